From an optimization exercise on the open Yosys and OpenROAD flow, aimed at small area; shortcuts taken in it are not production practice. RTL that was checked went through simulation tests only; none was proved equivalent to the original. Runs are listed by start time; runs that overlapped did not see each other's results, and the first one shown may already differ from the original design. The series may have gaps, and a smaller design here may also do less where the tests do not look. Only the layout flow was run in run 4; the RTL was not checked for function there. Power is estimated from default activity; no workload was simulated.

--- design.v ---
`timescale 1ns / 1ps
module Debouncer(
    input  wire clk,
    input  wire rst,
    input  wire btn_in,
    output reg  btn_out
);
    reg sync_0, sync_1;
    parameter THRESH = 1000;
    reg [$clog2(THRESH+1)-1:0] count;
    reg stable_state;
    always @(posedge clk or posedge rst) begin
        if (rst) begin
            sync_0       <= 1'b0;
            sync_1       <= 1'b0;
            count        <= 0;
            stable_state <= 0;
            btn_out      <= 0;
        end else begin
            sync_0 <= btn_in;
            sync_1 <= sync_0;
            if (sync_1 != stable_state) begin
                if (count < THRESH)
                    count <= count + 1;
                else begin
                    stable_state <= sync_1;
                    count <= 0;
                    btn_out <= (sync_1 == 1'b1) ? 1'b1 : 1'b0;
                end
            end else begin
                count <= 0;
                btn_out <= 0;
            end
        end
    end
endmodule
`timescale 1ns / 1ps
module vending_fsm(
    input  wire        clk,
    input  wire        rst,
    input  wire [1:0]  sw_item,    
    input  wire        db_btnU,    
    input  wire        db_btnL,    
    input  wire        db_btnR,    
    input  wire        db_btnD,    
    input  wire        db_btnC,    
    output reg  [11:0] display_val,    
    output reg         led_purchase,
    output reg         led_insuff
);
    localparam [1:0] ST_SELECT = 2'b00,
                     ST_COIN   = 2'b01,
                     ST_VEND   = 2'b10;
    reg [1:0] state, nxt_state;
    reg [11:0] price;      
    reg [11:0] coin_sum;   
    reg [11:0] change;
    reg insufficient_flag;
    function [11:0] get_price(input [1:0] sel);
        case(sel)
            2'b00: get_price = 12'd50;    
            2'b01: get_price = 12'd75;    
            2'b10: get_price = 12'd100;   
            2'b11: get_price = 12'd135;   
        endcase
    endfunction
    always @(posedge clk or posedge rst) begin
        if (rst)
            state <= ST_SELECT;
        else
            state <= nxt_state;
    end
    always @(*) begin
        nxt_state = state;
        case(state)
            ST_SELECT: begin
                if (db_btnU)       nxt_state = ST_COIN;
                else if (db_btnL)  nxt_state = ST_COIN;
                else if (db_btnR)  nxt_state = ST_COIN;
                else if (db_btnC)  nxt_state = ST_COIN;
            end
            ST_COIN: begin
                if (db_btnD)
                    nxt_state = ST_SELECT;
                else if (db_btnC) begin
                    if (coin_sum >= price)
                        nxt_state = ST_VEND;
                    else
                        nxt_state = ST_COIN;
                end
            end
            ST_VEND: begin
                if (db_btnC || db_btnD)
                    nxt_state = ST_SELECT;
            end
            default: nxt_state = ST_SELECT;
        endcase
    end
    always @(posedge clk or posedge rst) begin
        if (rst) begin
            coin_sum          <= 12'd0;
            price             <= 12'd0;
            change            <= 12'd0;
            insufficient_flag <= 1'b0;
            led_purchase      <= 1'b0;
            led_insuff        <= 1'b0;
            display_val       <= 12'd0;
        end else begin
            case(state)
                ST_SELECT: begin
                    price <= get_price(sw_item);
                    coin_sum <= 0;
                    insufficient_flag <= 1'b0;
                    led_purchase <= 1'b0;
                    led_insuff   <= 1'b0;
                    if (db_btnU)                     
                        coin_sum <= 12'd50;
                    else if (db_btnL)                
                        coin_sum <= 12'd25;
                    else if (db_btnR)                
                        coin_sum <= 12'd10;
                    else if (db_btnC) begin          
                        if (coin_sum >= price)
                            change <= coin_sum - price;
                        else
                            insufficient_flag <= 1'b1;
                    end
                    display_val <= price;  
                end
                ST_COIN: begin
                    if (db_btnU)
                        coin_sum <= coin_sum + 12'd50;
                    else if (db_btnL)
                        coin_sum <= coin_sum + 12'd25;
                    else if (db_btnR)
                        coin_sum <= coin_sum + 12'd10;
                    if (coin_sum >= price)
                        insufficient_flag <= 1'b0;
                    if (db_btnC) begin
                        if (coin_sum >= price) begin
                            change       <= coin_sum - price;
                            led_purchase <= 1'b1;  
                        end else begin
                            led_insuff   <= 1'b1;
                            insufficient_flag <= 1'b1;
                        end
                    end
                    if (db_btnD) begin
                        coin_sum          <= 0;
                        led_purchase      <= 0;
                        led_insuff        <= 0;
                        insufficient_flag <= 0;
                    end
                    display_val <= coin_sum;  
                end
                ST_VEND: begin
                    coin_sum          <= 0;
                    led_insuff        <= 0;
                    insufficient_flag <= 0;
                    display_val <= change;
                end
            endcase
        end
    end
endmodule
`timescale 1ns / 1ps
module SevenSegmentDriver(
    input  wire        clk,
    input  wire        rst,
    input  wire [11:0] value,   
    output reg  [7:0]  seg,     
    output reg  [3:0]  an       
);
    reg [3:0] digit [3:0];
    integer temp;
    reg [15:0] refresh_count;
    reg [1:0]  digit_index;
    always @(posedge clk or posedge rst) begin
        if (rst) begin
            refresh_count <= 0;
            digit_index   <= 0;
        end else begin
            refresh_count <= refresh_count + 1;
            digit_index   <= refresh_count[15:14];
        end
    end
    always @(*) begin
        temp     = value; 
        digit[3] = temp / 1000; 
        temp     = temp % 1000;
        digit[2] = temp / 100;
        temp     = temp % 100;
        digit[1] = temp / 10;
        digit[0] = temp % 10;
    end
    reg [7:0] seg_pattern;
    reg [3:0] curr_digit;
    always @(*) begin
        curr_digit = digit[digit_index];
        case (curr_digit)
            4'd0: seg_pattern = 8'b11000000;  
            4'd1: seg_pattern = 8'b11111001;  
            4'd2: seg_pattern = 8'b10100100;  
            4'd3: seg_pattern = 8'b10110000;  
            4'd4: seg_pattern = 8'b10011001;  
            4'd5: seg_pattern = 8'b10010010;  
            4'd6: seg_pattern = 8'b10000010;  
            4'd7: seg_pattern = 8'b11111000;  
            4'd8: seg_pattern = 8'b10000000;  
            4'd9: seg_pattern = 8'b10010000;  
            default: seg_pattern = 8'b11111111;  
        endcase
    end
    always @(*) begin
        seg = seg_pattern;
        an  = 4'b1111;
        an[digit_index] = 1'b0;   
    end
endmodule
`timescale 1ns / 1ps
module vending_machine_top(
    input  wire clk,         
    input  wire rst,         
    input  wire [1:0] sw_item,
    input  wire btnU,   
    input  wire btnL,   
    input  wire btnR,   
    input  wire btnD,   
    input  wire btnC,   
    output wire [7:0] seg,   
    output wire [3:0] an,    
    output reg [15:0] led_purchase,  
    output wire led_insuff     
);
    wire db_btnU, db_btnL, db_btnR, db_btnD, db_btnC;
    Debouncer debU (
        .clk(clk),
        .rst(rst),
        .btn_in(btnU),
        .btn_out(db_btnU)
    );
    Debouncer debL (
        .clk(clk),
        .rst(rst),
        .btn_in(btnL),
        .btn_out(db_btnL)
    );
    Debouncer debR (
        .clk(clk),
        .rst(rst),
        .btn_in(btnR),
        .btn_out(db_btnR)
    );
    Debouncer debD (
        .clk(clk),
        .rst(rst),
        .btn_in(btnD),
        .btn_out(db_btnD)
    );
    Debouncer debC (
        .clk(clk),
        .rst(rst),
        .btn_in(btnC),
        .btn_out(db_btnC)
    );
    wire [11:0] display_val;     
    wire fsm_purchase, fsm_insuff;
    vending_fsm fsm_unit (
        .clk(clk),
        .rst(rst),
        .sw_item(sw_item),
        .db_btnU(db_btnU),
        .db_btnL(db_btnL),
        .db_btnR(db_btnR),
        .db_btnD(db_btnD),
        .db_btnC(db_btnC),
        .display_val(display_val),
        .led_purchase(fsm_purchase),
        .led_insuff(fsm_insuff)
    );
    always @(posedge clk or posedge rst) begin
        if (rst) begin
            led_purchase <= 16'h0000;
        end
        else if (fsm_purchase) begin
            led_purchase <= 16'hFFFF;  
        end
        else begin
            led_purchase <= 16'h0000;  
        end
    end
    assign led_insuff   = fsm_insuff;
    SevenSegmentDriver sseg_unit (
        .clk(clk),
        .rst(rst),
        .value(display_val),
        .seg(seg),
        .an(an)
    );
endmodule
--- run.sh ---
#!/bin/bash
# synth_recipe.tcl (not shown) runs the flow's synth.tcl, then flattens the netlist and writes it again
# the make line also repeats each setting of config.mk as NAME=value (left out here)
make -C /OpenROAD-flow-scripts/flow DESIGN_CONFIG=/design/flow/config.mk WORK_HOME=/design/flow/orfs CLKGATE_MAP_FILE= SYNTH_SCRIPT=/design/flow/synth_recipe.tcl finish
--- config.mk ---
export PLATFORM = sky130hd
export DESIGN_NAME = vending_machine_top
export DESIGN_NICKNAME = vending_machine_top
export VERILOG_FILES = /design/flow/design.v
export SDC_FILE = /design/flow/constraint.sdc
export NUM_CORES = 4
export LEC_CHECK = 0
export CAP_MARGIN = 20
export CORE_MARGIN = 2
export CORE_UTILIZATION = 40
export SLEW_MARGIN = 20
--- constraint.sdc ---
create_clock -name core_clock -period 80.0 [get_ports {clk}]
set_input_delay 16.0000 -clock core_clock [delete_from_list [all_inputs] [get_ports {clk}]]
set_output_delay 16.0000 -clock core_clock [all_outputs]
set_load 0.01 [all_outputs]
==> results_dict.tcl, run 1 <==
set metrics [dict create \
    r2r_slack_ps 76850 \
    setup_viol 0 \
    synthFlopType "dfrtp_1" \
    chipWidth_um 154.6 \
    dr.pass1.iters 4 \
    hp-class "reg2reg" \
    ios 38 \
    cts_hold_buf 0 \
    path_class "reg2out" \
    grt_pass1_vias 6911 \
    p_leak_nw 4.354 \
    critPathLaunchType "flop" \
    cp_slowest_stage_delay_ps 710 \
    layout-drive-gt1-share_pct 9.293 \
    clock_path_buffers 2 \
    gp_congestion 0.8480 \
    dp_hpwl_um 13500 \
    fin_nets 1067 \
    area_growth_syn_to_layout_pct 12.23 \
    num_rows 55 \
    final_hold_viol_count 0 \
    cp-end-kind "output port" \
    route.antenna.remaining_nets 0 \
    status "finished clean" \
    cts_buffers 17 \
    ir_worst_vdd_uv 24.60 \
    synthDistinctLibCells 98 \
    crit_required_ps 64000 \
    coreArea_um2 22430 \
    final_cell_count_no_fill 1318 \
    cts_setup_buffers 0 \
    worstRegToRegCells 14 \
    die_h_um 154.6 \
    synth_area_per_cell_um2 8.898 \
    io_buffer_count 36 \
    reg2reg_from "fsm_unit.coin_sum[0]" \
    min_period_ps 24740 \
    worstHoldStart "debD.sync_0" \
    drt-wirelength-per-cell_um 14.47 \
    num_vias 7303 \
    via_per_inst 5.541 \
    holdPathEnd "debD.sync_1" \
    final_util_pct 45.36 \
    layout_common_cells "dfrtp_1 (137), nor2_1 (113), nand2_1 (85), o21ai_0 (67), nand3_1 (49)" \
    drv_slew 0 \
    grt-ovfl-total 0 \
    clockRootBuffer "clkbuf_16" \
    drcViolationCount 0 \
    dp_slack_ps 55840 \
    ys_seq_area_share_pct 37.81 \
    cts_max_level 4 \
    fin_skew_ps 5.898 \
    path_clk_slew_ps 60 \
    clk_latency_ps 420 \
    final_common_cell "dfrtp_1" \
    setup_ws_ps 55260 \
    start_util_pct 40.42 \
    die_area_um2 23890 \
    crit_slowest_cell "o2bb2ai_1" \
    rsz0062_at_grt "false" \
    dp.cells 1286 \
    crit_arrival_ps 8740 \
    reg2reg_to "fsm_unit.change[5]" \
    holdPathStages 0 \
    ys_seq_elements 137 \
    async_flop_share_pct 100.0 \
    synth_edf_count 0 \
    antenna_found_initial 0 \
    finalCritPeriodShare_pct 30.93 \
    num-fill-cells 2181 \
    yosysWarnings 5 \
    tritoncts "yes" \
    worst_pin_slew_ps 1063 \
    maxCapViolations 0 \
    cts_resized 0 \
    syn_inst 1019 \
    critPathLaunch "fsm_unit.display_val[8]" \
    cts_sinks 137 \
    max_freq_mhz 40.42 \
    synth_area_um2 9067 \
    grt_max_degree 74 \
    antenna_cells 0 \
    wirelength_um 19080 \
    grt_pass1_wl_um 33100 \
    track_usage_pct 16.58 \
    fin_tns_setup_ps 0 \
    first_iter_violations 399 \
    slew-limit-headroom_pct 28.73 \
    crit_fanout 14 \
    p_per_area_nw_per_um2 49.58 \
]
[synthesized netlist by cell type, types with 18 or more instances]
library cell,count,area [um2]
clkbuf_1,27,101.4
xor2_1,35,306.5
o21ai_0,67,335.3
nor2_1,113,424.2
a21oi_1,45,225.2
dfrtp_1,137,3428
nand3_1,49,245.2
and3_1,20,125.1
nand2_1,85,319.1
ha_1,37,462.9
buf_4,18,135.1
inv_1,46,172.7
xnor2_1,35,306.5
[flip-flops by register name (all words and copies together), names as in the netlist, 2 cells and up]
register                 count
sseg_unit.refresh_count     16
debD.count                  10
fsm_unit.price               8
debU.count                  10
fsm_unit.change             12
sseg_unit.digit_index        2
debL.count                  10
fsm_unit.coin_sum           12
fsm_unit.state               2
debR.count                  10
fsm_unit.display_val        12
debC.count                  10
[per-layer routing]
layer | vias up | part of all wire (%) | track usage (%) | wire, um
met4 | 0 | 1.6 | 5.644 | 308
met5 | - | 0 | 0 | 0
li1 | 3647 | - | - | -
met3 | 24 | 2.7 | 3.054 | 520
met2 | 111 | 47 | 26.21 | 8893
met1 | 3521 | 49 | 22.95 | 9357
[final cells by class]
class / instances / area (um2) / area share (%)
multi-input cells: 779 / 5176 / 50.87
flip-flops and latches: 137 / 3428 / 33.69
clock buffers: 21 / 460.4 / 4.525
repair buffers: 39 / 382.9 / 3.762
well taps: 285 / 356.6 / 3.504
clock inverters: 11 / 193.9 / 1.906
inverters: 46 / 177.7 / 1.746
[worst max path at each step]
stage | depth (start not counted) | to | slack (ps)
after floorplan | 30 | seg[6] | 57460
after global placement | 28 | seg[6] | 56050
after detailed placement | 28 | seg[6] | 55840
after CTS | 28 | seg[6] | 55370
after global routing | 26 | seg[3] | 54520
final | 28 | seg[6] | 55260
[logic make-up (layout without fill, tap and decap cells)]
| family | after synthesis | in the layout | synth area share, % |
|---|---|---|---|
| adder cells (fa/ha/maj) | 38 | 38 | 5.326 |
| multiplexers | 27 | 27 | 3.298 |
| buffers and inverters | 103 | 117 | 5.161 |
| other | 1 | 1 | 0.04136 |
| flip-flops | 137 | 137 | 37.81 |
| AO/OA/AOI/OAI | 268 | 268 | 21.03 |
| AND/OR/NAND/NOR | 374 | 374 | 20.27 |
| XOR/XNOR | 71 | 71 | 7.065 |
[through the flow]
stage / power, mW / instance area (um2) / hold WS [ps]
2_1_floorplan: 0.3339 / 9067 / 331.2
3_5_place_dp: 0.4167 / 9522 / 338.6
6_report: 0.5045 / 10180 / 350.0
4_1_cts: 0.5053 / 10180 / 352.6
3_3_place_gp: 0.4147 / 9522 / 332.2
5_1_grt: 0.5476 / 10180 / 360.0
[report_power, final]
part | switching, mW | total, mW | leakage, nW | internal, mW
Sequential | 0.0156 | 0.0961 | 1.79 | 0.0805
Combinational | 0.182 | 0.322 | 2.25 | 0.140
Clock | 0.0293 | 0.0863 | 0.317 | 0.0570
Total | 0.227 | 0.504 | 4.35 | 0.278
[critical path: cells and delay by family (launching register included)]
family	cells	cell delay [ps]
DFF	1	530
and+or+nand+nor	12	3100
AOI/OAI and AO/OA	11	3560
buffers and inverters	3	640
adders and majority gates	2	490
==> run 2: changes to the inputs <==
==> design.v (replaced) <==
`timescale 1ns / 1ps
module Debouncer(
    input  wire clk,
    input  wire rst,
    input  wire btn_in,
    output reg  btn_out
);
    localparam [9:0] CLR       = 10'h061;
    localparam [9:0] TERM_MASK = 10'h2fd;
    localparam [9:0] TERM      = 10'h055;
    reg sync_0, sync_1;
    reg stable_state;
    reg [9:0] q;
    wire differ = sync_1 ^ stable_state;
    wire term   = ((q & TERM_MASK) == TERM);
    wire run    = differ & ~term;
    always @(posedge clk or posedge rst) begin
        if (rst) begin
            sync_0       <= 1'b0;
            sync_1       <= 1'b0;
            stable_state <= 1'b0;
            btn_out      <= 1'b0;
        end else begin
            sync_0 <= btn_in;
            sync_1 <= sync_0;
            if (differ & term)
                stable_state <= sync_1;
            btn_out <= differ & (term ? sync_1 : btn_out);
        end
    end
    always @(posedge clk)
        q <= run ? {~q[8:0], q[2] ^ q[9]} : CLR;
endmodule
`timescale 1ns / 1ps
module vending_fsm(
    input  wire        clk,
    input  wire        rst,
    input  wire        started,
    input  wire [1:0]  sw_item,
    input  wire        db_btnU,    
    input  wire        db_btnL,    
    input  wire        db_btnR,    
    input  wire        db_btnD,    
    input  wire        db_btnC,    
    output reg  [14:0] display_val,    
    output wire        led_purchase,
    output reg         led_insuff
);
    localparam [1:0] ST_SELECT  = 2'b00,
                     ST_COIN    = 2'b01,
                     ST_SEL_PV  = 2'b10,    
                     ST_VEND    = 2'b11;
    reg [1:0]  state;
    reg [1:0]  item;
    reg [14:0] val;
    wire in_select = ~state[0];
    wire in_coin   = (state == ST_COIN);
    wire in_vend   = (state == ST_VEND);
    assign led_purchase = state[1];
    reg [14:0] price;
    always @(*) begin
        case (item)
            2'b00: price = 15'h050;
            2'b01: price = 15'h075;
            2'b10: price = 15'h100;
            default: price = 15'h135;
        endcase
    end
    wire enough = (val >= price);
    wire c50 = db_btnU;
    wire c25 = ~db_btnU & db_btnL;
    wire c10 = ~db_btnU & ~db_btnL & db_btnR;
    wire any_coin = db_btnU | db_btnL | db_btnR;
    reg [3:0] o, t, h;
    reg [2:0] k;
    reg [4:0] o1, t1, o4;
    reg [14:0] sum;
    always @(*) begin
        o1 = {1'b0, val[3:0]} + (c25 ? 5'd5 : 5'd0);
        o  = (o1 >= 5'd10) ? o1 - 5'd10 : o1;
        t1 = {1'b0, val[7:4]} + (c50 ? 5'd5 : c25 ? 5'd2 : c10 ? 5'd1 : 5'd0) + (o1 >= 5'd10);
        t  = (t1 >= 5'd10) ? t1 - 5'd10 : t1;
        h  = (t1 >= 5'd10) ? ((val[11:8] == 4'd9) ? 4'd0 : val[11:8] + 4'd1) : val[11:8];
        k  = val[14:12] + ((t1 >= 5'd10) && (val[11:8] == 4'd9));
        sum = {k, h, t, o};
        if (k == 3'd4 && (h != 4'd0 || (t == 4'd9 && o >= 4'd6))) begin
            if (h == 4'd0)
                sum = {11'd0, o - 4'd6};
            else begin
                o4 = {1'b0, o} + 5'd4;
                if (o4 >= 5'd10)
                    sum = {7'd0, t + 4'd1, o4[3:0] - 4'd10};
                else
                    sum = {7'd0, t, o4[3:0]};
            end
        end
    end
    reg [4:0] so, st, sh;
    reg [14:0] diff;
    always @(*) begin
        so = {1'b0, val[3:0]} - {1'b0, price[3:0]};
        if (so[4]) so = so + 5'd10;
        st = {1'b0, val[7:4]} - {1'b0, price[7:4]} - (({1'b0, val[3:0]} < {1'b0, price[3:0]}) ? 5'd1 : 5'd0);
        if (st[4]) st = st + 5'd10;
        sh = {1'b0, val[11:8]} - {1'b0, price[11:8]} - (({1'b0, val[7:0]} < {1'b0, price[7:0]}) ? 5'd1 : 5'd0);
        if (sh[4]) sh = sh + 5'd10;
        diff = {val[14:12] - ((val[11:0] < price[11:0]) ? 3'd1 : 3'd0), sh[3:0], st[3:0], so[3:0]};
    end
    wire vend_now = in_coin & ~db_btnD & db_btnC & enough;
    always @(posedge clk or posedge rst) begin
        if (rst) begin
            state       <= ST_SELECT;
            led_insuff  <= 1'b0;
            display_val <= 15'd0;
        end else begin
            case (state)
                ST_SELECT, ST_SEL_PV: begin
                    if (any_coin | db_btnC) state <= ST_COIN;
                    else                    state <= ST_SELECT;
                    led_insuff  <= 1'b0;
                    display_val <= started ? price : 15'd0;
                end
                ST_COIN: begin
                    if (db_btnD)
                        state <= ST_SELECT;
                    else if (db_btnC & enough)
                        state <= ST_VEND;
                    if (db_btnD)
                        led_insuff <= 1'b0;
                    else if (db_btnC & ~enough)
                        led_insuff <= 1'b1;
                    display_val <= val;
                end
                default: begin  
                    if (db_btnC | db_btnD) state <= ST_SEL_PV;
                    led_insuff  <= 1'b0;
                    display_val <= val;
                end
            endcase
        end
    end
    always @(posedge clk) begin
        if (in_select) begin
            item <= sw_item;
            val  <= c50 ? 15'h050 : c25 ? 15'h025 : c10 ? 15'h010 : 15'h000;
        end else if (vend_now)
            val <= diff;
        else if (in_coin)
            val <= sum;
    end
endmodule
`timescale 1ns / 1ps
module SevenSegmentDriver(
    input  wire        clk,
    input  wire        rst,
    input  wire [14:0] value,   
    output reg  [7:0]  seg,     
    output reg  [3:0]  an,      
    output reg         started  
);
    reg [13:0] refresh;
    reg [1:0]  digit_index;
    wire low_zero = (refresh[12:0] == 13'd0);
    wire fb       = refresh[13] ^ refresh[4] ^ refresh[2] ^ refresh[0] ^ low_zero;
    wire wrap     = low_zero & ~refresh[13];
    always @(posedge clk or posedge rst) begin
        if (rst) begin
            refresh     <= 14'd0;
            digit_index <= 2'd0;
            started     <= 1'b0;
        end else begin
            refresh <= {refresh[12:0], fb};
            started <= 1'b1;
            if (wrap & started)
                digit_index <= digit_index + 2'd1;
        end
    end
    reg [3:0] curr_digit;
    always @(*) begin
        case (digit_index)
            2'd0: curr_digit = value[3:0];
            2'd1: curr_digit = value[7:4];
            2'd2: curr_digit = value[11:8];
            default: curr_digit = {1'b0, value[14:12]};
        endcase
    end
    always @(*) begin
        case (curr_digit)
            4'd0: seg = 8'b11000000;
            4'd1: seg = 8'b11111001;
            4'd2: seg = 8'b10100100;
            4'd3: seg = 8'b10110000;
            4'd4: seg = 8'b10011001;
            4'd5: seg = 8'b10010010;
            4'd6: seg = 8'b10000010;
            4'd7: seg = 8'b11111000;
            4'd8: seg = 8'b10000000;
            4'd9: seg = 8'b10010000;
            default: seg = 8'b11111111;
        endcase
        an = 4'b1111;
        an[digit_index] = 1'b0;
    end
endmodule
`timescale 1ns / 1ps
module vending_machine_top(
    input  wire clk,         
    input  wire rst,         
    input  wire [1:0] sw_item,
    input  wire btnU,   
    input  wire btnL,   
    input  wire btnR,   
    input  wire btnD,   
    input  wire btnC,   
    output wire [7:0] seg,   
    output wire [3:0] an,    
    output wire [15:0] led_purchase,  
    output wire led_insuff
);
    wire db_btnU, db_btnL, db_btnR, db_btnD, db_btnC;
    Debouncer debU (.clk(clk), .rst(rst), .btn_in(btnU), .btn_out(db_btnU));
    Debouncer debL (.clk(clk), .rst(rst), .btn_in(btnL), .btn_out(db_btnL));
    Debouncer debR (.clk(clk), .rst(rst), .btn_in(btnR), .btn_out(db_btnR));
    Debouncer debD (.clk(clk), .rst(rst), .btn_in(btnD), .btn_out(db_btnD));
    Debouncer debC (.clk(clk), .rst(rst), .btn_in(btnC), .btn_out(db_btnC));
    wire [14:0] display_val;
    wire fsm_purchase;
    wire started;
    vending_fsm fsm_unit (
        .clk(clk), .rst(rst), .started(started), .sw_item(sw_item),
        .db_btnU(db_btnU), .db_btnL(db_btnL), .db_btnR(db_btnR),
        .db_btnD(db_btnD), .db_btnC(db_btnC),
        .display_val(display_val),
        .led_purchase(fsm_purchase),
        .led_insuff(led_insuff)
    );
    reg purchase_q;
    always @(posedge clk or posedge rst) begin
        if (rst) purchase_q <= 1'b0;
        else     purchase_q <= fsm_purchase;
    end
    assign led_purchase = {16{purchase_q}};
    SevenSegmentDriver sseg_unit (
        .clk(clk), .rst(rst), .value(display_val),
        .seg(seg), .an(an), .started(started)
    );
endmodule
==> results_dict.tcl, run 2 <==
set metrics [dict create \
    cts_hold_buf 0 \
    routed-wl-met2_um 6193 \
    wirelength_um 12780 \
    synth_edf_count 17 \
    fin_tns_setup_ps 0 \
    clockRootBuffer "clkbuf_16" \
    grt-ovfl-total 0 \
    clock_path_buffers 2 \
    antenna_cells 0 \
    die_area_um2 16990 \
    p_per_area_nw_per_um2 29.64 \
    drcViolationCount 0 \
    synth_area_leaders "dfrtp_1 (22%), dfxtp_1 (16%), edfxtp_1 (8.0%), ha_1 (7.6%), nor2_1 (4.8%)" \
    async_flop_share_pct 45.53 \
    yosys.area.top_type_share_pct 21.95 \
    dp_slack_ps 61260 \
    reg2reg_from "debU.btn_out" \
    path_clk_slew_ps 60 \
    fin_skew_ps 8.495 \
    area_growth_syn_to_layout_pct 16.07 \
    max_freq_mhz 52.15 \
    crit_required_ps 64000 \
    wl_met3_um 417 \
    synthTopCellsByCount "nor2_1 (81), dfrtp_1 (56), nand2_1 (55)" \
    layout_common_cells "nor2_1 (81), dfrtp_1 (56), nand2_1 (55), dfxtp_1 (50), inv_1 (43)" \
    r2r_slack_ps 72330 \
    yosysMostFrequentCell "nor2_1" \
    setup_viol 0 \
    finalCritPeriodShare_pct 23.97 \
    yosysWarnings 4 \
    layout-drive-gt1-share_pct 8.128 \
    holdPathEnd "debD.sync_1" \
    hp-class "reg2reg" \
    p_seq_share_pct 40.7 \
    tritoncts "yes" \
    cts_setup_buffers 0 \
    drv_slew 0 \
    path_cells "inv_1, ha_1, a222oi_1, a21oi_1, inv_1, ha_1, nand2_1, o21ai_0, a22oi_1, clkdlybuf4s50_1" \
    worstRegToRegCells 26 \
    setup_ws_ps 60820 \
    crit_family "compound AO/OA/AOI/OAI gates" \
    p_int_mw 0.1499 \
    grt_pass1_wl_um 21660 \
    die_h_um 130.3 \
    wl_met1_um 6033 \
    route.antenna.remaining_nets 0 \
    critPathLaunchType "flop" \
    synthDistinctLibCells 75 \
    num_rows 46 \
    final_hold_viol_count 0 \
    worstHoldStart "debD.sync_0" \
    clk_latency_ps 410 \
    via_per_inst 5.049 \
    dr.pass1.iters 5 \
    maxCapViolations 0 \
    synth_area_um2 6384 \
    p_sw_share_pct 31.73 \
    ios 38 \
    maxUsedRoutingLayer "met4" \
    cts_max_level 4 \
    cp-end-kind "output port" \
    cts_buffers 17 \
    dp_hpwl_um 9417 \
    min_period_ps 19180 \
    holdPathStages 0 \
    io_buffer_count 36 \
    ir_worst_vdd_uv 18.79 \
    grt_pass1_vias 4483 \
    num_vias 4569 \
    final_cell_count_no_fill 905 \
    synth_area_per_cell_um2 9.806 \
    cts_resized 0 \
    gp_congestion 0.8382 \
    ys_seq_elements 123 \
    crit_slowest_cell "clkdlybuf4s50_1" \
    grt_max_degree 57 \
    switchingPower_mw 0.06970 \
    coreArea_um2 15710 \
    power.share.combinational_pct 25.8 \
    cp_slowest_stage_delay_ps 560 \
    cts_sinks 123 \
    ys_seq_area_share_pct 45.63 \
    worst_pin_slew_ps 942.9 \
    track_usage_pct 16.18 \
    antenna_found_initial 0 \
    synthFlopType "dfrtp_1" \
    fin_nets 730 \
    dp.cells 873 \
    start_util_pct 40.63 \
    first_iter_violations 325 \
    crit_fanout 6 \
    rsz0062_at_grt "false" \
    path_class "reg2out" \
    finalPower_mw 0.2196 \
    crit_arrival_ps 3180 \
    syn_inst 651 \
    critPathBufInv 3 \
    top_regs "fsm_unit.display_val x15, fsm_unit.val x15, sseg_unit.refresh x14" \
    final_common_cell "nor2_1" \
    status "finished clean" \
    chipWidth_um 130.3 \
    slew-limit-headroom_pct 36.66 \
    clkPwrFrac_pct 33.5 \
    reg2reg_to "fsm_unit.val[7]" \
    p_leak_nw 3.135 \
    yosysTopAreaCell "dfrtp_1" \
    drt-wirelength-per-cell_um 14.12 \
]
-- run 2: how the worst max path moves through the flow --
stage                                        start     end  depth (start not counted)
final                     sseg_unit.digit_index[0]  seg[4]                         10
after global routing      sseg_unit.digit_index[0]  seg[4]                         10
after CTS                 sseg_unit.digit_index[0]  seg[4]                         10
after detailed placement  sseg_unit.digit_index[0]  seg[4]                         10
after global placement    sseg_unit.digit_index[0]  seg[0]                         10
after floorplan           sseg_unit.digit_index[0]  seg[5]                          8
-- run 2: layout make-up --
class | instances | area, um2
fill | 1445 | 8303
timing repair buffer | 37 | 367.9
clock buffer | 21 | 471.7
clock inverter | 11 | 106.4
inverter | 47 | 176.4
tap | 216 | 270.3
multi-input combinational | 450 | 3104
sequential | 123 | 2913
-- run 2: metal layers --
metal  vias up  track usage, %
met5         -               0
li1       2298               -
met2        78           26.73
met4         0           5.444
met1      2181           21.15
met3        12           3.567
-- run 2: kinds of logic (layout without fill, tap and decap cells) --
group / count (synthesis) / after routing / share of synthesized area [%]
adders and majority gates: 45 / 45 / 9.526
muxes: 10 / 10 / 1.666
xor gates and xnor gates: 40 / 40 / 5.782
DFF: 123 / 123 / 45.63
other: 1 / 2 / 0.05874
AOI/OAI and AO/OA: 141 / 141 / 15.46
buffers and inverters: 79 / 116 / 5.802
and+or+nand+nor: 212 / 212 / 16.07
-- run 2: power groups by stage --
stage                     registers, mW  clock network [mW]  logic (mW)
after floorplan                  0.0862                   0      0.0453
after detailed placement         0.0904                   0      0.0566
after global routing             0.0913              0.0784      0.0646
after global placement           0.0901                   0      0.0549
final                            0.0894              0.0735      0.0567
after CTS                        0.0895              0.0752      0.0570
-- run 2: through the flow --
stage          instance area (um2)  utilization (%)  hold WS (ps)
3_3_place_gp                  6832            43.48         336.6
5_1_grt                       7410            47.16         353.7
3_5_place_dp                  6832            43.48         335.5
4_1_cts                       7410            47.16         347.8
6_report                      7410            47.16         346.4
2_1_floorplan                 6387                -         331.2
==> run 3: changes to the inputs <==
--- a/config.mk
+++ b/config.mk
@@ -5,7 +5,10 @@
 export SDC_FILE = /design/flow/constraint.sdc
 export NUM_CORES = 4
 export LEC_CHECK = 0
+export ABC_AREA = 1
 export CAP_MARGIN = 20
 export CORE_MARGIN = 2
 export CORE_UTILIZATION = 40
+export CTS_BUF_LIST = sky130_fd_sc_hd__clkbuf_4
+export CTS_CLUSTER_SIZE = 30
 export SLEW_MARGIN = 20
==> results_dict.tcl, run 3 <==
set metrics [dict create \
    clock_path_buffers 2 \
    hp-class "reg2reg" \
    area_growth_syn_to_layout_pct 11.88 \
    io_buffer_count 36 \
    chipWidth_um 128.7 \
    wirelength_um 12230 \
    die_h_um 128.7 \
    finalCritPeriodShare_pct 23.89 \
    ys_seq_area_share_pct 46.80 \
    num-fill-cells 1476 \
    start_util_pct 40.94 \
    cts_max_level 4 \
    cp-end-kind "output port" \
    ios 38 \
    synthFlopType "dfrtp_1" \
    maxCapViolations 0 \
    yosysWarnings 4 \
    cts_hold_buf 0 \
    dp_hpwl_um 9376 \
    final_common_cell "nand2_1" \
    final_cell_count_no_fill 956 \
    drt-wirelength-per-cell_um 12.80 \
    path_clk_slew_ps 100 \
    path_class "reg2out" \
    layout-drive-gt1-share_pct 9.138 \
    clockRootBuffer "clkbuf_4" \
    dp.cells 922 \
    grt_pass1_wl_um 21100 \
    crit_required_ps 64000 \
    synth_area_per_cell_um2 8.656 \
    ys_seq_elements 123 \
    min_period_ps 19110 \
    grt_max_degree 57 \
    synthDistinctLibCells 50 \
    grt-ovfl-total 0 \
    p_leak_nw 3.439 \
    yosys.area.top_type_share_pct 22.52 \
    dr.pass1.iters 5 \
    clk_latency_ps 510 \
    via_per_inst 4.925 \
    rsz0062_at_grt "false" \
    max_freq_mhz 52.32 \
    die_area_um2 16570 \
    layout_common_cells "nand2_1 (138), inv_1 (98), nor2_1 (77), dfrtp_1 (56), dfxtp_1 (50)" \
    crit_fanout 7 \
    tritoncts "yes" \
    track_usage_pct 16.03 \
    synth_edf_count 17 \
    async_flop_share_pct 45.53 \
    whs_ps 360.2 \
    synthTopCellsByCount "nand2_1 (138), inv_1 (99), nor2_1 (77)" \
    gp_congestion 0.8490 \
    top_regs "fsm_unit.display_val x15, fsm_unit.val x15, sseg_unit.refresh x14" \
    syn_inst 719 \
    slew-limit-headroom_pct 48.22 \
    route.antenna.remaining_nets 0 \
    crit_arrival_ps 3110 \
    cts_buffers 17 \
    status "finished clean" \
    fin_skew_ps 19.21 \
    drcViolationCount 0 \
    final_hold_viol_count 0 \
    grt_pass1_vias 4634 \
    p_per_area_nw_per_um2 26.52 \
    cts_resized 0 \
    first_iter_violations 323 \
    synth_area_um2 6223 \
    setup_viol 0 \
    multi_input_area_um2 2768 \
    fin_tns_setup_ps 0 \
    yosysTopAreaCell "dfrtp_1" \
    ir_worst_vdd_uv 19.01 \
    synth_area_leaders "dfrtp_1 (23%), dfxtp_1 (16%), nand2_1 (8.3%), edfxtp_1 (8.2%), ha_1 (7.8%)" \
    fin_nets 807 \
    num_rows 45 \
    ff_latch_area_um2 2913 \
    critPathLaunchType "flop" \
    num_vias 4708 \
    setup_ws_ps 60890 \
    cts_sinks 123 \
    dp_slack_ps 61410 \
    yosysMostFrequentCell "nand2_1" \
    coreArea_um2 15200 \
    cts_setup_buffers 0 \
    drv_slew 0 \
    antenna_found_initial 1 \
    worst_pin_slew_ps 776.7 \
]
## run 3: changes by cell type after synthesis, moves of 12 or more
cell     before  now
nand2_1      55  138
xnor2_1      29   11
nand3_1       6   43
a21oi_1      32   18
inv_1        44   99
nor2b_1      12    0
nand2_2       0   12
## run 3: report_power, final
| part | switching (mW) | internal, mW |
|---|---|---|
| Combinational | 0.0315 | 0.0225 |
| Clock | 0.0230 | 0.0190 |
| Sequential | 0.0101 | 0.0785 |
| Total | 0.0646 | 0.120 |
## run 3: layout make-up
| cell class | instances | share of cell area, % |
|---|---|---|
| flip-flops and latches | 123 | 41.83 |
| inverters | 105 | 5.660 |
| multi-input cells | 469 | 39.75 |
| clock inverters | 14 | 2.084 |
| well taps | 188 | 3.378 |
| diodes | 2 | 0.07188 |
| clock buffers | 18 | 1.941 |
| repair buffers | 37 | 5.283 |
## run 3: cell families (layout without fill, tap and decap cells)
group	Yosys count	count (layout)	share of synthesized area (%)
muxes	3	3	0.5227
buffers and inverters	128	174	8.786
xor gates and xnor gates	27	27	3.800
AOI/OAI and AO/OA	79	79	7.399
and+or+nand+nor	313	313	22.86
other	1	4	0.06026
adders and majority gates	45	45	9.771
DFF	123	123	46.80
## run 3: metal layers
layer  share of wire (%)  GRT usage (%)
met3                 3.9          3.742
met1                  48          20.68
met2                  47          26.33
met5                   0              0
met4                 1.9          6.010
## run 3: worst paths after layout
| path | from | to | slack [ps] | depth (start not counted) |
|---|---|---|---|---|
| worst max register to register | debU.btn_out | fsm_unit.val[3] | 74160 | 30 |
| worst max-delay path | sseg_unit.digit_index[0] | seg[0] | 60890 | 9 |
| min in group asynchronous | rst | debD.stable_state | 16000 | 3 |
| max in group asynchronous | rst | fsm_unit.display_val[4] | 63540 | 3 |
| worst min register to register | debL.sync_0 | debL.sync_1 | 360 | 0 |
| worst min-delay path | debL.sync_0 | debL.sync_1 | 360 | 0 |
## run 3: metrics by stage
stage	util [%]	area, um2	power [mW]
finish	45.80	6963	0.1846
global route	45.80	6963	0.1995
CTS	45.77	6958	0.1867
detailed placement	43.93	6678	0.1437
global placement	43.93	6678	0.1407
floorplan	-	6227	0.1281
## run 3: worst max-delay path: stages (launching register included)
cell,delay [ps]
dfrtp_1,420
inv_1,110
ha_1,270
a21oi_1,170
nand3_1,80
o21ai_0,210
inv_1,230
o21ai_0,450
o21ai_0,170
clkdlybuf4s50_1,510
==> run 4: changes to the inputs <==
--- a/design.v
+++ b/design.v
@@ -46,107 +46,150 @@
     output wire        led_purchase,
     output reg         led_insuff
 );
-    localparam [1:0] ST_SELECT  = 2'b00,
-                     ST_COIN    = 2'b01,
-                     ST_SEL_PV  = 2'b10,    
-                     ST_VEND    = 2'b11;
-    reg [1:0]  state;
+    localparam [2:0] ST_SEL    = 3'b000,
+                     ST_CABS   = 3'b001,
+                     ST_COIN   = 3'b010,
+                     ST_SELPV  = 3'b100,
+                     ST_VEND   = 3'b110;
+    localparam [14:0] V0   = 15'b000_0000_0000_0000,
+                      V10  = 15'b000_0000_0001_0000,
+                      V25  = 15'b000_0000_0010_1000,
+                      V50  = 15'b000_0000_1000_0000,
+                      V75  = 15'b000_0000_1010_1000,
+                      V100 = 15'b000_0001_0000_0000,
+                      V135 = 15'b000_0001_0011_1000;
+    reg [2:0]  state;
     reg [1:0]  item;
-    reg [14:0] val;
-    wire in_select = ~state[0];
-    wire in_coin   = (state == ST_COIN);
-    wire in_vend   = (state == ST_VEND);
-    assign led_purchase = state[1];
-    reg [14:0] price;
+    reg [2:0]  op;
+    assign led_purchase = state[2];
+    wire [2:0] r0 = display_val[2:0];
+    wire       q0 = display_val[3];
+    wire [2:0] r1 = display_val[6:4];
+    wire       q1 = display_val[7];
+    wire [2:0] r2 = display_val[10:8];
+    wire       q2 = display_val[11];
+    wire [2:0] r3 = display_val[14:12];
+    wire sub = op[2];
+    wire f5 = sub ? op[0] : (op[1:0] == 2'b10);
+    reg       a5;
+    reg [1:0] ar;
+    always @(*) begin
+        case (op)
+            3'd0: {a5, ar} = {1'b0, 2'd0};    
+            3'd1: {a5, ar} = {1'b0, 2'd1};    
+            3'd2: {a5, ar} = {1'b0, 2'd2};    
+            3'd3: {a5, ar} = {1'b1, 2'd0};    
+            3'd4: {a5, ar} = {1'b1, 2'd0};    
+            3'd5: {a5, ar} = {1'b0, 2'd2};    
+            3'd6: {a5, ar} = {1'b0, 2'd0};    
+            default: {a5, ar} = {1'b1, 2'd1};  
+        endcase
+    end
+    wire c1  = q0 & f5;
+    wire q0a = q0 ^ f5;
+    wire [3:0] rs1 = r1 + ar + c1;
+    wire k1  = (rs1 >= 4'd5);
+    wire [2:0] r1a = k1 ? rs1 - 4'd5 : rs1[2:0];
+    wire q1a = q1 ^ a5 ^ k1;
+    wire c2  = (q1 & a5) | (q1 & k1) | (a5 & k1);
+    reg [2:0] r2a; reg q2a; reg inc3, dec3;
+    always @(*) begin
+        r2a = r2; q2a = q2; inc3 = 1'b0; dec3 = 1'b0;
+        if (!sub) begin
+            if (c2) begin
+                if (r2 == 3'd4) begin r2a = 3'd0; q2a = ~q2; inc3 = q2; end
+                else r2a = r2 + 3'd1;
+            end
+        end else if ((op == 3'd7) ? c2 : !c2) begin    
+            if (r2 == 3'd0) begin r2a = 3'd4; q2a = ~q2; dec3 = ~q2; end
+            else r2a = r2 - 3'd1;
+        end else if (op == 3'd7) begin                 
+            if (r2 < 3'd2) begin r2a = r2 + 3'd3; q2a = ~q2; dec3 = ~q2; end
+            else r2a = r2 - 3'd2;
+        end
+    end
+    wire [2:0] r3a = inc3 ? r3 + 3'd1 : dec3 ? r3 - 3'd1 : r3;
+    wire wrap = ~sub & r3[2] & (c2 | (q1a & (r1a == 3'd4) & q0a & (r0 != 3'd0)));
+    wire       cw  = q0a & (r0 != 3'd0);
+    wire [2:0] r0f = !wrap ? r0 : (r0 == 3'd0) ? 3'd4 : r0 - 3'd1;
+    wire       q0f = q0a ^ (wrap & (r0 != 3'd0));
+    wire [2:0] r1f = !(wrap & cw) ? r1a : (r1a == 3'd4) ? 3'd0 : r1a + 3'd1;
+    wire       q1f = q1a ^ (wrap & cw & (r1a == 3'd4));
+    wire [14:0] sum = wrap ? {7'd0, q1f, r1f, q0f, r0f}
+                           : {r3a, q2a, r2a, q1a, r1a, q0a, r0};
+    wire [1:0] coin = {db_btnU | db_btnL, db_btnU | (~db_btnL & db_btnR)};
+    wire is_cabs = (state == ST_CABS);
+    reg en;
     always @(*) begin
         case (item)
-            2'b00: price = 15'h050;
-            2'b01: price = 15'h075;
-            2'b10: price = 15'h100;
-            default: price = 15'h135;
-        endcase
-    end
-    wire enough = (val >= price);
-    wire c50 = db_btnU;
-    wire c25 = ~db_btnU & db_btnL;
-    wire c10 = ~db_btnU & ~db_btnL & db_btnR;
-    wire any_coin = db_btnU | db_btnL | db_btnR;
-    reg [3:0] o, t, h;
-    reg [2:0] k;
-    reg [4:0] o1, t1, o4;
-    reg [14:0] sum;
-    always @(*) begin
-        o1 = {1'b0, val[3:0]} + (c25 ? 5'd5 : 5'd0);
-        o  = (o1 >= 5'd10) ? o1 - 5'd10 : o1;
-        t1 = {1'b0, val[7:4]} + (c50 ? 5'd5 : c25 ? 5'd2 : c10 ? 5'd1 : 5'd0) + (o1 >= 5'd10);
-        t  = (t1 >= 5'd10) ? t1 - 5'd10 : t1;
-        h  = (t1 >= 5'd10) ? ((val[11:8] == 4'd9) ? 4'd0 : val[11:8] + 4'd1) : val[11:8];
-        k  = val[14:12] + ((t1 >= 5'd10) && (val[11:8] == 4'd9));
-        sum = {k, h, t, o};
-        if (k == 3'd4 && (h != 4'd0 || (t == 4'd9 && o >= 4'd6))) begin
-            if (h == 4'd0)
-                sum = {11'd0, o - 4'd6};
-            else begin
-                o4 = {1'b0, o} + 5'd4;
-                if (o4 >= 5'd10)
-                    sum = {7'd0, t + 4'd1, o4[3:0] - 4'd10};
-                else
-                    sum = {7'd0, t, o4[3:0]};
-            end
-        end
-    end
-    reg [4:0] so, st, sh;
-    reg [14:0] diff;
-    always @(*) begin
-        so = {1'b0, val[3:0]} - {1'b0, price[3:0]};
-        if (so[4]) so = so + 5'd10;
-        st = {1'b0, val[7:4]} - {1'b0, price[7:4]} - (({1'b0, val[3:0]} < {1'b0, price[3:0]}) ? 5'd1 : 5'd0);
-        if (st[4]) st = st + 5'd10;
-        sh = {1'b0, val[11:8]} - {1'b0, price[11:8]} - (({1'b0, val[7:0]} < {1'b0, price[7:0]}) ? 5'd1 : 5'd0);
-        if (sh[4]) sh = sh + 5'd10;
-        diff = {val[14:12] - ((val[11:0] < price[11:0]) ? 3'd1 : 3'd0), sh[3:0], st[3:0], so[3:0]};
-    end
+            2'b00: en = (sum >= V50);
+            2'b01: en = (sum >= V75);
+            2'b10: en = (sum >= V100);
+            default: en = (sum >= V135);
+        endcase
+    end
+    wire enough = is_cabs ? (op[1:0] == 2'b11 && item == 2'b00) : en;
+    reg [14:0] konst;
+    always @(*) begin
+        if (is_cabs)
+            case (op[1:0])
+                2'b00: konst = V0;  2'b01: konst = V10;
+                2'b10: konst = V25; default: konst = V50;
+            endcase
+        else if (!started)
+            konst = V0;
+        else case (item)
+            2'b00: konst = V50;
+            2'b01: konst = V75;
+            2'b10: konst = V100;
+            default: konst = V135;
+        endcase
+    end
+    wire in_coin = ~state[2] & (state[1] | state[0]);
     wire vend_now = in_coin & ~db_btnD & db_btnC & enough;
     always @(posedge clk or posedge rst) begin
         if (rst) begin
-            state       <= ST_SELECT;
+            state       <= ST_SEL;
             led_insuff  <= 1'b0;
-            display_val <= 15'd0;
+            display_val <= V0;
         end else begin
             case (state)
-                ST_SELECT, ST_SEL_PV: begin
-                    if (any_coin | db_btnC) state <= ST_COIN;
-                    else                    state <= ST_SELECT;
-                    led_insuff  <= 1'b0;
-                    display_val <= started ? price : 15'd0;
-                end
-                ST_COIN: begin
+                ST_CABS, ST_COIN: begin
                     if (db_btnD)
-                        state <= ST_SELECT;
+                        state <= ST_SEL;
                     else if (db_btnC & enough)
                         state <= ST_VEND;
+                    else
+                        state <= ST_COIN;
                     if (db_btnD)
                         led_insuff <= 1'b0;
                     else if (db_btnC & ~enough)
                         led_insuff <= 1'b1;
-                    display_val <= val;
+                end
+                ST_VEND: begin
+                    if (db_btnC | db_btnD) state <= ST_SELPV;
+                    led_insuff <= 1'b0;
                 end
                 default: begin  
-                    if (db_btnC | db_btnD) state <= ST_SEL_PV;
-                    led_insuff  <= 1'b0;
-                    display_val <= val;
+                    state <= (db_btnU | db_btnL | db_btnR | db_btnC) ? ST_CABS : ST_SEL;
+                    led_insuff <= 1'b0;
                 end
             endcase
+            if (in_coin && !is_cabs || state == ST_VEND)
+                display_val <= sum;
+            else
+                display_val <= konst;
         end
     end
     always @(posedge clk) begin
-        if (in_select) begin
+        if (vend_now)
+            op <= {1'b1, item};
+        else if (state == ST_VEND)
+            op <= 3'b000;
+        else
+            op <= {1'b0, coin};
+        if (state[1:0] == 2'b00)
             item <= sw_item;
-            val  <= c50 ? 15'h050 : c25 ? 15'h025 : c10 ? 15'h010 : 15'h000;
-        end else if (vend_now)
-            val <= diff;
-        else if (in_coin)
-            val <= sum;
     end
 endmodule
 `timescale 1ns / 1ps
@@ -186,16 +229,16 @@
     end
     always @(*) begin
         case (curr_digit)
-            4'd0: seg = 8'b11000000;
-            4'd1: seg = 8'b11111001;
-            4'd2: seg = 8'b10100100;
-            4'd3: seg = 8'b10110000;
-            4'd4: seg = 8'b10011001;
-            4'd5: seg = 8'b10010010;
-            4'd6: seg = 8'b10000010;
-            4'd7: seg = 8'b11111000;
-            4'd8: seg = 8'b10000000;
-            4'd9: seg = 8'b10010000;
+            4'b0000: seg = 8'b11000000;  
+            4'b0001: seg = 8'b11111001;  
+            4'b0010: seg = 8'b10100100;  
+            4'b0011: seg = 8'b10110000;  
+            4'b0100: seg = 8'b10011001;  
+            4'b1000: seg = 8'b10010010;  
+            4'b1001: seg = 8'b10000010;  
+            4'b1010: seg = 8'b11111000;  
+            4'b1011: seg = 8'b10000000;  
+            4'b1100: seg = 8'b10010000;  
             default: seg = 8'b11111111;
         endcase
         an = 4'b1111;
==> flow/run.sh (new file) <==
#!/bin/bash
# Own layout flow: the standard synthesis, unchanged; then its
# combinational cells are mapped again by ABC with an area-only script (the
# registers, their names and cell types, and the ports are kept as they are);
# then the standard layout from floorplan to finish, with the port
# buffers made of sky130_fd_sc_hd__buf_1 and the clock tree built with the
# options in flow/cts_args.txt (no dummy loads).
# Each tool's output goes to a log file of its own in the work folder.
set -euo pipefail
WORK=$(pwd)
RES=$WORK/orfs/results/$FLOW_PLATFORM/vending_machine_top/base
LOGS=$WORK/orfs/logs/$FLOW_PLATFORM/vending_machine_top/base
LIB=$FLOW_HOME/platforms/$FLOW_PLATFORM/lib/sky130_fd_sc_hd__tt_025C_1v80.lib
YOSYS=$(command -v yosys || echo "$FLOW_HOME/../tools/install/yosys/bin/yosys")

# 1. standard synthesis
bash standard.sh synth > "$WORK/log_1_standard_synth.txt" 2>&1
cp "$RES/1_2_yosys.v" "$WORK/standard_synth.v"

# 2. map the logic again (registers kept)
python3 "$WORK/flow/libcells.py" "$LIB" > "$WORK/comb_cells.v"
DONT_USE=$(grep -o -- "-dont_use [A-Za-z0-9_]*" "$LOGS/1_2_yosys.log" | sort -u | tr '\n' ' ')
cat > "$WORK/resynth.ys" <<EOS
read_liberty -lib $LIB
read_verilog -overwrite $WORK/comb_cells.v
read_verilog $WORK/standard_synth.v
hierarchy -check -top $FLOW_TOP
flatten
techmap
opt -purge
rename -hide w:* x:* %d
abc -script $WORK/flow/area.abc -liberty $LIB $DONT_USE
opt_clean -purge
hilomap -singleton -hicell sky130_fd_sc_hd__conb_1 HI -locell sky130_fd_sc_hd__conb_1 LO
splitnets
opt_clean -purge
read_liberty -lib -ignore_redef $LIB
hierarchy -check -top $FLOW_TOP
check -assert
stat -liberty $LIB
write_verilog -noattr -nohex -nodec $WORK/resynth.v
EOS
"$YOSYS" -s "$WORK/resynth.ys" > "$WORK/log_2_resynth.txt" 2>&1
python3 "$WORK/flow/checkregs.py" "$WORK/standard_synth.v" "$WORK/resynth.v" > "$WORK/log_2_checkregs.txt" 2>&1
cp "$WORK/resynth.v" "$RES/1_2_yosys.v"
touch "$RES/1_2_yosys.v"
rm -f "$RES/1_synth.odb" "$RES/1_synth.sdc"

# 3. standard layout from the new netlist
CTS_ARGS=$(cat "$WORK/flow/cts_args.txt")
bash standard.sh BUFFER_PORTS_ARGS="-buffer_cell sky130_fd_sc_hd__buf_1" CTS_ARGS="$CTS_ARGS" finish > "$WORK/log_3_standard_layout.txt" 2>&1
test -f "$WORK/out/final.def"
==> flow/area.abc (new file) <==
strash
&get -n
&deepsyn -T 60
&put
&get -n
&dch -f
&nf -R 1000
&put
==> flow/checkregs.py (new file) <==
#!/usr/bin/env python3
# Checks that two netlists have the same registers: same instance names and
# the same cell types (drive strength aside), and the same ports.
import re, sys

def regs(path):
    text = open(path).read()
    out = {}
    for m in re.finditer(r'^\s*(sky130_fd_sc_hd__(\w+?)_\d+)\s+(\\\S+|\S+)\s*\(', text, re.M):
        base = m.group(2)
        if re.match(r'(s?e?df|dl)', base):
            out[m.group(3)] = base
    return out

a, b = regs(sys.argv[1]), regs(sys.argv[2])
print('registers: standard %d, new %d' % (len(a), len(b)))
bad = [k for k in set(a) | set(b) if a.get(k) != b.get(k)]
for k in sorted(bad)[:20]:
    print('differs:', k, a.get(k), b.get(k))
if bad or not a:
    sys.exit(1)
print('same registers')
==> flow/cts_args.txt (new file) <==
-sink_clustering_enable -repair_clock_nets -buf_list sky130_fd_sc_hd__clkbuf_8 -sink_clustering_size 20 -dont_use_dummy_load
==> flow/libcells.py (new file) <==
#!/usr/bin/env python3
# Writes Verilog models of the liberty's combinational cells (from their
# "function" attributes), for Yosys to read over its blackbox cells so that
# ABC can map the standard synthesis's logic again. Sequential cells, and
# cells with no function, are left out (they stay blackboxes).
import re, sys

def tokens(text):
    # strip comments
    text = re.sub(r'/\*.*?\*/', '', text, flags=re.S)
    return text

def parse_cells(text):
    cells = {}
    i = 0
    for m in re.finditer(r'\bcell\s*\(\s*"?([A-Za-z0-9_]+)"?\s*\)\s*\{', text):
        name = m.group(1)
        start = m.end()
        depth = 1; j = start
        while depth:
            c = text[j]
            if c == '{': depth += 1
            elif c == '}': depth -= 1
            j += 1
        cells[name] = text[start:j - 1]
    return cells

def pins(body):
    out = []
    for m in re.finditer(r'\bpin\s*\(\s*"?([A-Za-z0-9_]+)"?\s*\)\s*\{', body):
        name = m.group(1)
        start = m.end(); depth = 1; j = start
        while depth:
            c = body[j]
            if c == '{': depth += 1
            elif c == '}': depth -= 1
            j += 1
        pb = body[start:j - 1]
        # only the pin's own attributes (depth 0)
        own = re.sub(r'\{[^{}]*\}', '', pb)
        while re.search(r'\{[^{}]*\}', own):
            own = re.sub(r'\{[^{}]*\}', '', own)
        d = re.search(r'direction\s*:\s*"?(\w+)"?', own)
        f = re.search(r'function\s*:\s*"([^"]*)"', own)
        out.append((name, d.group(1) if d else None, f.group(1) if f else None))
    return out

def vexpr(f):
    f = f.replace('!', '~').replace('+', '|').replace('*', '&')
    return f

text = tokens(open(sys.argv[1]).read())
cells = parse_cells(text)
for name, body in sorted(cells.items()):
    if re.search(r'\b(ff|latch|statetable)\s*\(', body):
        continue
    ps = pins(body)
    outs = [(n, f) for n, d, f in ps if d == 'output']
    ins = [n for n, d, f in ps if d == 'input']
    if not outs or any(f is None for n, f in outs):
        continue
    if any(re.search(r'VPWR|VGND|KAPWR|VPB|VNB', f) for n, f in outs):
        continue
    print('module %s(%s);' % (name, ', '.join(ins + [n for n, f in outs])))
    for n in ins:
        print('  input %s;' % n)
    for n, f in outs:
        print('  output %s;' % n)
        print('  assign %s = %s;' % (n, vexpr(f)))
    print('endmodule')
==> standard.sh (new file) <==
#!/bin/bash
# synth_recipe.tcl (not shown) runs the flow's synth.tcl, then flattens the netlist and writes it again
# the make line also repeats each setting of config.mk as NAME=value (left out here)
make -C /OpenROAD-flow-scripts/flow DESIGN_CONFIG=/design/flow/config.mk WORK_HOME=/design/flow/orfs CLKGATE_MAP_FILE= SYNTH_SCRIPT=/design/flow/synth_recipe.tcl "${@:-finish}"
--- a/config.mk
+++ b/config.mk
@@ -5,10 +5,7 @@
 export SDC_FILE = /design/flow/constraint.sdc
 export NUM_CORES = 4
 export LEC_CHECK = 0
-export ABC_AREA = 1
 export CAP_MARGIN = 20
 export CORE_MARGIN = 2
 export CORE_UTILIZATION = 40
-export CTS_BUF_LIST = sky130_fd_sc_hd__clkbuf_4
-export CTS_CLUSTER_SIZE = 30
 export SLEW_MARGIN = 20
removed: run.sh
==> results_dict.tcl, run 4 <==
set metrics [dict create \
    status "finished clean" \
    max_freq_mhz 54.50 \
    final_common_cell "dfrtp_1" \
    slew-limit-headroom_pct 50.97 \
    die_h_um 107.7 \
    ir_worst_vdd_uv 15.22 \
    dp_hpwl_um 5894 \
    cts_max_level 3 \
    drcViolationCount 0 \
    p_leak_nw 1.988 \
    io_buffer_count 36 \
    finalCritPeriodShare_pct 22.94 \
    wirelength_um 8062 \
    synth_area_um2 4300 \
    syn_inst 425 \
    tritoncts "yes" \
    clockRootBuffer "clkbuf_8" \
    num-fill-cells 1015 \
    gp_congestion 0.8909 \
    cp-end-kind "output port" \
    grt_pass1_vias 3013 \
    layout_common_cells "dfrtp_1 (57), nor2_1 (55), dfxtp_1 (53), nand2_1 (50), buf_1 (36)" \
    fin_nets 483 \
    layout-drive-gt1-share_pct 2.331 \
    area_growth_syn_to_layout_pct 10.24 \
    holdPathStages 0 \
    cts_setup_buffers 0 \
    cts_hold_buf 0 \
    clk_latency_ps 360 \
    path_cells "nor2b_1, a22oi_1, nand2_1, a21oi_1, clkinv_1, o21bai_1, o21a_1, o21ai_0, buf_1" \
    grt_pass1_wl_um 14030 \
    hp-class "reg2reg" \
    cts_resized 0 \
    drv_slew 0 \
    die_area_um2 11600 \
    worstHoldStart "debL.sync_0" \
    grt-ovfl-total 0 \
    via_per_inst 5.104 \
    ios 38 \
    cts_buffers 9 \
    fin_skew_ps 20.53 \
    setup_viol 0 \
    num_vias 3103 \
    rsz0062_at_grt "false" \
    chipWidth_um 107.7 \
    cts_sinks 112 \
    maxCapViolations 0 \
    critPathLaunchType "flop" \
    final_area_um2 4741 \
    coreArea_um2 10370 \
    r2r_slack_ps 75190 \
    clock_path_buffers 2 \
    top_regs "fsm_unit.display_val x15, sseg_unit.refresh x14" \
    first_iter_violations 224 \
    path_class "reg2out" \
    path_clk_slew_ps 90 \
    crit_slowest_cell "dfrtp_1" \
    cp_slowest_stage_delay_ps 460 \
    min_period_ps 18350 \
    crit_required_ps 64000 \
    yosysWarnings 4 \
    largest_register_ff_count 15 \
    drt-wirelength-per-cell_um 13.26 \
    fin_tns_setup_ps 0 \
    start_util_pct 41.47 \
    top_register "fsm_unit.display_val" \
    antenna_found_initial 0 \
    antenna_cells 0 \
    crit_family "compound AO/OA/AOI/OAI gates" \
    holdPathEnd "debL.sync_1" \
    route.antenna.remaining_nets 0 \
    dr.pass1.iters 4 \
    worst_pin_slew_ps 735.4 \
    num_rows 37 \
    p_per_area_nw_per_um2 29.42 \
    reg2reg_from "fsm_unit.op[2]" \
    grt_max_degree 58 \
    worstRegToRegCells 22 \
    placed_area_um2 4617 \
    track_usage_pct 15.33 \
    crit_fanout 8 \
    crit_arrival_ps 2350 \
    reg2reg_to "fsm_unit.op[1]" \
    synth_area_per_cell_um2 10.12 \
    final_hold_viol_count 0 \
    critPathBufInv 2 \
]
-- run 4: cell types whose count changed in the layout (fill, tap and decap cells not counted), moves of 33 or more --
cell             change
buf_1               +36
clkdlybuf4s50_1     -36
ha_1                -39
inv_1               -98
nand2_1             -88
nand3_1             -33
-- run 4: final cells by class --
| type | instances | area (um2) | area share, % |
|---|---|---|---|
| Clock buffer | 9 | 123.9 | 2.613 |
| Timing Repair Buffer | 37 | 142.6 | 3.009 |
| Inverter | 15 | 56.30 | 1.188 |
| Multi-Input combinational cell | 299 | 1700 | 35.87 |
| Sequential cell | 112 | 2547 | 53.73 |
| Tap cell | 136 | 170.2 | 3.589 |
-- run 4: worst max path at each step --
| stage | from | endpoint | cells past startpoint |
|---|---|---|---|
| floorplan | sseg_unit.digit_index[0] | seg[2] | 6 |
| global placement | sseg_unit.digit_index[1] | seg[6] | 9 |
| detailed placement | sseg_unit.digit_index[0] | seg[6] | 7 |
| CTS | sseg_unit.digit_index[1] | seg[6] | 9 |
| global route | sseg_unit.digit_index[0] | seg[6] | 9 |
| finish | sseg_unit.digit_index[1] | seg[6] | 9 |
-- run 4: layer usage --
metal  routed length [um]  GRT usage [%]
met1                 4008          20.97
met2                 3559          23.54
met3                  348          2.663
met4                  145          7.418
met5                    0              0
-- run 4: through the flow --
stage	setup WS [ps]	power (mW)	utilization [%]	cells	hold WS, ps
floorplan	62330	0.1042	-	426	331.2
global placement	62230	0.1133	44.52	599	333.2
detailed placement	62110	0.1145	44.52	599	334.7
CTS	61690	0.1412	45.72	608	350.5
global route	61450	0.1498	45.72	608	363.5
finish	61650	0.1395	45.72	608	348.7
-- run 4: worst reg2reg max path, cell delays in order, from the launching register on --
cell,delay (ps)
dfxtp_1,480
nor2b_1,200
nor2b_1,170
nor2_1,90
nor2_1,190
clkinv_1,90
a21oi_1,280
a21oi_1,190
maj3_1,440
xnor2_1,180
o211ai_1,350
nor3_1,110
nor2b_1,290
xor2_1,150
o21ai_0,150
o21ai_0,120
nor2_1,100
nor3_1,70
or3b_1,440
and3_1,240
a21oi_1,190
nor2_1,80
o21ai_0,150
-- run 4: where the power goes --
group	switching [mW]	leakage, nW	internal, mW
registers	0.00972	1.17	0.0704
clock network	0.0163	0.0647	0.0102
logic	0.0187	0.756	0.0142
==> run 5: changes to the inputs <==
--- a/design.v
+++ b/design.v
@@ -19,15 +19,15 @@
             sync_0       <= 1'b0;
             sync_1       <= 1'b0;
             stable_state <= 1'b0;
-            btn_out      <= 1'b0;
         end else begin
             sync_0 <= btn_in;
             sync_1 <= sync_0;
             if (differ & term)
                 stable_state <= sync_1;
-            btn_out <= differ & (term ? sync_1 : btn_out);
-        end
-    end
+        end
+    end
+    always @(posedge clk)
+        btn_out <= differ & (term ? sync_1 : btn_out);
     always @(posedge clk)
         q <= run ? {~q[8:0], q[2] ^ q[9]} : CLR;
 endmodule
@@ -42,7 +42,7 @@
     input  wire        db_btnR,    
     input  wire        db_btnD,    
     input  wire        db_btnC,    
-    output reg  [14:0] display_val,    
+    output wire [14:0] display_val,    
     output wire        led_purchase,
     output reg         led_insuff
 );
@@ -61,7 +61,12 @@
     reg [2:0]  state;
     reg [1:0]  item;
     reg [2:0]  op;
+    reg [3:0]  d_lo;
+    reg [10:0] d_hi;
+    assign display_val = {d_hi, d_lo};
     assign led_purchase = state[2];
+    wire is_cabs = (state == ST_CABS);
+    wire in_coin = ~state[2] & (state[1] | state[0]);
     wire [2:0] r0 = display_val[2:0];
     wire       q0 = display_val[3];
     wire [2:0] r1 = display_val[6:4];
@@ -118,7 +123,6 @@
     wire [14:0] sum = wrap ? {7'd0, q1f, r1f, q0f, r0f}
                            : {r3a, q2a, r2a, q1a, r1a, q0a, r0};
     wire [1:0] coin = {db_btnU | db_btnL, db_btnU | (~db_btnL & db_btnR)};
-    wire is_cabs = (state == ST_CABS);
     reg en;
     always @(*) begin
         case (item)
@@ -145,13 +149,13 @@
             default: konst = V135;
         endcase
     end
-    wire in_coin = ~state[2] & (state[1] | state[0]);
+    wire [14:0] d_next = (in_coin && !is_cabs || state == ST_VEND) ? sum : konst;
     wire vend_now = in_coin & ~db_btnD & db_btnC & enough;
     always @(posedge clk or posedge rst) begin
         if (rst) begin
             state       <= ST_SEL;
             led_insuff  <= 1'b0;
-            display_val <= V0;
+            d_lo        <= 4'd0;
         end else begin
             case (state)
                 ST_CABS, ST_COIN: begin
@@ -171,17 +175,15 @@
                     led_insuff <= 1'b0;
                 end
                 default: begin  
-                    state <= (db_btnU | db_btnL | db_btnR | db_btnC) ? ST_CABS : ST_SEL;
+                    state <= (started & (db_btnU | db_btnL | db_btnR | db_btnC)) ? ST_CABS : ST_SEL;
                     led_insuff <= 1'b0;
                 end
             endcase
-            if (in_coin && !is_cabs || state == ST_VEND)
-                display_val <= sum;
-            else
-                display_val <= konst;
+            d_lo <= d_next[3:0];
         end
     end
     always @(posedge clk) begin
+        d_hi <= d_next[14:4];
         if (vend_now)
             op <= {1'b1, item};
         else if (state == ST_VEND)
==> results_dict.tcl, run 5 <==
set metrics [dict create \
    clk_latency_ps 360 \
    fin_skew_ps 23.18 \
    dr.pass1.iters 4 \
    setup_viol 0 \
    cts_setup_buffers 0 \
    cts_resized 0 \
    antenna_found_initial 0 \
    antenna_cells 0 \
    yosysWarnings 4 \
    route.antenna.remaining_nets 0 \
    path_cells "nor2b_1, clkinv_1, o22ai_1, nor2_1, o21ai_0, nand2_1, nor2_1, nor2_1, a21oi_1, a21oi_1, and2_0, buf_1" \
    syn_inst 425 \
    io_buffer_count 36 \
    reg2reg_to "fsm_unit.led_insuff" \
    holdPathStages 0 \
    min_period_ps 18680 \
    synth_area_um2 4169 \
    slew-limit-headroom_pct 51.50 \
    ios 38 \
    cts_buffers 9 \
    worst_pin_slew_ps 717.3 \
    coreArea_um2 10230 \
    p_per_area_nw_per_um2 30.63 \
    die_area_um2 11260 \
    area_growth_syn_to_layout_pct 10.56 \
    layout_common_cells "nor2_1 (71), dfxtp_1 (69), nand2_1 (42), dfrtp_1 (41), buf_1 (36)" \
    reg2reg_from "fsm_unit.op[2]" \
    start_util_pct 40.75 \
    track_usage_pct 14.77 \
    cp_slowest_stage_delay_ps 460 \
    hp-class "reg2reg" \
    status "finished clean" \
    dp_hpwl_um 5603 \
    synth_area_per_cell_um2 9.809 \
    maxCapViolations 0 \
    cts_hold_buf 0 \
    worstRegToRegCells 22 \
    top_regs "sseg_unit.refresh x14, fsm_unit.d_hi x11" \
    crit_fanout 7 \
    max_freq_mhz 53.53 \
    via_per_inst 4.980 \
    worstHoldStart "debR.sync_0" \
    clockRootBuffer "clkbuf_8" \
    tritoncts "yes" \
    grt_max_degree 42 \
    largest_register_ff_count 14 \
    crit_slowest_cell "dfrtp_1" \
    drv_slew 0 \
    grt_pass1_vias 2889 \
    chipWidth_um 106.1 \
    final_common_cell "nor2_1" \
    critPathLaunch "sseg_unit.digit_index[0]" \
    path_class "reg2out" \
    cp-end-kind "output port" \
    crit_arrival_ps 2680 \
    final_area_um2 4609 \
    finalCritPeriodShare_pct 23.35 \
    final_util_pct 45.05 \
    first_iter_violations 127 \
    ir_worst_vdd_uv 12.77 \
    wirelength_um 7721 \
    num_rows 37 \
    fin_tns_setup_ps 0 \
    holdPathEnd "debR.sync_1" \
    critPathLaunchType "flop" \
    grt_pass1_wl_um 13100 \
    grt-ovfl-total 0 \
    crit_required_ps 64000 \
    die_h_um 106.1 \
    fin_nets 483 \
    gp_congestion 0.8664 \
    cts_max_level 3 \
    top_register "sseg_unit.refresh" \
    p_leak_nw 1.825 \
    num_vias 3028 \
    cts_sinks 112 \
    placed_area_um2 4486 \
    rsz0062_at_grt "false" \
    layout-drive-gt1-share_pct 2.119 \
    clock_path_buffers 2 \
    critPathMostFrequentCell "nor2_1" \
    drt-wirelength-per-cell_um 12.70 \
    finalPower_mw 0.1412 \
    drcViolationCount 0 \
    final_hold_viol_count 0 \
    r2r_slack_ps 74690 \
    path_clk_slew_ps 90 \
]
-- run 5: how the worst max path moves through the flow --
stage              to  slack (ps)  cells after the start
2_1_floorplan  seg[0]       61900                     11
3_3_place_gp   seg[0]       61900                     12
3_5_place_dp   seg[0]       61740                     12
4_1_cts        seg[0]       61330                     12
5_1_grt        seg[0]       60990                     12
6_report       seg[0]       61320                     12
-- run 5: where the power goes --
group | total (mW) | internal [mW] | switching (mW)
registers | 0.0810 | 0.0716 | 0.00935
clock network | 0.0264 | 0.0102 | 0.0162
logic | 0.0338 | 0.0142 | 0.0197
total | 0.141 | 0.0960 | 0.0452
-- run 5: final cells by class --
type / count / area [um2]
fill: 995 / 5622
sequential: 112 / 2467
multi-input combinational: 299 / 1649
tap: 136 / 170.2
timing repair buffer: 37 / 142.6
clock buffer: 9 / 123.9
inverter: 15 / 56.30
-- run 5: metrics by stage --
stage | cells | worst slack, ps | hold slack [ps]
2_1_floorplan | 426 | 61900 | 331.2
3_3_place_gp | 599 | 61900 | 332.3
3_5_place_dp | 599 | 61740 | 335.5
4_1_cts | 608 | 61330 | 358.8
5_1_grt | 608 | 60990 | 364.2
6_report | 608 | 61320 | 355.8
-- run 5: layer usage --
metal	vias to the layer above	wire, um	track usage (%)
met4	0	153	6.485
met3	14	308	3.924
li1	1535	-	-
met1	1419	3819	19.56
met2	60	3440	22.81
met5	-	0	0
-- run 5: critical path: cells and delay by family, from the launching register on --
family / cells / cell delay, ps
compound gates: 4 / 650
buf+inv: 2 / 280
flops: 1 / 460
simple gates: 6 / 950
==> run 6: changes to the inputs <==
--- a/design.v
+++ b/design.v
@@ -46,11 +46,10 @@
     output wire        led_purchase,
     output reg         led_insuff
 );
-    localparam [2:0] ST_SEL    = 3'b000,
-                     ST_CABS   = 3'b001,
-                     ST_COIN   = 3'b010,
-                     ST_SELPV  = 3'b100,
-                     ST_VEND   = 3'b110;
+    localparam [1:0] ST_SEL    = 2'b00,
+                     ST_COIN   = 2'b01,
+                     ST_SELPV  = 2'b10,
+                     ST_VEND   = 2'b11;
     localparam [14:0] V0   = 15'b000_0000_0000_0000,
                       V10  = 15'b000_0000_0001_0000,
                       V25  = 15'b000_0000_0010_1000,
@@ -58,15 +57,16 @@
                       V75  = 15'b000_0000_1010_1000,
                       V100 = 15'b000_0001_0000_0000,
                       V135 = 15'b000_0001_0011_1000;
-    reg [2:0]  state;
+    reg [1:0]  state;
     reg [1:0]  item;
-    reg [2:0]  op;
+    reg [3:0]  op4;      
+    wire [2:0] op = op4[2:0];
     reg [3:0]  d_lo;
     reg [10:0] d_hi;
     assign display_val = {d_hi, d_lo};
-    assign led_purchase = state[2];
-    wire is_cabs = (state == ST_CABS);
-    wire in_coin = ~state[2] & (state[1] | state[0]);
+    assign led_purchase = state[1];
+    wire in_coin = (state == ST_COIN);
+    wire is_cabs = in_coin & op4[3];
     wire [2:0] r0 = display_val[2:0];
     wire       q0 = display_val[3];
     wire [2:0] r1 = display_val[6:4];
@@ -140,14 +140,15 @@
                 2'b00: konst = V0;  2'b01: konst = V10;
                 2'b10: konst = V25; default: konst = V50;
             endcase
-        else if (!started)
-            konst = V0;
-        else case (item)
-            2'b00: konst = V50;
-            2'b01: konst = V75;
-            2'b10: konst = V100;
-            default: konst = V135;
-        endcase
+        else begin
+            case (item)
+                2'b00: konst = V50;
+                2'b01: konst = V75;
+                2'b10: konst = V100;
+                default: konst = V135;
+            endcase
+            konst[3] = konst[3] & started;
+        end
     end
     wire [14:0] d_next = (in_coin && !is_cabs || state == ST_VEND) ? sum : konst;
     wire vend_now = in_coin & ~db_btnD & db_btnC & enough;
@@ -158,7 +159,7 @@
             d_lo        <= 4'd0;
         end else begin
             case (state)
-                ST_CABS, ST_COIN: begin
+                ST_COIN: begin
                     if (db_btnD)
                         state <= ST_SEL;
                     else if (db_btnC & enough)
@@ -175,7 +176,7 @@
                     led_insuff <= 1'b0;
                 end
                 default: begin  
-                    state <= (started & (db_btnU | db_btnL | db_btnR | db_btnC)) ? ST_CABS : ST_SEL;
+                    state <= (started & (db_btnU | db_btnL | db_btnR | db_btnC)) ? ST_COIN : ST_SEL;
                     led_insuff <= 1'b0;
                 end
             endcase
@@ -185,12 +186,12 @@
     always @(posedge clk) begin
         d_hi <= d_next[14:4];
         if (vend_now)
-            op <= {1'b1, item};
+            op4 <= {2'b01, item};
         else if (state == ST_VEND)
-            op <= 3'b000;
+            op4 <= 4'b0000;
         else
-            op <= {1'b0, coin};
-        if (state[1:0] == 2'b00)
+            op4 <= {~state[0], 1'b0, coin};    
+        if (!state[0])
             item <= sw_item;
     end
 endmodule
@@ -229,20 +230,16 @@
             default: curr_digit = {1'b0, value[14:12]};
         endcase
     end
-    always @(*) begin
-        case (curr_digit)
-            4'b0000: seg = 8'b11000000;  
-            4'b0001: seg = 8'b11111001;  
-            4'b0010: seg = 8'b10100100;  
-            4'b0011: seg = 8'b10110000;  
-            4'b0100: seg = 8'b10011001;  
-            4'b1000: seg = 8'b10010010;  
-            4'b1001: seg = 8'b10000010;  
-            4'b1010: seg = 8'b11111000;  
-            4'b1011: seg = 8'b10000000;  
-            4'b1100: seg = 8'b10010000;  
-            default: seg = 8'b11111111;
-        endcase
+    wire [3:0] c = curr_digit;
+    always @(*) begin
+        seg[7] = 1'b1;
+        seg[6] = (~c[1] & ~c[2] & ~c[3]) | (~c[0] & c[1] & c[3]);
+        seg[5] = (~c[0] & c[1]) | (c[0] & ~c[3]);
+        seg[4] = (c[0] & ~c[3]) | c[2] | (~c[0] & c[3]);
+        seg[3] = (c[0] & ~c[1] & ~c[3]) | (~c[0] & c[1] & c[3]) | (c[2] & ~c[3]);
+        seg[2] = (~c[0] & c[1] & ~c[3]);
+        seg[1] = (~c[1] & ~c[2] & c[3]);
+        seg[0] = (c[0] & ~c[1] & ~c[3]) | (c[2] & ~c[3]);
         an = 4'b1111;
         an[digit_index] = 1'b0;
     end
==> flow/area.abc (replaced) <==
strash
&get -n
&deepsyn -T 120
&put
dch -f
amap -m
==> results_dict.tcl, run 6 <==
set metrics [dict create \
    crit_slowest_cell "a31oi_1" \
    grt_pass1_vias 2853 \
    crit_required_ps 64000 \
    cts_hold_buf 0 \
    top_register "sseg_unit.refresh" \
    crit_family "compound AO/OA/AOI/OAI gates" \
    min_period_ps 18380 \
    track_usage_pct 14.52 \
    area_growth_syn_to_layout_pct 10.79 \
    p_int_mw 0.09276 \
    fin_nets 499 \
    placed_area_um2 4358 \
    layout-drive-gt1-share_pct 2.049 \
    p_sw_share_pct 32.62 \
    dp.cells 612 \
    clock_path_buffers 2 \
    final_common_cell "nor2_1" \
    switchingPower_mw 0.04492 \
    multi_input_area_um2 1384 \
    first_iter_violations 192 \
    io_buffer_count 36 \
    setup_viol 0 \
    largest_register_ff_count 14 \
    p_leak_nw 1.780 \
    via_per_inst 4.939 \
    drv_slew 0 \
    wirelength_um 7571 \
    critPathMostFrequentCell "clkinv_1" \
    dp_hpwl_um 5686 \
    crit_arrival_ps 2380 \
    dp_slack_ps 62030 \
    drt-wirelength-per-cell_um 12.19 \
    max_freq_mhz 54.40 \
    grt_max_degree 41 \
    ios 38 \
    finalPower_mw 0.1377 \
    dr.pass1.iters 4 \
    cts_setup_buffers 0 \
    slew-limit-headroom_pct 56.84 \
    setup_ws_ps 61620 \
    finalCritPeriodShare_pct 22.98 \
    num_vias 3067 \
    cp-end-kind "output port" \
    chipWidth_um 104.6 \
    yosysWarnings 4 \
    layout_common_cells "nor2_1 (99), dfxtp_1 (70), clkinv_1 (54), nand2_1 (40), dfrtp_1 (40)" \
    cts_sinks 112 \
    cts_resized 0 \
    top_regs "sseg_unit.refresh x14, fsm_unit.d_hi x11" \
    maxCapViolations 0 \
    clockRootBuffer "clkbuf_8" \
    p_per_area_nw_per_um2 30.72 \
    critPathBufInv 3 \
    path_cells "clkinv_1, nand2_1, o22ai_1, a31oi_1, clkinv_1, nor2_1, a22oi_1, o21ai_0, buf_1" \
    path_class "reg2out" \
    antenna_found_initial 0 \
    die_h_um 104.6 \
    fin_tns_setup_ps 0 \
    crit_fanout 6 \
    cp_slowest_stage_delay_ps 410 \
    grt-ovfl-total 0 \
    clk_latency_ps 350 \
    synth_area_um2 4045 \
    die_area_um2 10930 \
    tritoncts "yes" \
    hp-class "reg2reg" \
    rsz0062_at_grt "false" \
    status "finished clean" \
    fin_skew_ps 16.47 \
    ir_worst_vdd_uv 12.05 \
    cts_max_level 3 \
    critPathLaunchType "flop" \
    power.share.combinational_pct 24.6 \
    final_util_pct 45.85 \
    path_clk_slew_ps 90 \
    ff_latch_area_um2 2462 \
    final_hold_viol_count 0 \
    coreArea_um2 9774 \
    num-fill-cells 951 \
    num_rows 36 \
    synth_area_per_cell_um2 9.173 \
    whs_ps 345.2 \
    clkPwrFrac_pct 18.7 \
    final_cell_count_no_fill 621 \
    syn_inst 441 \
    gp_congestion 0.8280 \
    worst_pin_slew_ps 641.6 \
    route.antenna.remaining_nets 0 \
    start_util_pct 41.39 \
    p_seq_share_pct 56.7 \
    grt_pass1_wl_um 12790 \
    antenna_cells 0 \
    cts_buffers 9 \
    drcViolationCount 0 \
    final_area_um2 4482 \
]
[run 6: cell count changes in the layout (fill, tap and decap cells not counted), sizes merged, moves of 7 or more]
cell and change:
o22ai +9, or2 -7, xnor2 -11, nor2 +28
clkinv +39, nor2b -13, xor2 -9, nand3 -8
nand2b -14
[run 6: power groups by stage]
stage	clock, mW	sequential [mW]	combinational [mW]
after detailed placement	0	0.0793	0.0339
after CTS	0.0269	0.0782	0.0340
final	0.0257	0.0781	0.0339
after floorplan	0	0.0773	0.0263
after global placement	0	0.0791	0.0329
after global routing	0.0292	0.0800	0.0392
[run 6: metal layers]
metal / track usage [%] / wire, um
met3: 3.618 / 332
met2: 21.94 / 3286
met1: 19.60 / 3796
met5: 0 / 0
met4: 6.757 / 155
[run 6: worst paths after layout]
kind                                     startpoint  slack (ps)  depth (start not counted)                 to
max                        sseg_unit.digit_index[0]       61620                          9             seg[3]
min                                     debC.sync_0         350                          0        debC.sync_1
max reg2reg                         fsm_unit.op4[2]       75470                         25    fsm_unit.op4[1]
min reg2reg                             debC.sync_0         350                          0        debC.sync_1
max in group asynchronous                       rst       63890                          3  fsm_unit.state[1]
min in group asynchronous                       rst       15730                          3        debC.sync_1
[run 6: layout make-up]
cell class / instances / area share (%)
Multi-Input combinational cell: 276 / 30.88
Clock buffer: 9 / 2.764
Sequential cell: 112 / 54.94
Tap cell: 133 / 3.713
Inverter: 54 / 4.523
Timing Repair Buffer: 37 / 3.183
[run 6: worst reg2reg max path, stage by stage, from the launching register on]
cell and delay (ps):
dfxtp_1 470, clkinv_1 180, nor2_1 170, o22ai_1 100, a31oi_1 250, nand2_1 150, and2_0 210, o22ai_1 260
nand2_1 130, nor2_1 130, o22ai_1 110, nor3_1 470, clkinv_1 170, nand2_1 150, nor2_1 80, clkinv_1 150
nor2_1 90, o21a_1 120, a311oi_1 220, nor2_1 80, o22a_1 200, a21oi_1 170, nor3_1 80, clkinv_1 70
a21oi_1 90, o22ai_1 160
==> run 7: changes to the inputs <==
==> flow/cts_args.txt (replaced) <==
-sink_clustering_enable -repair_clock_nets -buf_list sky130_fd_sc_hd__clkbuf_4 -root_buf sky130_fd_sc_hd__clkbuf_16 -tree_buf sky130_fd_sc_hd__clkbuf_4 -sink_clustering_size 20 -dont_use_dummy_load
==> results_dict.tcl, run 7 <==
set metrics [dict create \
    reg2reg_to "fsm_unit.op4[0]" \
    grt_max_degree 41 \
    ir_worst_vdd_uv 12.61 \
    die_area_um2 10930 \
    final_area_um2 4583 \
    die_h_um 104.6 \
    chipWidth_um 104.6 \
    r2r_slack_ps 75480 \
    crit_fanout 6 \
    fin_tns_setup_ps 0 \
    worstHoldStart "debC.sync_0" \
    placed_area_um2 4358 \
    layout_common_cells "nor2_1 (99), dfxtp_1 (70), clkinv_1 (54), nand2_1 (40), dfrtp_1 (40)" \
    clk_latency_ps 340 \
    min_period_ps 18380 \
    critPathMostFrequentCell "clkinv_1" \
    track_usage_pct 14.64 \
    p_leak_nw 1.826 \
    holdPathEnd "debC.sync_1" \
    max_freq_mhz 54.42 \
    grt-ovfl-total 0 \
    cts_max_level 3 \
    status "finished clean" \
    slew-limit-headroom_pct 56.84 \
    whs_ps 343.2 \
    clock_path_buffers 2 \
    switchingPower_mw 0.04650 \
    p_seq_share_pct 52.4 \
    start_util_pct 41.39 \
    cp_slowest_stage_delay_ps 420 \
    path_class "reg2out" \
    holdPathStages 0 \
    cts_resized 0 \
    setup_ws_ps 61620 \
    fin_nets 499 \
    cp-end-kind "output port" \
    first_iter_violations 184 \
    power.share.combinational_pct 22.8 \
    dp.cells 612 \
    p_int_mw 0.1026 \
    cts_buffers 9 \
    path_cells "clkinv_1, nand2_1, o22ai_1, a31oi_1, clkinv_1, nor2_1, a22oi_1, o21ai_0, buf_1" \
    final_hold_viol_count 0 \
    rsz0062_at_grt "false" \
    path_clk_slew_ps 70 \
    wirelength_um 7606 \
    synth_area_per_cell_um2 9.173 \
    finalCritPeriodShare_pct 22.97 \
    dr.pass1.iters 5 \
    antenna_cells 0 \
    tritoncts "yes" \
    drt-wirelength-per-cell_um 12.25 \
    yosysWarnings 4 \
    ios 38 \
    p_sw_share_pct 31.19 \
    crit_required_ps 64000 \
    num_vias 3080 \
    critPathLaunchType "flop" \
    dp_slack_ps 62030 \
    cts_sinks 112 \
    drcViolationCount 0 \
    setup_viol 0 \
    p_per_area_nw_per_um2 32.53 \
    crit_slowest_cell "a31oi_1" \
    io_buffer_count 36 \
    maxCapViolations 0 \
    largest_register_ff_count 14 \
    crit_family "compound AO/OA/AOI/OAI gates" \
    via_per_inst 4.960 \
    clockRootBuffer "clkbuf_16" \
    num-fill-cells 943 \
    cts_setup_buffers 0 \
    worstRegToRegCells 25 \
    area_growth_syn_to_layout_pct 13.30 \
    syn_inst 441 \
    grt_pass1_wl_um 12890 \
    route.antenna.remaining_nets 0 \
    layout-drive-gt1-share_pct 2.049 \
    final_common_cell "nor2_1" \
    worst_pin_slew_ps 641.6 \
    synth_area_um2 4045 \
    antenna_found_initial 0 \
    top_regs "sseg_unit.refresh x14, fsm_unit.d_hi x11" \
    num_rows 36 \
    drv_slew 0 \
    reg2reg_from "fsm_unit.op4[2]" \
    final_cell_count_no_fill 621 \
    gp_congestion 0.8280 \
    top_register "sseg_unit.refresh" \
    critPathBufInv 3 \
    dp_hpwl_um 5686 \
    crit_arrival_ps 2380 \
    grt_pass1_vias 2844 \
    clkPwrFrac_pct 24.7 \
    hp-class "reg2reg" \
    cts_hold_buf 0 \
    fin_skew_ps 12.62 \
    coreArea_um2 9774 \
]
run 7: final cells by class:
type                       count  area, um2  share of cell area, %
tap                          133      166.4                  3.631
multi-input combinational    276       1384                  30.19
clock buffer                   9      225.2                  4.914
timing repair buffer          37      142.6                  3.112
sequential                   112       2462                  53.73
inverter                      54      202.7                  4.423
run 7: through the flow:
step	utilization [%]	power, mW
CTS	46.89	0.1503
floorplan	-	0.1036
finish	46.89	0.1491
detailed placement	44.59	0.1132
global placement	44.59	0.1120
global route	46.89	0.1596
run 7: worst max path at each step:
stage	startpoint	endpoint	slack, ps	depth (start not counted)
final	sseg_unit.digit_index[0]	seg[3]	61620	9
after global routing	sseg_unit.digit_index[0]	seg[3]	61380	9
after CTS	sseg_unit.digit_index[0]	seg[3]	61680	9
after detailed placement	sseg_unit.digit_index[0]	seg[3]	62030	9
after global placement	sseg_unit.digit_index[0]	seg[3]	62230	9
after floorplan	sseg_unit.digit_index[0]	seg[3]	62360	8
run 7: power by group through the flow:
stage               Combinational [mW]  Clock, mW  Sequential [mW]
floorplan                       0.0263          0           0.0773
global placement                0.0329          0           0.0791
detailed placement              0.0339          0           0.0793
CTS                             0.0341     0.0379           0.0783
global route                    0.0392     0.0403           0.0801
finish                          0.0340     0.0369           0.0782
run 7: routing by layer:
| metal | GRT usage, % | wire length (um) | vias to the layer above |
|---|---|---|---|
| li1 | - | - | 1585 |
| met1 | 19.75 | 3712 | 1396 |
| met2 | 22.04 | 3288 | 88 |
| met3 | 3.868 | 435 | 11 |
| met4 | 6.660 | 170 | 0 |
| met5 | 0 | 0 | - |
==> run 8: changes to the inputs <==
==> flow/cts_args.txt (replaced) <==
-sink_clustering_enable -repair_clock_nets -buf_list sky130_fd_sc_hd__clkbuf_16 -root_buf sky130_fd_sc_hd__clkbuf_16 -sink_clustering_size 40 -sink_clustering_max_diameter 300 -dont_use_dummy_load
==> results_dict.tcl, run 8 <==
set metrics [dict create \
    gp_congestion 0.8280 \
    ios 38 \
    finalCritPeriodShare_pct 22.97 \
    dp_hpwl_um 5686 \
    dp.cells 612 \
    hp-class "reg2reg" \
    cp-end-kind "output port" \
    reg2reg_to "fsm_unit.op4[0]" \
    final_common_cell "nor2_1" \
    tritoncts "yes" \
    worstRegToRegCells 25 \
    top_register "sseg_unit.refresh" \
    grt-ovfl-total 0 \
    status "finished clean" \
    syn_inst 441 \
    p_per_area_nw_per_um2 32.53 \
    cts_max_level 3 \
    holdPathEnd "debC.sync_1" \
    maxCapViolations 0 \
    coreArea_um2 9774 \
    whs_ps 343.2 \
    wirelength_um 7606 \
    ir_worst_vdd_uv 12.61 \
    clockRootBuffer "clkbuf_16" \
    crit_arrival_ps 2380 \
    crit_fanout 6 \
    antenna_found_initial 0 \
    layout-drive-gt1-share_pct 2.049 \
    critPathLaunchType "flop" \
    p_leak_nw 1.826 \
    drt-wirelength-per-cell_um 12.25 \
    clk_latency_ps 340 \
    area_growth_syn_to_layout_pct 13.30 \
    via_per_inst 4.960 \
    chipWidth_um 104.6 \
    grt_max_degree 41 \
    largest_register_ff_count 14 \
    fin_tns_setup_ps 0 \
    cts_setup_buffers 0 \
    synth_area_per_cell_um2 9.173 \
    drv_slew 0 \
    die_h_um 104.6 \
    clock_path_buffers 2 \
    final_cell_count_no_fill 621 \
    final_util_pct 46.89 \
    setup_ws_ps 61620 \
    synth_area_um2 4045 \
    r2r_slack_ps 75480 \
    cts_buffers 9 \
    path_clk_slew_ps 70 \
    drcViolationCount 0 \
    reg2reg_from "fsm_unit.op4[2]" \
    slew-limit-headroom_pct 56.84 \
    num_rows 36 \
    holdPathStages 0 \
    dp_slack_ps 62030 \
    finalPower_mw 0.1491 \
    min_period_ps 18380 \
    max_freq_mhz 54.42 \
    track_usage_pct 14.64 \
    path_class "reg2out" \
    worstHoldStart "debC.sync_0" \
    layout_common_cells "nor2_1 (99), dfxtp_1 (70), clkinv_1 (54), nand2_1 (40), dfrtp_1 (40)" \
    die_area_um2 10930 \
    crit_required_ps 64000 \
    placed_area_um2 4358 \
    io_buffer_count 36 \
    grt_pass1_wl_um 12890 \
    first_iter_violations 184 \
    fin_skew_ps 12.62 \
    setup_viol 0 \
    cts_sinks 112 \
    top_regs "sseg_unit.refresh x14, fsm_unit.d_hi x11" \
    rsz0062_at_grt "false" \
    final_area_um2 4583 \
    route.antenna.remaining_nets 0 \
    cts_resized 0 \
    fin_nets 499 \
    yosysWarnings 4 \
    grt_pass1_vias 2844 \
    worst_pin_slew_ps 641.6 \
    start_util_pct 41.39 \
    dr.pass1.iters 5 \
    cts_hold_buf 0 \
    critPathLaunch "sseg_unit.digit_index[0]" \
    final_hold_viol_count 0 \
    antenna_cells 0 \
    num_vias 3080 \
]
## run 8: worst max path at each step
stage	end	cells past startpoint
after CTS	seg[3]	9
after global routing	seg[3]	9
after floorplan	seg[3]	8
final	seg[3]	9
after detailed placement	seg[3]	9
after global placement	seg[3]	9
## run 8: metal layers
metal  vias up  track usage (%)  routed length [um]
met4         0            6.660                 170
met3        11            3.868                 435
met5         -                0                   0
met1      1396            19.75                3712
met2        88            22.04                3288
li1       1585                -                   -
## run 8: layout make-up
class	instances	area (um2)
fillers	943	5191
flip-flops and latches	112	2462
multi-input cells	276	1384
clock buffers	9	225.2
inverters	54	202.7
well taps	133	166.4
repair buffers	37	142.6
## run 8: power breakdown
group / leakage (nW) / switching [mW] / internal [mW]
clock network: 0.111 / 0.0170 / 0.0199
logic: 0.622 / 0.0219 / 0.0121
registers: 1.09 / 0.00757 / 0.0706
total: 1.83 / 0.0465 / 0.103
## run 8: critical path, stage by stage, from the launching register on
cell and delay, ps:
dfrtp_1 390, clkinv_1 150, nand2_1 190, o22ai_1 90
a31oi_1 420, clkinv_1 240, nor2_1 180, a22oi_1 110
o21ai_0 110, buf_1 170
==> run 9: changes to the inputs <==
==> flow/cts_args.txt (replaced) <==
-sink_clustering_enable -repair_clock_nets -buf_list sky130_fd_sc_hd__clkbuf_8 -root_buf sky130_fd_sc_hd__clkbuf_8 -sink_clustering_size 30 -sink_clustering_max_diameter 300 -dont_use_dummy_load
==> results_dict.tcl, run 9 <==
set metrics [dict create \
    num_vias 3067 \
    fin_tns_setup_ps 0 \
    cts_max_level 3 \
    tritoncts "yes" \
    die_area_um2 10930 \
    worst_pin_slew_ps 641.6 \
    max_freq_mhz 54.40 \
    grt-ovfl-total 0 \
    antenna_found_initial 0 \
    reg2reg_from "fsm_unit.op4[2]" \
    top_regs "sseg_unit.refresh x14, fsm_unit.d_hi x11" \
    critPathLaunchType "flop" \
    crit_required_ps 64000 \
    start_util_pct 41.39 \
    min_period_ps 18380 \
    num-fill-cells 951 \
    first_iter_violations 192 \
    p_per_area_nw_per_um2 30.72 \
    final_common_cell "nor2_1" \
    coreArea_um2 9774 \
    critPathLaunch "sseg_unit.digit_index[0]" \
    placed_area_um2 4358 \
    fin_skew_ps 16.47 \
    area_growth_syn_to_layout_pct 10.79 \
    chipWidth_um 104.6 \
    holdPathStages 0 \
    clockRootBuffer "clkbuf_8" \
    clock_path_buffers 2 \
    layout-drive-gt1-share_pct 2.049 \
    synth_area_per_cell_um2 9.173 \
    status "finished clean" \
    wirelength_um 7571 \
    antenna_cells 0 \
    dr.pass1.iters 4 \
    cts_hold_buf 0 \
    drt-wirelength-per-cell_um 12.19 \
    cts_sinks 112 \
    layout_common_cells "nor2_1 (99), dfxtp_1 (70), clkinv_1 (54), nand2_1 (40), dfrtp_1 (40)" \
    final_hold_viol_count 0 \
    top_register "sseg_unit.refresh" \
    p_leak_nw 1.780 \
    track_usage_pct 14.52 \
    cts_setup_buffers 0 \
    largest_register_ff_count 14 \
    crit_fanout 6 \
    grt_pass1_vias 2853 \
    drv_slew 0 \
    setup_ws_ps 61620 \
    slew-limit-headroom_pct 56.84 \
    crit_arrival_ps 2380 \
    worstHoldStart "debC.sync_0" \
    grt_pass1_wl_um 12790 \
    cts_resized 0 \
    worstRegToRegCells 25 \
    clk_latency_ps 350 \
    die_h_um 104.6 \
    maxCapViolations 0 \
    io_buffer_count 36 \
    path_clk_slew_ps 90 \
    num_rows 36 \
    route.antenna.remaining_nets 0 \
    fin_nets 499 \
    syn_inst 441 \
    cts_buffers 9 \
    final_area_um2 4482 \
    rsz0062_at_grt "false" \
    dp_hpwl_um 5686 \
    drcViolationCount 0 \
    finalCritPeriodShare_pct 22.98 \
    synth_area_um2 4045 \
    yosysWarnings 4 \
    cp-end-kind "output port" \
    gp_congestion 0.8280 \
    grt_max_degree 41 \
    setup_viol 0 \
    via_per_inst 4.939 \
    path_class "reg2out" \
    dp_slack_ps 62030 \
    hp-class "reg2reg" \
    ios 38 \
    ir_worst_vdd_uv 12.05 \
]
run 9: changes by cell type in the layout (fill, tap and decap cells not counted):
cell | before | now
clkbuf_8 | 0 | 9
clkbuf_16 | 9 | 0
run 9: through the flow:
stage	power [mW]	hold slack, ps	instances	util [%]
after floorplan	0.1036	331.2	442	-
after global placement	0.1120	333.7	612	44.59
after detailed placement	0.1132	337.8	612	44.59
after CTS	0.1391	349.9	621	45.85
after global routing	0.1484	373.9	621	45.85
final	0.1377	345.2	621	45.85
run 9: critical path, stage by stage (launching register included):
cell      delay, ps
dfrtp_1         400
clkinv_1        150
nand2_1         190
o22ai_1          90
a31oi_1         410
clkinv_1        240
nor2_1          170
a22oi_1         110
o21ai_0         110
buf_1           170
run 9: layout make-up:
cell class / count / area [um2] / area share, %
Inverter: 54 / 202.7 / 4.523
Sequential cell: 112 / 2462 / 54.94
Multi-Input combinational cell: 276 / 1384 / 30.88
Tap cell: 133 / 166.4 / 3.713
Clock buffer: 9 / 123.9 / 2.764
Timing Repair Buffer: 37 / 142.6 / 3.183
run 9: final timing paths:
kind / endpoint / slack [ps]
setup / recovery: seg[3] / 61620
hold / removal: debC.sync_1 / 350
setup reg to reg: fsm_unit.op4[1] / 75470
hold reg to reg: debC.sync_1 / 350
max in group asynchronous: fsm_unit.state[1] / 63890
min in group asynchronous: debC.sync_1 / 15730
run 9: report_power, final:
group	switching, mW	leakage (nW)	internal [mW]
Sequential	0.00757	1.09	0.0705
Clock	0.0155	0.0647	0.0102
Combinational	0.0218	0.622	0.0121
run 9: metal layers:
metal	share of wire, %	vias to the layer above	wire length [um]	track usage [%]
li1	-	1585	-	-
met1	50	1404	3796	19.60
met2	43	66	3286	21.94
met3	4.4	12	332	3.618
met4	2.0	0	155	6.757
met5	0	-	0	0
==> run 10: changes to the inputs <==
==> flow/cts_args.txt (replaced) <==
-sink_clustering_enable -repair_clock_nets -buf_list sky130_fd_sc_hd__clkbuf_16 -root_buf sky130_fd_sc_hd__clkbuf_16 -sink_clustering_size 40 -sink_clustering_max_diameter 300 -sink_clustering_levels 1 -dont_use_dummy_load
==> results_dict.tcl, run 10 <==
set metrics [dict create \
    setup_viol 0 \
    r2r_slack_ps 75480 \
    gp_congestion 0.8280 \
    status "finished clean" \
    fin_skew_ps 12.62 \
    rsz0062_at_grt "false" \
    track_usage_pct 14.64 \
    whs_ps 343.2 \
    syn_inst 441 \
    antenna_cells 0 \
    dr.pass1.iters 5 \
    fin_nets 499 \
    setup_ws_ps 61620 \
    clockRootBuffer "clkbuf_16" \
    path_clk_slew_ps 70 \
    antenna_found_initial 0 \
    synth_area_per_cell_um2 9.173 \
    final_common_cell "nor2_1" \
    first_iter_violations 184 \
    worstRegToRegCells 25 \
    path_cells "clkinv_1, nand2_1, o22ai_1, a31oi_1, clkinv_1, nor2_1, a22oi_1, o21ai_0, buf_1" \
    reg2reg_to "fsm_unit.op4[0]" \
    top_register "sseg_unit.refresh" \
    dp_slack_ps 62030 \
    cp-end-kind "output port" \
    final_hold_viol_count 0 \
    worst_pin_slew_ps 641.6 \
    slew-limit-headroom_pct 56.84 \
    crit_fanout 6 \
    die_area_um2 10930 \
    dp_hpwl_um 5686 \
    synth_area_um2 4045 \
    final_cell_count_no_fill 621 \
    path_class "reg2out" \
    ios 38 \
    layout_common_cells "nor2_1 (99), dfxtp_1 (70), clkinv_1 (54), nand2_1 (40), dfrtp_1 (40)" \
    yosysWarnings 4 \
    largest_register_ff_count 14 \
    grt_pass1_wl_um 12890 \
    drcViolationCount 0 \
    top_regs "sseg_unit.refresh x14, fsm_unit.d_hi x11" \
    cts_resized 0 \
    p_per_area_nw_per_um2 32.53 \
    route.antenna.remaining_nets 0 \
    critPathLaunchType "flop" \
    area_growth_syn_to_layout_pct 13.30 \
    critPathLaunch "sseg_unit.digit_index[0]" \
    chipWidth_um 104.6 \
    maxCapViolations 0 \
    p_leak_nw 1.826 \
    clk_latency_ps 340 \
    critPathCapture "seg[3]" \
    reg2reg_from "fsm_unit.op4[2]" \
    grt_pass1_vias 2844 \
    tritoncts "yes" \
    crit_arrival_ps 2380 \
    critPathMostFrequentCell "clkinv_1" \
    crit_slowest_cell "a31oi_1" \
    max_freq_mhz 54.42 \
    cts_max_level 3 \
    cts_hold_buf 0 \
    hp-class "reg2reg" \
    finalCritPeriodShare_pct 22.97 \
    ir_worst_vdd_uv 12.61 \
    via_per_inst 4.960 \
    drv_slew 0 \
    clock_path_buffers 2 \
    layout-drive-gt1-share_pct 2.049 \
    crit_required_ps 64000 \
    fin_tns_setup_ps 0 \
    coreArea_um2 9774 \
    cts_buffers 9 \
    grt-ovfl-total 0 \
    cts_sinks 112 \
    dp.cells 612 \
    die_h_um 104.6 \
    start_util_pct 41.39 \
    min_period_ps 18380 \
    wirelength_um 7606 \
    num_rows 36 \
    cp_slowest_stage_delay_ps 420 \
    grt_max_degree 41 \
    holdPathStages 0 \
    num_vias 3080 \
    drt-wirelength-per-cell_um 12.25 \
    cts_setup_buffers 0 \
    io_buffer_count 36 \
]
## run 10: through the flow
stage / util, % / power [mW] / cell area [um2]
2_1_floorplan: - / 0.1036 / 4049
3_3_place_gp: 44.59 / 0.1120 / 4358
3_5_place_dp: 44.59 / 0.1132 / 4358
4_1_cts: 46.89 / 0.1503 / 4583
5_1_grt: 46.89 / 0.1596 / 4583
6_report: 46.89 / 0.1491 / 4583
## run 10: final cells by class
cell class / count / area, um2
clock buffer: 9 / 225.2
fill: 943 / 5191
inverter: 54 / 202.7
multi-input combinational: 276 / 1384
sequential: 112 / 2462
tap: 133 / 166.4
timing repair buffer: 37 / 142.6
## run 10: critical path: cells and delay by family (launching register included)
kind | cells | cell delay [ps]
AO/OA/AOI/OAI | 4 | 730
buffers and inverters | 3 | 560
flip-flops | 1 | 390
AND/OR/NAND/NOR | 2 | 370
## run 10: worst min-delay path by stage
stage,startpoint,slack [ps],endpoint
floorplan,debC.sync_0,330,debC.sync_1
finish,debC.sync_0,340,debC.sync_1
CTS,debC.sync_0,350,debC.sync_1
global route,debR.sync_0,370,debR.sync_1
global placement,debU.sync_0,330,debU.sync_1
detailed placement,debL.sync_0,340,debL.sync_1
## run 10: per-layer routing
| metal | global-route usage [%] | vias up | part of all wire [%] |
|---|---|---|---|
| met4 | 6.660 | 0 | 2.2 |
| li1 | - | 1585 | - |
| met2 | 22.04 | 88 | 43 |
| met3 | 3.868 | 11 | 5.7 |
| met5 | 0 | - | 0 |
| met1 | 19.75 | 1396 | 49 |
## run 10: power breakdown
part / total (mW) / internal, mW / switching (mW)
clock: 0.0369 / 0.0199 / 0.0170
combinational: 0.0340 / 0.0121 / 0.0219
sequential: 0.0782 / 0.0706 / 0.00757
total: 0.149 / 0.103 / 0.0465

port drivers added, routing unchanged:
Ports are ideal in the flow. The routed layouts listed here were re-timed in OpenROAD.
Step 1: set_driving_cell puts a clkbuf_16 on clk and a buf_2 on each other input, an assumption about the parent block.
Step 2, shift: input delay + t, output delay - t, t = (earliest + latest rising clock arrival at the registers) / 2. This alone moves slack from input paths to output paths.
Three values: ideal, step 1, step 2; two values: the first two.
run	t, ns	setup WS [ns]	worst data-port slew with drivers (ns)	cell pins on the clock port's net
run 1	0.456	55.259 / 55.216 / 55.672	0.03	1
run 2	0.451	60.825 / 60.780 / 61.230	0.04	1
run 3	0.540	60.888 / 60.847 / 61.387	0.04	1
run 4	0.382	61.652 / 61.622 / 62.004	0.04	1
run 5	0.386	61.319 / 61.284 / 61.670	0.04	1
run 6	0.373	61.616 / 61.584 / 61.957	0.03	1
run 7	0.367	61.625 / 61.587 / 61.955	0.03	1
run 8	0.367	61.625 / 61.587 / 61.955	0.03	1
run 9	0.373	61.616 / 61.584 / 61.957	0.03	1
run 10	0.367	61.625 / 61.587 / 61.955	0.03	1
After both steps setup and hold are still met in every run listed.
